What follows belongs to an exercise in optimizing a design on an open flow for small area and a short achievable clock period; a production flow would make more cautious choices.
RTL that was checked went through simulation tests only; none was proved equivalent to the original.
Runs are listed by start time; runs that overlapped did not see each other's results, and the first one shown may already differ from the original design.
The series may have gaps, and a smaller design here may also do less where the tests do not look.
The RTL of run 2 was laid out without a check of its function.

===== flow/constraint.sdc =====
create_clock -name core_clock -period 30.0 [get_ports {clk}]
set_input_delay 6.0000 -clock core_clock [delete_from_list [all_inputs] [get_ports {clk}]]
set_output_delay 6.0000 -clock core_clock [all_outputs]
set_load 0.01 [all_outputs]

===== flow/config.mk =====
export PLATFORM = sky130hd
export DESIGN_NAME = ERM16_microprocessor
export DESIGN_NICKNAME = ERM16_microprocessor
export VERILOG_FILES = /design/flow/design.v
export SDC_FILE = /design/flow/constraint.sdc
export NUM_CORES = 4
export LEC_CHECK = 0
export CAP_MARGIN = 20
export CORE_MARGIN = 2
export CORE_UTILIZATION = 40
export SLEW_MARGIN = 20

===== flow/run.sh =====
#!/bin/bash
# synth_recipe.tcl (not shown) runs the flow's synth.tcl, then flattens the netlist and writes it again
# the make line also repeats each setting of config.mk as NAME=value (left out here)
make -C /OpenROAD-flow-scripts/flow DESIGN_CONFIG=/design/flow/config.mk WORK_HOME=/design/flow/orfs CLKGATE_MAP_FILE= SYNTH_SCRIPT=/design/flow/synth_recipe.tcl finish

===== flow/design.v =====
module muxN
 #(parameter bits = 16,size = 2,set=1)
 (input logic [size-1:0] [bits-1:0] DI,input logic [set-1:0] sel,output logic [bits-1:0] DO);
 assign DO = DI[sel];
 endmodule
module muxflags (input logic [5:0] DI,input logic [2:0] sel,output logic DO);
assign DO = DI[sel];
endmodule
module register 
 #(parameter bits = 6)
 (input logic [bits-1:0]  D,input logic clk,rst,hlt,output logic [bits-1:0] Q);
 always_ff @ (posedge clk,posedge rst) begin
	 if (rst) Q <= 'b0;
	 else if (hlt) Q <= D;
 end
endmodule
module reg_file
 #(parameter bits = 16,N = 3)
 (input logic [N-1:0] RA1,RA2,WA3,input logic WE3,clk,rst,input logic [bits-1:0] WD3,output logic [bits-1:0] RD1,RD2);
 logic [bits-1:0] sram [2**N-1:0];
 always_ff @ (posedge clk,posedge rst) begin
	 if (rst) begin
		 sram[0] <= 'b0;
		 sram[1] <= 'b0;
		 sram[2] <= 'b0;
		 sram[3] <= 'b0;
		 sram[4] <= 'b0;
		 sram[5] <= 'b0;
		 sram[6] <= 'b0;
		 sram[7] <= 'b0;
	end
	 else if (WE3) sram[WA3] <= WD3;
 end
 assign RD1 = sram[RA1];
 assign RD2 = sram[RA2];
endmodule
module extension
#(parameter inp_bits = 6)
(input logic [inp_bits-1:0] DI,output logic [2*inp_bits-1:0] DO);
always_comb begin
	DO = 'b0;
	case(DI[inp_bits-1])
		1: begin 
			DO[inp_bits-1:0] = DI;
			DO[2*inp_bits-1:inp_bits] = 'b11111111;
		end
		0: begin
			DO[inp_bits-1:0] = DI;
			DO[2*inp_bits-1:inp_bits] = 'b0;
		 end
		default: DO = 'b0;
	endcase
end
endmodule
module alu16
 #(parameter control_alu = 5)
 (input logic [15:0] a,b,input logic [control_alu-1:0] func,input logic [5:0] flagsin,output logic [5:0] flagsout,output logic [15:0] y);
 always_comb begin
	flagsout = 'b0;
	y = 'b0;
	case(func)
		0: {flagsout[4],y} = a+b+flagsin[3];  
		1: {flagsout[4],y} = a-b-flagsin[3];
		2: {flagsout[4],y} = a*b;
		3: {flagsout[4],y} = (b == 16'b0) ? 17'h0ffff : a/b;  
		4: y = (b == 16'b0) ? a : a%b;  
		5: y = ~b;
		6: y = a|b;
		7: y = a&b;
		8: y = ~(a|b);
		9: y = ~(a&b);
		10: y = a^b;
		11: y = ~(a^b);
		12: begin
			y[7:0] = b[15:8];
			y[15:8] = b[7:0];
		    end
		13: {flagsout[3],y} = a << b;
		14: {flagsout[3],y} = a >> b;
		15: {flagsout[3],y} = a >>> b;
		16: y = y;
		17: begin
		flagsout[5] = (a == b);
		flagsout[2] = (y%2);
		flagsout[1] = (a>b);
		flagsout[0] = (a<b); 
		end
		default: begin
			y = 'b0;
			flagsout = 'b0;
		 end
	endcase
 end	 
endmodule
module control_unit
 #(parameter FLAGS_size = 6)
 (input logic [6:0] opcode,input logic clk,state_flag_bit,init,
 output logic wrmem,ioe,intreq,decodeinstr,we3,rst,hlt,wrpc,prefix,jump,ch,ret,wrflags,seladdr,
 output logic [FLAGS_size-1:0] Jcc,output logic [4:0] func,output logic [3:0] stwr,
 output logic [1:0] spc_a,output logic [2:0] spc_b);
 typedef enum logic [5:0] {LDW = 6'b0,STW,MOV,
			HLT,RST,INT,IN,OUT,CH,RET,
			ADD,SUB,MUL,DIV,
			MVN,OR,AND,ORN,ANDN,EOR,EON,LSL,
			LSR,ASR,REV,
			J,JZ,JNZ,JC,JNC,JO,JNO,JP,JNP,JG,JL,JNG,JNL,CMP,MOD} instr;
	typedef enum logic [4:0] {ADD_OP = 5'b0,SUB_OP,MUL_OP,DIV_OP,MOD_OP,
			MVN_OP,OR_OP,AND_OP,ORN_OP,ANDN_OP,EOR_OP,EON_OP,REV_OP,
			LSL_OP,LSR_OP,ASR_OP,
			NOP_OP,CMP_OP} alu;
 typedef enum logic {r=1'b0,i} prefx;
 instr command;
 prefx ext;
 logic [2:0] state;
 assign {command,ext} = opcode;
 always_ff @(posedge clk,posedge init) begin
	if (init) begin
		func <= NOP_OP;
		wrmem <= 0;
		ioe <= 0;
		intreq <= 0;
		decodeinstr <= 1; 
		stwr <= 'b0;
		we3 <= 0;
		rst <= 1;
		wrpc <= 0;
		prefix <= 0;
		jump <= 0;
		ch <= 0;
		hlt <= 0;
		ret <= 0;
		spc_a <= 'b0;
		spc_b <= 'b0;
		wrflags <= 0;
		Jcc <= 'b0;
		seladdr <= 0;
		state <= 0;
	end
	else begin
		if (hlt) state <= state;
		else begin 
			hlt <= 0;
			state <= state + 3'b001;
		end
		case(state)
			0: begin  
				func <= NOP_OP;
				wrmem <= 0;
				ioe <= 0;
				intreq <= 0;
				decodeinstr <= 1;
				stwr <= 'b0;
				we3 <= 0;
				rst <= 0;
				wrpc <= 0; 
				prefix <= 0;
				jump <= 0;
				ch <= 0;
				hlt <= 0;
				ret <= 0;
				spc_a <= 'b0;
				spc_b <= 'b0;
				wrflags <= 0;
				Jcc <= 'b0;
				seladdr <= 0;
			   end
			 1: begin  
				spc_a <= 1;
				spc_b <= 2;
				func <= ADD_OP;
				decodeinstr <= 0;
			   end
			2: begin
				wrpc <= 1;
			  end 
			3: begin  
				case(command)
					LDW: begin  
						seladdr <= 1;
						wrpc <= 0;
						func <= NOP_OP;
					   end
					STW: begin  
						wrpc <= 0;
						func <= NOP_OP;
						seladdr <= 1;
					   end
					 MOV: begin  
						func <= NOP_OP;
						wrpc <= 0;
						we3 <= 1;
						if (ext == r) stwr <= 2;
						else stwr <= 1;
						state <= 0;
					   end
					  RST: begin  
						rst <= 1;
						state <= 0;
					  end
					  HLT: begin  
						hlt <= 1;
						wrpc <= 0;
						state <= 7;
					  end
					  IN: begin  
						wrpc <= 0;
						func <= NOP_OP;
						seladdr <= 1;
					   end
					   OUT: begin  
						wrpc <= 0;
						func <= NOP_OP;
						seladdr <= 1;
					  end
					  INT: begin  
						wrpc <= 0;
						func <= NOP_OP;
						seladdr <= 1;
					   end
					  CH: begin  
						wrpc <= 0;
						ch <= 1;
						if (ext == r) prefix <= 0;
						else prefix <= i;
						jump <= 1;
						stwr <= 0;
					   end
					   RET: begin  
						wrpc <= 0;
						func <= NOP_OP;
						ret <= 1;
						prefix <= 0;
						jump <= 1;
					   end
					   CMP: begin
						   spc_a <=0;
						   func <= CMP_OP;
						   wrflags <= 1;
						   wrpc <= 0;
						   state <= 0;
					     end
					   ADD: begin  
						spc_a <= 0;
						func <= ADD_OP;
						wrflags <= 1;
						wrpc <= 0;
						stwr <= 0;
						we3 <= 1;
						state <= 0;
						if (ext == r) spc_b <= 0;
						else spc_b <= 1;
					    end
					   SUB: begin  
						spc_a <= 0;
						func <= SUB_OP;
						wrflags <= 1;
						wrpc <= 0;
						stwr <= 0;
						we3 <= 1;
						state <= 0;
						if (ext == r) spc_b <= 0;
						else spc_b <= 1;
					    end
					   MUL: begin  
						spc_a <= 0;
						func <= MUL_OP;
						wrflags <= 1;
						wrpc <= 0;
						stwr <= 0;
						we3 <= 1;
						state <= 0;
						if (ext == r) spc_b <= 0;
						else spc_b <= 1;
					    end
					    DIV: begin  
						spc_a <= 0;
						func <= DIV_OP;			
						wrflags <= 1;
						wrpc <= 0;
						stwr <= 0;
						we3 <= 1;
						state <= 0;
						if (ext == r) spc_b <= 0;
						else spc_b <= 1;
					    end
					    MOD: begin  
						spc_a <= 0;
						func <= MOD_OP;
						wrflags <= 1;
						wrpc <= 0;
						stwr <= 0;
						we3 <= 1;
						state <= 0;
						if (ext == r) spc_b <= 0;
						else spc_b <= 1;
					    end
					   MVN: begin  
						spc_a <= 0;
						func <= MVN_OP;
						wrflags <= 1;
						wrpc <= 0;
						stwr <= 0;
						we3 <= 1;
						state <= 0;
						if (ext == r) spc_b <= 0;
						else spc_b <= 1;
					    end
					    OR: begin  
						spc_a <= 0;
						func <= OR_OP;
						wrflags <= 1;
						wrpc <= 0;
						stwr <= 0;
						we3 <= 1;
						state <= 0;
						if (ext == r) spc_b <= 0;
						else spc_b <= 1;
					    end
					    AND: begin  
						spc_a <= 0;
						func <= AND_OP;
						wrflags <= 1;
						wrpc <= 0;
						stwr <= 0;
						we3 <= 1;
						state <= 0;
						if (ext == r) spc_b <= 0;
						else spc_b <= 1;
					    end
					   ANDN: begin  
						spc_a <= 0;
						func <= ANDN_OP;
						wrflags <= 1;
						wrpc <= 0;
						stwr <= 0;
						we3 <= 1;
						state <= 0;
						if (ext == r) spc_b <= 0;
						else spc_b <= 1;
					    end
					    ORN: begin  
						spc_a <= 0;
						func <= ORN_OP;
						wrflags <= 1;
						wrpc <= 0;
						stwr <= 0;
						we3 <= 1;
						state <= 0;
						if (ext == r) spc_b <= 0;
						else spc_b <= 1;
					    end
						EOR: begin  
						spc_a <= 0;
						func <= EOR_OP;
						wrflags <= 1;
						wrpc <= 0;
						stwr <= 0;
						we3 <= 1;
						state <= 0;
						if (ext == r) spc_b <= 0;
						else spc_b <= 1;
					    end
					    EON: begin  
						spc_a <= 0;
						func <= EON_OP;
						wrflags <= 1;
						wrpc <= 0;
						stwr <= 0;
						we3 <= 1;
						state <= 0;
						if (ext == r) spc_b <= 0;
						else spc_b <= 1;
					    end
					    REV: begin  
						spc_a <= 0;
						func <= REV_OP;
						wrflags <= 1;
						wrpc <= 0;
						stwr <= 0;
						we3 <= 1;
						state <= 0;
						if (ext == r) spc_b <= 0;
						else spc_b <= 1;
					    end
					    LSL: begin  
						spc_a <= 0;
						func <= LSL_OP;
						wrflags <= 1;
						wrpc <= 0;
						stwr <= 0;
						we3 <= 1;
						state <= 0;
						if (ext == r) spc_b <= 0;
						else spc_b <= 1;
					    end
					    LSR: begin  
						spc_a <= 0;
						func <= LSR_OP;
						wrflags <= 1;
						wrpc <= 0;
						stwr <= 0;
						we3 <= 1;
						state <= 0;
						if (ext == r) spc_b <= 0;
						else spc_b <= 1;
					    end
					    ASR: begin  
						spc_a <= 0;
						func <= ASR_OP;
						wrflags <= 1;
						wrpc <= 0;
						stwr <= 0;
						we3 <= 1;
						state <= 0;
						if (ext == r) spc_b <= 0;
						else spc_b <= 1;
					    end
					    J: begin  
						if (ext == r) prefix <= 0;
						else prefix <= 1;
						jump <= 1;
						func <= NOP_OP;
						end
						JZ: begin  
						if (ext == r) prefix <= 0;
						else prefix <= 1;
						Jcc <= 5;
						jump <= 1;
						func <= NOP_OP;
						wrpc <= 0;
						end
						JNZ: begin  
						if (ext == r) prefix <= 0;
						else prefix <= 1;
						Jcc <= 5;
						jump <= 1;
						func <= NOP_OP;
						wrpc <= 0;
						end
						JC: begin  
						if (ext == r) prefix <= 0;
						else prefix <= 1;
						Jcc <= 3;
						jump <= 1;
						func <= NOP_OP;
						wrpc <= 0;
						end
						JNC: begin  
						if (ext == r) prefix <= 0;
						else prefix <= 1;
						Jcc <= 3;
						jump <= 1;
						func <= NOP_OP;
						wrpc <= 0;
						end
						JO: begin  
						if (ext == r) prefix <= 0;
						else prefix <= 1;
						Jcc <= 4;
						jump <= 1;
						func <= NOP_OP;
						wrpc <= 0;
						end
						JNO: begin  
						if (ext == r) prefix <= 0;
						else prefix <= 1;
						Jcc <= 4;
						jump <= 1;
						func <= NOP_OP;
						wrpc <= 0;
						end
						JP: begin  
						if (ext == r) prefix <= 0;
						else prefix <= 1;
						Jcc <= 2;
						jump <= 1;
						func <= NOP_OP;
						wrpc <= 0;
						end
						JNP: begin  
						if (ext == r) prefix <= 0;
						else prefix <= 1;
						Jcc <= 2;
						jump <= 1;
						func <= NOP_OP;
						wrpc <= 0;
						end
						JG: begin  
						if (ext == r) prefix <= 0;
						else prefix <= 1;
						Jcc <= 1;
						jump <= 1;
						func <= NOP_OP;
						wrpc <= 0;
						end
						JL: begin  
						if (ext == r) prefix <= 0;
						else prefix <= 1;
						Jcc <= 0;
						jump <= 1;
						func <= NOP_OP;
						wrpc <= 0;
						end
						JNG: begin  
						if (ext == r) prefix <= 0;
						else prefix <= 1;
						Jcc <= 1;
						jump <= 1;
						func <= NOP_OP;
						wrpc <= 0;
						end
						JNL: begin  
						if (ext == r) prefix <= 0;
						else prefix <= 1;
						Jcc <= 0;
						jump <= 1;
						func <= NOP_OP;
						wrpc <= 0;
						end
					    default: state <= 0;
				endcase
			   end
			4: begin  
				case(command)
					LDW: begin  
						stwr <= 3;
						we3 <= 1;
						seladdr <= 0;
						state <= 0;
					   end
					STW: begin  
						wrmem <= 1;
						state <= 0;
					   end
					IN: begin  
							ioe <= 1;
					end
					OUT: begin  
							ioe <= 1;
							state <= 0;
					end
					INT: begin  
							intreq <= 1;
							state <= 0;
					end
					CH: begin  
						we3 <= 1;
						ch <= 0;
					 end
					RET: begin  
						wrpc <= 1;
						state <= 0;
					end
					JZ: begin  
						state <= 0;
						wrpc <= state_flag_bit;
					end
					JNZ: begin  
						state <= 0;
						wrpc <= ~state_flag_bit;
					end
					JC: begin  
						state <= 0;
						wrpc <= state_flag_bit;
					end
					JNC: begin  
						state <= 0;
						wrpc <= ~state_flag_bit;
					end
					JO: begin  
						state <= 0;
						wrpc <= state_flag_bit;
					end
					JNO: begin  
						state <= 0;
						wrpc <= ~state_flag_bit;
					end
					JP: begin  
						state <= 0;
						wrpc <= state_flag_bit;
					end
					JNP: begin  
						state <= 0;
						wrpc <= ~state_flag_bit;
					end
					JG: begin  
						state <= 0;
						wrpc <= state_flag_bit;
					end
					JL: begin  
						state <= 0;
						wrpc <= state_flag_bit;
					end
					JNG: begin  
						state <= 0;
						wrpc <= ~state_flag_bit;
					end
					JNL: begin  
						state <= 0;
						wrpc <= ~state_flag_bit;
					end				
				endcase
			end
			    5: begin  
					if(command == CH) begin
						wrpc <= 1;
						state <= 0;
					end
					else if(command == IN) begin
						stwr <= 4;
						we3 <= 1;
						state <= 0;
					end
				end 
			endcase	
		end
 end
endmodule
module ERM16_microprocessor (input logic init,clk,input logic [15:0] DI,output logic [15:0] ADDR_BUS,DO,output logic wrmem,ioe,intreq);
logic [15:0] WD3,RD1,RD2;
logic [6:0] q_ir;
logic [8:0] q_op;
logic [15:0] imm,a,b,ALUresult;
logic [15:0] DI_PC,DO_PC;
logic [2:0] A1,A3;
logic [2:0] raf_const;
logic [15:0] w1,w2;
logic [15:0] A_ALU,B_ALU;
logic [5:0] flags_in,flags_out;
logic decodeinstr,we3,rst,hlt,wrpc,prefix,jump,ch,ret,wrflags,seladdr,state_flag_bit;
 logic [5:0] Jcc;
 logic [4:0] func;
 logic [3:0] stwr;
 logic [1:0] spc_a;
 logic [2:0] spc_b;
 logic [15:0] w_ALUresult;
register #(7) IR(DI[15:9],clk,rst,~hlt|decodeinstr,q_ir);
register #(9) AR(DI[8:0],clk,rst,~hlt|decodeinstr,q_op);
muxN #(16,5,3) mux4({DI,a,b,imm,w_ALUresult},stwr,WD3);
assign raf_const = 3'b111; 
muxN #(3) mux_A1 ({raf_const,q_op[8:6]},ret,A1);
muxN #(3) mux_A3 ({raf_const,q_op[8:6]},ch,A3);
reg_file regfile(A1,q_op[5:3],A3,we3,clk,rst,WD3,RD1,RD2);
logic [11:0] imm12;
extension ext16(q_op[5:0],imm12);
assign imm = {4'b0,imm12};  
register #(16*2) DR({RD1,RD2},clk,rst,~hlt,{a,b});
muxN mux_spc_a ({DO_PC,a},spc_a,A_ALU);
muxN #(16,3,2) mux_spc_b ({16'b010,imm,b},spc_b,B_ALU);
alu16 ALU(A_ALU,B_ALU,func,flags_out,flags_in,ALUresult);
latch_mem save_aluresultREG(ALUresult,clk,rst,~wrpc,w_ALUresult);
register flags(flags_in,clk,rst,wrflags,flags_out);
muxflags mux_Jcc(flags_out,Jcc,state_flag_bit);
muxN mux_prefix({imm,a},prefix,w1);
muxN mux_jump({w1,w_ALUresult},jump,DI_PC);
register #(16) PC(DI_PC,clk,rst,wrpc,DO_PC);
muxN mux_sel_addr ({b,DO_PC},seladdr,w2);
register #(16) ARR(w2,clk,rst,~hlt,ADDR_BUS);
register #(16) MD(a,clk,rst,~hlt,DO);
control_unit cb(q_ir,clk,state_flag_bit,init,wrmem,ioe,intreq,decodeinstr,we3,rst,hlt,wrpc,prefix,jump,ch,ret,wrflags,seladdr,Jcc,func,stwr,spc_a,spc_b);
endmodule
module latch_mem (input logic [15:0] DI,input logic clk,rst,wrpc,output logic [15:0] DO);
logic [15:0] held;
always_ff @(posedge clk,posedge rst) begin
	if (rst) held <= 16'h0;
	else if (wrpc) held <= DI;
end
assign DO = wrpc ? DI : held;
endmodule

==> flow_metrics.tcl, run 1 <==
set metrics [dict create \
    layout_commonest_cell "buf_4" \
    synth_ff_type "dfrtp_1" \
    start_util_pct 40.14 \
    worstPathArrival_ns 29.18 \
    status "finished clean" \
    grt_start_max_net_pins 97 \
    grt_pass1_vias 40600 \
    wirelength_um 179600 \
    async_reset_ff_share_pct 100.0 \
    clock.fmax_mhz 34.77 \
    dp.cells 6716 \
    critPathMaxStageDelay_ns 0.53 \
    clkLatencyLatePin_ns 0.56 \
    synth-seq-area-share_pct 17.57 \
    gp_congestion 1.032 \
    cp_max_fo 14 \
    min_period_ns 28.76 \
    drive_above_1_share_pct 20.30 \
    drtAntennaViolNets 0 \
    top_layer "met5" \
    crit_path_end_kind "register" \
    synthesis.area_sq_um 39340 \
    yosysTopAreaCellShare_pct 17.37 \
    path_common_cell "ha_1" \
    slew_headroom_pct 13.63 \
    drcViolationCount 0 \
    drt-met1-wl_um 74280 \
    worst_pin_slew_ns 1.263 \
    clk_path_buf_depth 3 \
    antenna_found_initial 9 \
    cp_data_required_time_ns 30.42 \
    drv_cap 0 \
    cts_tree "done" \
    synth_top_area_cell "dfrtp_1" \
    cts_made_buffers 34 \
    core_sq_um 97990 \
    drv_slew 0 \
    num_vias 42840 \
    htree_num_levels 2 \
    period_share_pct 95.87 \
    critPathLaunchType "register" \
    ios 53 \
    synth_area_leaders "dfrtp_1 (17%), ha_1 (13%), nand2_1 (5.2%)" \
    syn-num-nets 5597 \
    grt_pass1_wl_um 263400 \
    wl_met2_um 76860 \
    grt.overflow.total 0 \
    path_class "register to register" \
    nets 6049 \
    finalClockSkew_ns 0.02140 \
    hp-class "register to async pin" \
    io_buffers 52 \
    area_growth_pct 20.46 \
    track_usage_pct 34.22 \
    die_area_sq_um 100900 \
    post-route-util_pct 48.36 \
    cts_sinks 276 \
    setup_violations 0 \
    synthCells 5060 \
    die_w_um 317.6 \
    synth_edf_count 0 \
    finalNonFillerCells 6830 \
    finalHoldViolations 0 \
    clock_tree.root_cell "clkbuf_16" \
    rows 115 \
    crit_slowest_cell "or4_1" \
    ys_types 113 \
    ys_warn_count 15 \
    path_clk_slew_ns 0.06 \
    die_h_um 317.6 \
    drt_iter0_drc 4669 \
    ys_seq_elements 276 \
    via_per_inst 6.273 \
    most-common-layout-cells "buf_4 (598), nand2_1 (538), nor2_1 (466)" \
    drtPass1Iterations 9 \
    dp_hpwl_um 135400 \
    avgSynthCellArea_sq_um 7.774 \
    met3_length_um 17140 \
    wl_per_cell_um 26.30 \
]
sequential cells by signal, summed over array words and instances, names as in the netlist, 2 cells and up:
name,cells
ARR.Q,16
PC.Q,16
AR.Q,9
cb.Jcc,3
regfile.sram,128
save_aluresultREG.held,16
cb.state,3
cb.func,5
IR.Q,7
cb.spc_b,2
MD.Q,16
flags.Q,5
DR.Q,32
cb.stwr,3
Yosys cell counts, types with 24 or more instances:
| cell | count |
|---|---|
| or2_2 | 42 |
| a22oi_1 | 25 |
| and2_1 | 24 |
| or3_1 | 48 |
| mux2_2 | 148 |
| a31oi_1 | 78 |
| ha_1 | 420 |
| nor2b_1 | 50 |
| a222oi_1 | 33 |
| a21o_1 | 102 |
| o21ai_0 | 394 |
| a211oi_1 | 51 |
| nand4_1 | 33 |
| nor3_1 | 144 |
| o31ai_1 | 54 |
| buf_1 | 33 |
| nand2b_1 | 42 |
| o22ai_1 | 44 |
| inv_1 | 283 |
| o21a_1 | 106 |
| nor2_1 | 476 |
| nand3_1 | 121 |
| nand2_1 | 543 |
| a21boi_0 | 24 |
| a21oi_1 | 339 |
| a221oi_1 | 24 |
| buf_2 | 27 |
| and3_1 | 28 |
| o211ai_1 | 68 |
| xor2_1 | 82 |
| dfrtp_1 | 273 |
| mux2i_1 | 93 |
| xnor2_1 | 137 |
| fa_1 | 99 |
| clkbuf_1 | 176 |
through the flow:
step | hold WS [ns] | cell area (sq um) | setup slack [ns] | TNS (ns)
after global routing | 0.4660 | 47370 | -0.2370 | -2.448
after CTS | 0.4310 | 46190 | 0.02343 | 0
final | 0.3878 | 47380 | 1.238 | 0
after detailed placement | 0.4268 | 44850 | -0.7219 | -56.22
after floorplan | 0.4502 | 39350 | 0.04649 | 0
after global placement | 0.4276 | 44840 | -0.4020 | -21.43
routing by layer:
layer	GRT usage, %	vias to the layer above
li1	-	19410
met4	18.18	8
met5	0	-
met2	52.34	2280
met1	45.53	20590
met3	6.744	559
cell type report:
cell class                 instances  area, sq um
tap                             1287         1610
fill                            9729        50600
inverter                         299         1130
clock inverter                    11        186.4
timing repair buffer             664         5194
antenna                            6        15.01
multi-input combinational       4237        31340
sequential                       276         6918
clock buffer                      50        992.2
logic make-up (layout without fill, tap and decap cells):
group | Yosys count | after routing | share of synthesized area (%)
and+or+nand+nor | 1627 | 1627 | 18.87
AOI/OAI and AO/OA | 1611 | 1611 | 27.13
buffers and inverters | 547 | 1024 | 5.452
adders and majority gates | 519 | 519 | 18.40
DFF | 276 | 276 | 17.57
muxes | 261 | 261 | 7.707
xor gates and xnor gates | 219 | 219 | 4.876
other | 0 | 6 | 0
worst max-delay path, delay by kind of cell, from the launching register on:
family	cells	cell delay [ns]
simple gates	40	8.15
compound gates	72	12.58
mux	1	0.39
fa+ha+maj	16	5.13
flops	1	0.42
buf+inv	11	1.91
worst paths after layout:
| kind | cells past startpoint | slack [ns] | endpoint | start |
|---|---|---|---|---|
| max | 140 | 1.24 | regfile.sram[3][0] | cb.spc_b[0] |
| min | 1 | 0.39 | flags.Q[4] | cb.rst |
| max reg2reg | 140 | 1.24 | regfile.sram[3][0] | cb.spc_b[0] |
| min reg2reg | 1 | 0.39 | flags.Q[4] | cb.rst |
| max in group asynchronous | 3 | 23.80 | cb.hlt | init |
| min in group core_clock | 2 | 0.49 | ARR.Q[1] | ARR.Q[1] |
what timing repair did:
action / in CTS / in global routing
hold buffers: 0 / 0
cloned: 0 / 2
buffers inserted: 7 / 38
resized for setup: 28 / 205
pin swaps: 3 / 59
setup endpoints to repair: 142 / 149
Power of run 1 is not shown: default switching activity piles up to over one toggle a cycle in this logic, so the estimate is an artifact.
==> run 2: changes to the inputs <==
--- a/flow/design.v
+++ b/flow/design.v
@@ -18,3 +18,4 @@
  #(parameter bits = 16,N = 3)
- (input logic [N-1:0] RA1,RA2,WA3,input logic WE3,clk,rst,input logic [bits-1:0] WD3,output logic [bits-1:0] RD1,RD2);
+ (input logic [N-1:0] RA1,RA2,WA3,input logic WE3,LWE,input logic [N-1:0] LWA,input logic [bits-1:0] LWD,
+  input logic clk,rst,input logic [bits-1:0] WD3,output logic [bits-1:0] RD1,RD2);
  logic [bits-1:0] sram [2**N-1:0];
@@ -22,11 +23,5 @@
 	 if (rst) begin
-		 sram[0] <= 'b0;
-		 sram[1] <= 'b0;
-		 sram[2] <= 'b0;
-		 sram[3] <= 'b0;
-		 sram[4] <= 'b0;
-		 sram[5] <= 'b0;
-		 sram[6] <= 'b0;
-		 sram[7] <= 'b0;
-	end
+		 for (int i = 0; i < 2**N; i++) sram[i] <= 'b0;
+	 end
+	 else if (LWE) sram[LWA] <= LWD;
 	 else if (WE3) sram[WA3] <= WD3;
@@ -56,3 +51,13 @@
  #(parameter control_alu = 5)
- (input logic [15:0] a,b,input logic [control_alu-1:0] func,input logic [5:0] flagsin,output logic [5:0] flagsout,output logic [15:0] y);
+ (input logic [15:0] a,b,pc,input logic sel_pc,input logic [control_alu-1:0] func,input logic [5:0] flagsin,output logic [5:0] flagsout,output logic [15:0] y);
+ logic sub,cin,co;
+ logic [15:0] sum,bx;
+ logic [16:0] shl;
+ logic [15:0] shr;
+ assign sub = (func == 5'd1) | (func == 5'd17);
+ assign cin = (func == 5'd17) ? 1'b1 : (sub ^ flagsin[3]);
+ assign bx = sub ? ~b : b;
+ assign {co,sum} = a + bx + cin;
+ assign shl = {1'b0,a} << b;
+ assign shr = a >> b;
  always_comb begin
@@ -60,35 +65,65 @@
 	y = 'b0;
-	case(func)
-		0: {flagsout[4],y} = a+b+flagsin[3];  
-		1: {flagsout[4],y} = a-b-flagsin[3];
-		2: {flagsout[4],y} = a*b;
-		3: {flagsout[4],y} = (b == 16'b0) ? 17'h0ffff : a/b;  
-		4: y = (b == 16'b0) ? a : a%b;  
-		5: y = ~b;
-		6: y = a|b;
-		7: y = a&b;
-		8: y = ~(a|b);
-		9: y = ~(a&b);
-		10: y = a^b;
-		11: y = ~(a^b);
-		12: begin
-			y[7:0] = b[15:8];
-			y[15:8] = b[7:0];
-		    end
-		13: {flagsout[3],y} = a << b;
-		14: {flagsout[3],y} = a >> b;
-		15: {flagsout[3],y} = a >>> b;
-		16: y = y;
-		17: begin
-		flagsout[5] = (a == b);
-		flagsout[2] = (y%2);
-		flagsout[1] = (a>b);
-		flagsout[0] = (a<b); 
+	if (sel_pc) begin
+		if (func == 5'd0) y = pc + {14'b0,1'b1,flagsin[3]};
+	end
+	else case(func)
+		5'd0: begin y = sum; flagsout[4] = co; end
+		5'd1: begin y = sum; flagsout[4] = ~co; end
+		5'd5: y = ~b;
+		5'd6: y = a|b;
+		5'd7: y = a&b;
+		5'd8: y = ~(a|b);
+		5'd9: y = ~(a&b);
+		5'd10: y = a^b;
+		5'd11: y = ~(a^b);
+		5'd12: y = {b[7:0],b[15:8]};
+		5'd13: {flagsout[3],y} = shl;
+		5'd14: y = shr;
+		5'd15: y = shr;
+		5'd17: begin
+			flagsout[5] = (a == b);
+			flagsout[1] = co & (a != b);
+			flagsout[0] = ~co;
 		end
-		default: begin
-			y = 'b0;
-			flagsout = 'b0;
-		 end
+		default: y = 'b0;
+	endcase
+ end
+endmodule
+module long_unit
+ (input logic clk,input logic [15:0] a,b,input logic [1:0] step,input logic is_mul,is_mod,
+  output logic [15:0] res,output logic p16);
+ logic [15:0] r;
+ logic [11:0] q;
+ logic [3:0] dn,bn,qb;
+ logic [16:0] t,mt;
+ logic [15:0] rd;
+ always_comb
+	case (step)
+		2'd0: begin dn = a[15:12]; bn = b[3:0]; end
+		2'd1: begin dn = a[11:8]; bn = b[7:4]; end
+		2'd2: begin dn = a[7:4]; bn = b[11:8]; end
+		default: begin dn = a[3:0]; bn = b[15:12]; end
 	endcase
- end	 
+ always_comb begin
+	rd = r;
+	for (int k = 3; k >= 0; k--) begin
+		t = {rd,dn[k]};
+		if (t >= {1'b0,b}) begin
+			rd = t[15:0] - b;
+			qb[k] = 1'b1;
+		end
+		else begin
+			rd = t[15:0];
+			qb[k] = 1'b0;
+		end
+	end
+ end
+ assign mt = {1'b0,r} + {1'b0,a} * bn;
+ always_ff @(posedge clk) begin
+	if (step == 2'd3) r <= 16'b0;
+	else r <= is_mul ? {3'b0,mt[16:4]} : rd;
+	q <= {q[7:0],is_mul ? mt[3:0] : qb};
+ end
+ assign res = is_mul ? {mt[3:0],q[3:0],q[7:4],q[11:8]} : is_mod ? rd : {q,qb};
+ assign p16 = mt[4];
 endmodule
@@ -99,3 +134,3 @@
  output logic [FLAGS_size-1:0] Jcc,output logic [4:0] func,output logic [3:0] stwr,
- output logic [1:0] spc_a,output logic [2:0] spc_b);
+ output logic [1:0] spc_a,output logic [2:0] spc_b,output logic [2:0] state);
  typedef enum logic [5:0] {LDW = 6'b0,STW,MOV,
@@ -113,3 +148,2 @@
  prefx ext;
- logic [2:0] state;
  assign {command,ext} = opcode;
@@ -619,51 +653,87 @@
 module ERM16_microprocessor (input logic init,clk,input logic [15:0] DI,output logic [15:0] ADDR_BUS,DO,output logic wrmem,ioe,intreq);
-logic [15:0] WD3,RD1,RD2;
+logic decodeinstr,we3,rst,hlt,wrpc,prefix,jump,ch,ret,wrflags,seladdr,state_flag_bit;
+logic [5:0] Jcc;
+logic [4:0] func;
+logic [3:0] stwr;
+logic [1:0] spc_a;
+logic [2:0] spc_b;
+logic [2:0] state;
 logic [6:0] q_ir;
 logic [8:0] q_op;
-logic [15:0] imm,a,b,ALUresult;
-logic [15:0] DI_PC,DO_PC;
-logic [2:0] A1,A3;
-logic [2:0] raf_const;
-logic [15:0] w1,w2;
-logic [15:0] A_ALU,B_ALU;
+logic [15:0] imm,a,b,Bop,RD1,RD2,WD3,ALUresult,w_ALUresult,held,DI_PC,DO_PC;
 logic [5:0] flags_in,flags_out;
-logic decodeinstr,we3,rst,hlt,wrpc,prefix,jump,ch,ret,wrflags,seladdr,state_flag_bit;
- logic [5:0] Jcc;
- logic [4:0] func;
- logic [3:0] stwr;
- logic [1:0] spc_a;
- logic [2:0] spc_b;
- logic [15:0] w_ALUresult;
-register #(7) IR(DI[15:9],clk,rst,~hlt|decodeinstr,q_ir);
-register #(9) AR(DI[8:0],clk,rst,~hlt|decodeinstr,q_op);
-muxN #(16,5,3) mux4({DI,a,b,imm,w_ALUresult},stwr,WD3);
-assign raf_const = 3'b111; 
-muxN #(3) mux_A1 ({raf_const,q_op[8:6]},ret,A1);
-muxN #(3) mux_A3 ({raf_const,q_op[8:6]},ch,A3);
-reg_file regfile(A1,q_op[5:3],A3,we3,clk,rst,WD3,RD1,RD2);
-logic [11:0] imm12;
-extension ext16(q_op[5:0],imm12);
-assign imm = {4'b0,imm12};  
-register #(16*2) DR({RD1,RD2},clk,rst,~hlt,{a,b});
-muxN mux_spc_a ({DO_PC,a},spc_a,A_ALU);
-muxN #(16,3,2) mux_spc_b ({16'b010,imm,b},spc_b,B_ALU);
-alu16 ALU(A_ALU,B_ALU,func,flags_out,flags_in,ALUresult);
-latch_mem save_aluresultREG(ALUresult,clk,rst,~wrpc,w_ALUresult);
-register flags(flags_in,clk,rst,wrflags,flags_out);
-muxflags mux_Jcc(flags_out,Jcc,state_flag_bit);
-muxN mux_prefix({imm,a},prefix,w1);
-muxN mux_jump({w1,w_ALUresult},jump,DI_PC);
-register #(16) PC(DI_PC,clk,rst,wrpc,DO_PC);
-muxN mux_sel_addr ({b,DO_PC},seladdr,w2);
-register #(16) ARR(w2,clk,rst,~hlt,ADDR_BUS);
-register #(16) MD(a,clk,rst,~hlt,DO);
-control_unit cb(q_ir,clk,state_flag_bit,init,wrmem,ioe,intreq,decodeinstr,we3,rst,hlt,wrpc,prefix,jump,ch,ret,wrflags,seladdr,Jcc,func,stwr,spc_a,spc_b);
-endmodule
-module latch_mem (input logic [15:0] DI,input logic clk,rst,wrpc,output logic [15:0] DO);
-logic [15:0] held;
-always_ff @(posedge clk,posedge rst) begin
-	if (rst) held <= 16'h0;
-	else if (wrpc) held <= DI;
-end
-assign DO = wrpc ? DI : held;
+logic [2:0] A1,A3;
+logic lstart,lmul,ldiv,lmod,lbusy,llast,lhold,lcur_mul;
+logic [2:0] ldest;
+logic [15:0] lres;
+logic lp16;
+control_unit cb(q_ir,clk,state_flag_bit,init,wrmem,ioe,intreq,decodeinstr,we3,rst,hlt,wrpc,prefix,jump,ch,ret,wrflags,seladdr,Jcc,func,stwr,spc_a,spc_b,state);
+always_ff @(posedge clk,posedge rst)
+	if (rst) {q_ir,q_op} <= 16'b0;
+	else if (~hlt|decodeinstr) {q_ir,q_op} <= DI;
+assign imm = {4'b0,{6{q_op[5]}},q_op[5:0]};
+assign A1 = ret ? 3'b111 : q_op[8:6];
+assign A3 = ch ? 3'b111 : q_op[8:6];
+always_comb
+	case (stwr[2:0])
+		3'd0: WD3 = w_ALUresult;
+		3'd1: WD3 = imm;
+		3'd2: WD3 = b;
+		3'd3: WD3 = a;
+		default: WD3 = DI;
+	endcase
+reg_file regfile(A1,q_op[5:3],A3,we3,llast,ldest,lres,clk,rst,WD3,RD1,RD2);
+assign lstart = (func == 5'd2) | (func == 5'd3) | (func == 5'd4);
+assign lbusy = lmul | ldiv | lmod;
+assign llast = lbusy & (state == 3'd3);
+assign lhold = lstart | (lbusy & ~llast);
+always_ff @(posedge clk,posedge rst)
+	if (rst) {lmul,ldiv,lmod} <= 3'b0;
+	else if (lstart) {lmul,ldiv,lmod} <= {func == 5'd2,func == 5'd3,func == 5'd4};
+	else if (llast) {lmul,ldiv,lmod} <= 3'b0;
+always_ff @(posedge clk)
+	if (lstart) ldest <= q_op[8:6];
+always_ff @(posedge clk,posedge rst)
+	if (rst) a <= 16'b0;
+	else if (~hlt & ~lhold) a <= (llast & (A1 == ldest)) ? lres : RD1;
+always_ff @(posedge clk,posedge rst)
+	if (rst) b <= 16'b0;
+	else if (~hlt) b <= lhold ? Bop : (llast & (q_op[5:3] == ldest)) ? lres : RD2;
+always_comb
+	if (lbusy) Bop = b;
+	else case (spc_b[1:0])
+		2'd0: Bop = b;
+		2'd1: Bop = imm;
+		default: Bop = 16'd2;
+	endcase
+assign lcur_mul = lbusy ? lmul : (func == 5'd2);
+alu16 ALU(a,Bop,DO_PC,spc_a[0],func,flags_out,flags_in,ALUresult);
+long_unit LU(clk,a,Bop,state[1:0],lcur_mul,lmod,lres,lp16);
+always_ff @(posedge clk,posedge rst)
+	if (rst) held <= 16'b0;
+	else if (~wrpc) held <= ALUresult;
+assign w_ALUresult = wrpc ? held : ALUresult;
+logic f5,f4,f3,f1,f0;
+always_ff @(posedge clk,posedge rst)
+	if (rst) {f5,f3,f1,f0} <= 4'b0;
+	else if (wrflags) {f5,f3,f1,f0} <= {flags_in[5],flags_in[3],flags_in[1:0]};
+always_ff @(posedge clk,posedge rst)
+	if (rst) f4 <= 1'b0;
+	else if (wrflags) f4 <= flags_in[4];
+	else if (llast & lmul) f4 <= lp16;
+assign flags_out = {f5,f4,f3,1'b0,f1,f0};
+assign state_flag_bit = flags_out[Jcc[2:0]];
+assign DI_PC = jump ? (prefix ? imm : a) : w_ALUresult;
+always_ff @(posedge clk,posedge rst)
+	if (rst) DO_PC <= 16'b0;
+	else if (wrpc) DO_PC <= DI_PC;
+always_ff @(posedge clk,posedge rst)
+	if (rst) begin
+		ADDR_BUS <= 16'b0;
+		DO <= 16'b0;
+	end
+	else if (~hlt) begin
+		ADDR_BUS <= seladdr ? b : DO_PC;
+		DO <= a;
+	end
 endmodule
==> flow_metrics.tcl, run 2 <==
set metrics [dict create \
    clkLatencyLatePin_ns 0.60 \
    ys_seq_elements 310 \
    clk_path_buf_depth 3 \
    die_h_um 266.0 \
    post_cts_buffers 0 \
    multi_input_area_sq_um 18440 \
    status "finished clean" \
    worst_pin_slew_ns 1.205 \
    ys_warn_count 6 \
    r2r-start "lmod" \
    via_per_inst 6.623 \
    r2r_slack_ns 14.16 \
    crit_start "lmod" \
    grt_pass1_vias 26640 \
    area_growth_pct 10.36 \
    drtAntennaViolNets 0 \
    layout_commonest_cell "nand2_1" \
    yosysMostFrequentCell "nand2_1" \
    cts_made_buffers 39 \
    hp-class "register to register" \
    ys_types 115 \
    setup_violations 0 \
    cts_tree "done" \
    synth_ff_type "dfrtp_1" \
    io_buffers 52 \
    gp_congestion 1.049 \
    finalClockSkew_ns 0.02136 \
    most-common-layout-cells "nand2_1 (355), nor2_1 (302), a21oi_1 (293)" \
    dp_hpwl_um 86250 \
    r2r_end "regfile.sram[6][7]" \
    slew_headroom_pct 19.06 \
    start_util_pct 40.24 \
    rsz0062_at_grt "no" \
    clock.fmax_mhz 63.14 \
    wirelength_um 119400 \
    async_reset_ff_share_pct 90.00 \
    synth_edf_count 3 \
    synth_top_area_cell "dfrtp_1" \
    cts_sinks 310 \
    ios 53 \
    path_class "register to register" \
    crit_slowest_cell "a21oi_1" \
    track_usage_pct 33.10 \
    drive_above_1_share_pct 10.56 \
    syn-num-nets 3578 \
    drt_iter0_drc 3672 \
    core_sq_um 68230 \
    avgSynthCellArea_sq_um 8.127 \
    tns_ns 0 \
    period_share_pct 52.79 \
    cp_max_fo 25 \
    grt_pass1_wl_um 175300 \
    nets 3533 \
    drcViolationCount 0 \
    die_w_um 266.0 \
    grt_start_max_net_pins 113 \
    regMostFlops "regfile.sram" \
    hold_buffers 0 \
    endpoint "regfile.sram[6][7]" \
    drtPass1Iterations 8 \
    cp_data_required_time_ns 30.43 \
    regArea_sq_um 7637 \
    htree_num_levels 2 \
    netlist_top_cells_count "nand2_1 (355), nor2_1 (304), a21oi_1 (294)" \
    worstPathArrival_ns 16.27 \
    rows 96 \
    wl_per_cell_um 28.13 \
    num_vias 28110 \
    synth-seq-area-share_pct 27.81 \
    crit_path_end_kind "register" \
    finalNonFillerCells 4244 \
    die_area_sq_um 70750 \
    fillers 6838 \
    critPathLaunchType "register" \
    critPathMaxStageDelay_ns 0.91 \
    reg2reg_depth 44 \
    path_clk_slew_ns 0.06 \
    antenna_found_initial 2 \
    synthCells 3378 \
    cts_resized 0 \
    grt.overflow.total 0 \
    drv_cap 0 \
    dp.cells 4174 \
    min_period_ns 15.84 \
    largest_register_ffs 128 \
    drv_slew 0 \
    path_common_cell "a21oi_1" \
    num_antenna_cells 0 \
    synthesis.area_sq_um 27450 \
    yosysTopAreaCellShare_pct 25.16 \
    synth_area_leaders "dfrtp_1 (25%), ha_1 (6.2%), a21oi_1 (5.4%)" \
    clock_tree.root_cell "clkbuf_16" \
    finalHoldViolations 0 \
]
==> run 2: cell count changes in the layout (fill, tap and decap cells not counted), sizes merged, moves of 41 or more <==
cell | previous run | this run
buf | 610 | 91
ha | 420 | 135
nand2 | 543 | 355
nor2 | 477 | 306
inv | 291 | 136
o21ai | 414 | 271
o21a | 106 | 29
a21o | 102 | 36
xor2 | 82 | 27
fa | 99 | 47
xnor2 | 137 | 85
a21oi | 340 | 298
mux2 | 149 | 108
o211ai | 68 | 27
==> run 2: how the worst min path moves through the flow <==
| stage | startpoint | endpoint | slack (ns) | depth (start not counted) |
|---|---|---|---|---|
| 5_1_grt | LU.q[6] | LU.q[10] | 0.38 | 0 |
| 4_1_cts | LU.q[4] | LU.q[8] | 0.37 | 0 |
| 2_1_floorplan | LU.q[1] | LU.q[5] | 0.34 | 0 |
| 6_report | LU.q[4] | LU.q[8] | 0.37 | 0 |
| 3_3_place_gp | LU.q[6] | LU.q[10] | 0.36 | 0 |
| 3_5_place_dp | LU.q[4] | LU.q[8] | 0.36 | 0 |
==> run 2: stage by stage <==
stage          util (%)  setup slack (ns)  hold slack (ns)  cell area [sq um]
6_report          44.41             14.16           0.3675              30300
5_1_grt           44.41             12.98           0.3807              30300
4_1_cts           44.41             14.68           0.3679              30300
3_5_place_dp      42.38             14.72           0.3583              28910
3_3_place_gp      42.38             14.95           0.3609              28910
2_1_floorplan         -             17.88           0.3385              27450
==> run 2: cells by family after synthesis <==
family,after synthesis,synth area share [%]
AND/OR/NAND/NOR,1094,18.33
XOR/XNOR,112,3.600
buffers and inverters,367,5.186
flip-flops,310,27.81
AO/OA/AOI/OAI,1119,27.18
adder cells (fa/ha/maj),182,9.580
multiplexers,194,8.308
==> run 2: layout make-up <==
cell class / instances / share of cell area [%]
inverter: 138 / 1.734
clock inverter: 13 / 0.8301
sequential: 310 / 25.21
timing repair buffer: 143 / 3.973
tap: 882 / 3.642
multi-input combinational: 2701 / 60.87
clock buffer: 57 / 3.741
==> run 2: metal layers <==
metal  wire (um)  GRT usage [%]
met2       49200          47.77
met1       47290          43.67
met3       14000          8.928
met4        8864          21.06
met5          25              0
==> run 2: critical path: cells and delay by family, from the launching register on <==
kind | cells | cell delay, ns
buf+inv | 2 | 0.55
flops | 1 | 0.36
simple gates | 16 | 5.78
compound gates | 22 | 7.41
fa+ha+maj | 4 | 1.53
Power of run 2 is left out for the same reason.
==> run 3: changes to the inputs <==
--- a/flow/design.v
+++ b/flow/design.v
@@ -91,40 +91,2 @@
 endmodule
-module long_unit
- (input logic clk,input logic [15:0] a,b,input logic [1:0] step,input logic is_mul,is_mod,
-  output logic [15:0] res,output logic p16);
- logic [15:0] r;
- logic [11:0] q;
- logic [3:0] dn,bn,qb;
- logic [16:0] t,mt;
- logic [15:0] rd;
- always_comb
-	case (step)
-		2'd0: begin dn = a[15:12]; bn = b[3:0]; end
-		2'd1: begin dn = a[11:8]; bn = b[7:4]; end
-		2'd2: begin dn = a[7:4]; bn = b[11:8]; end
-		default: begin dn = a[3:0]; bn = b[15:12]; end
-	endcase
- always_comb begin
-	rd = r;
-	for (int k = 3; k >= 0; k--) begin
-		t = {rd,dn[k]};
-		if (t >= {1'b0,b}) begin
-			rd = t[15:0] - b;
-			qb[k] = 1'b1;
-		end
-		else begin
-			rd = t[15:0];
-			qb[k] = 1'b0;
-		end
-	end
- end
- assign mt = {1'b0,r} + {1'b0,a} * bn;
- always_ff @(posedge clk) begin
-	if (step == 2'd3) r <= 16'b0;
-	else r <= is_mul ? {3'b0,mt[16:4]} : rd;
-	q <= {q[7:0],is_mul ? mt[3:0] : qb};
- end
- assign res = is_mul ? {mt[3:0],q[3:0],q[7:4],q[11:8]} : is_mod ? rd : {q,qb};
- assign p16 = mt[4];
-endmodule
 module control_unit
@@ -665,3 +627,4 @@
 logic [2:0] A1,A3;
-logic lstart,lmul,ldiv,lmod,lbusy,llast,lhold,lcur_mul;
+logic lmul,ldiv,lmod,limm,lany,llast,lhold;
+logic [15:0] lB;
 logic [2:0] ldest;
@@ -669,6 +632,7 @@
 logic lp16;
+logic [16:0] acc,lx;
+logic [3:0] lqb;
 control_unit cb(q_ir,clk,state_flag_bit,init,wrmem,ioe,intreq,decodeinstr,we3,rst,hlt,wrpc,prefix,jump,ch,ret,wrflags,seladdr,Jcc,func,stwr,spc_a,spc_b,state);
-always_ff @(posedge clk,posedge rst)
-	if (rst) {q_ir,q_op} <= 16'b0;
-	else if (~hlt|decodeinstr) {q_ir,q_op} <= DI;
+always_ff @(posedge clk)
+	{q_ir,q_op} <= DI;
 assign imm = {4'b0,{6{q_op[5]}},q_op[5:0]};
@@ -685,21 +649,25 @@
 reg_file regfile(A1,q_op[5:3],A3,we3,llast,ldest,lres,clk,rst,WD3,RD1,RD2);
-assign lstart = (func == 5'd2) | (func == 5'd3) | (func == 5'd4);
-assign lbusy = lmul | ldiv | lmod;
-assign llast = lbusy & (state == 3'd3);
-assign lhold = lstart | (lbusy & ~llast);
 always_ff @(posedge clk,posedge rst)
-	if (rst) {lmul,ldiv,lmod} <= 3'b0;
-	else if (lstart) {lmul,ldiv,lmod} <= {func == 5'd2,func == 5'd3,func == 5'd4};
-	else if (llast) {lmul,ldiv,lmod} <= 3'b0;
+	if (rst) {lmul,ldiv,lmod,limm} <= 4'b0;
+	else if (state == 3'd3) begin
+		lmul <= q_ir[6:1] == 6'd12;
+		ldiv <= q_ir[6:1] == 6'd13;
+		lmod <= q_ir[6:1] == 6'd39;
+		limm <= q_ir[0] & ((q_ir[6:1] == 6'd12) | (q_ir[6:1] == 6'd13) | (q_ir[6:1] == 6'd39));
+	end
+	else limm <= 1'b0;
+assign lany = lmul | ldiv | lmod;
+assign llast = lany & (state == 3'd3);
+assign lhold = lany & (state != 3'd3);
 always_ff @(posedge clk)
-	if (lstart) ldest <= q_op[8:6];
-always_ff @(posedge clk,posedge rst)
-	if (rst) a <= 16'b0;
-	else if (~hlt & ~lhold) a <= (llast & (A1 == ldest)) ? lres : RD1;
-always_ff @(posedge clk,posedge rst)
-	if (rst) b <= 16'b0;
-	else if (~hlt) b <= lhold ? Bop : (llast & (q_op[5:3] == ldest)) ? lres : RD2;
+	if (state == 3'd0) ldest <= q_op[8:6];
+assign lB = limm ? imm : b;
+always_ff @(posedge clk)
+	if (lhold) a <= {a[11:0],lqb};
+	else a <= (llast & (A1 == ldest)) ? lres : RD1;
+always_ff @(posedge clk)
+	if (lhold) b <= lB;
+	else b <= (llast & (q_op[5:3] == ldest)) ? lres : RD2;
 always_comb
-	if (lbusy) Bop = b;
-	else case (spc_b[1:0])
+	case (spc_b[1:0])
 		2'd0: Bop = b;
@@ -708,8 +676,21 @@
 	endcase
-assign lcur_mul = lbusy ? lmul : (func == 5'd2);
 alu16 ALU(a,Bop,DO_PC,spc_a[0],func,flags_out,flags_in,ALUresult);
-long_unit LU(clk,a,Bop,state[1:0],lcur_mul,lmod,lres,lp16);
-always_ff @(posedge clk,posedge rst)
-	if (rst) held <= 16'b0;
-	else if (~wrpc) held <= ALUresult;
+always_comb begin
+	logic [16:0] x,addend,s;
+	logic co;
+	lx = acc;
+	for (int k = 3; k >= 0; k--) begin
+		x = {lx[15:0],lmul ? 1'b0 : a[12+k]};
+		addend = lmul ? {1'b0,lB & {16{a[12+k]}}} : {1'b1,~lB};
+		{co,s} = {1'b0,x} + {1'b0,addend} + {17'b0,~lmul};
+		lqb[k] = co;
+		lx = (lmul | co) ? s : x;
+	end
+end
+always_ff @(posedge clk)
+	acc <= (state == 3'd3) ? 17'b0 : lx;
+assign lres = (lmul | lmod) ? lx[15:0] : {a[11:0],lqb};
+assign lp16 = lx[16];
+always_ff @(posedge clk)
+	if (~wrpc) held <= ALUresult;
 assign w_ALUresult = wrpc ? held : ALUresult;
@@ -730,10 +711,6 @@
 always_ff @(posedge clk,posedge rst)
-	if (rst) begin
-		ADDR_BUS <= 16'b0;
-		DO <= 16'b0;
-	end
-	else if (~hlt) begin
-		ADDR_BUS <= seladdr ? b : DO_PC;
-		DO <= a;
-	end
+	if (rst) ADDR_BUS <= 16'b0;
+	else if (~hlt) ADDR_BUS <= seladdr ? b : DO_PC;
+always_ff @(posedge clk)
+	DO <= a;
 endmodule
--- a/flow/config.mk
+++ b/flow/config.mk
@@ -7,2 +7,3 @@
 export LEC_CHECK = 0
+export ABC_AREA = 1
 export CAP_MARGIN = 20
==> flow_metrics.tcl, run 3 <==
set metrics [dict create \
    core_sq_um 57810 \
    dp.cells 4261 \
    clk_path_buf_depth 3 \
    ys_seq_elements 298 \
    ios 53 \
    largest_register_ffs 128 \
    rows 88 \
    drcViolationCount 0 \
    ys_warn_count 5 \
    finalHoldViolations 0 \
    worstPathArrival_ns 11.64 \
    grt_pass1_vias 23610 \
    crit_path_end_kind "register" \
    setup_violations 0 \
    cts_tree "done" \
    hp-class "register to async pin" \
    die_w_um 245.9 \
    clock.fmax_mhz 89.36 \
    finalNonFillerCells 4332 \
    die_area_sq_um 60480 \
    yosysTopAreaCellShare_pct 21.06 \
    die_h_um 245.9 \
    grt_pass1_wl_um 150200 \
    clkLatencyLatePin_ns 0.58 \
    crit_slowest_cell "clkinv_1" \
    synth_area_leaders "dfrtp_1 (21%), nand2_1 (15%), dfxtp_1 (8.2%)" \
    endpoint "regfile.sram[4][14]" \
    ys_types 62 \
    drv_cap 0 \
    synth_ff_type "dfrtp_1" \
    cp_max_fo 25 \
    drt_iter0_drc 3478 \
    wl_met2_um 42520 \
    synth_top_area_cell "dfrtp_1" \
    reg2reg_depth 60 \
    layout_commonest_cell "nand2_1" \
    most-common-layout-cells "nand2_1 (966), inv_1 (399), a21oi_1 (272)" \
    worst_pin_slew_ns 1.041 \
    met3_length_um 10520 \
    rsz0062_at_grt "no" \
    yosysMostFrequentCell "nand2_1" \
    min_period_ns 11.19 \
    critPathLaunchType "register" \
    via_per_inst 5.987 \
    gp_congestion 0.9856 \
    area_growth_pct 11.45 \
    path_clk_slew_ns 0.07 \
    hold_buffers 0 \
    synthCells 3518 \
    syn-num-nets 3661 \
    grt_start_max_net_pins 104 \
    num_vias 25930 \
    period_share_pct 37.30 \
    drv_slew 0 \
    io_buffers 52 \
    post_cts_buffers 0 \
    nets 3679 \
    antenna_found_initial 6 \
    r2r_end "regfile.sram[4][14]" \
    start_util_pct 40.50 \
    path_class "register to register" \
    grt.overflow.total 0 \
    finalClockSkew_ns 0.02087 \
    cts_resized 0 \
    cts_made_buffers 37 \
    netlist_top_cells_count "nand2_1 (966), inv_1 (400), a21oi_1 (272)" \
    synthesis.area_sq_um 23410 \
    tns_ns 0 \
    track_usage_pct 32.87 \
    cts_sinks 298 \
    critPathMaxStageDelay_ns 0.59 \
    avgSynthCellArea_sq_um 6.655 \
    clock_tree.root_cell "clkbuf_16" \
    regMostFlops "regfile.sram" \
    crit_start "a[15]" \
    drtPass1Iterations 6 \
    dp_hpwl_um 73520 \
    drt-met1-wl_um 43480 \
    path_common_cell "nand2_1" \
    top_layer "met5" \
    status "finished clean" \
    drive_above_1_share_pct 5.919 \
    r2r-start "a[15]" \
    wl_per_cell_um 23.42 \
    post-route-util_pct 45.14 \
    drtAntennaViolNets 0 \
    slew_headroom_pct 28.81 \
    synth_edf_count 3 \
    cp_data_required_time_ns 30.45 \
    htree_num_levels 2 \
    r2r_slack_ns 18.81 \
    synth-seq-area-share_pct 29.88 \
    wirelength_um 101500 \
    async_reset_ff_share_pct 66.78 \
]
run 3: cell types whose count changed after synthesis, sizes merged, moves of 76 or more:
cell | previous run | this run
nand2 | 355 | 994
inv | 133 | 405
nand3 | 89 | 232
mux2 | 108 | 2
dfrtp | 276 | 197
clkbuf | 189 | 113
run 3: cells by family after synthesis:
kind of cell / after synthesis / share of synthesized area [%]
AOI/OAI and AO/OA: 859 / 21.87
xor gates and xnor gates: 64 / 2.394
adders and majority gates: 125 / 7.001
buffers and inverters: 555 / 8.995
DFF: 298 / 29.88
muxes: 4 / 0.1817
and+or+nand+nor: 1613 / 29.68
run 3: critical path, delay by kind of cell (launching register included):
family          cells  cell delay, ns
compound gates     15            2.64
xor+xnor            1            0.07
fa+ha+maj           5            1.96
buf+inv            13            2.87
flops               1            0.30
simple gates       26            3.20
run 3: per-layer routing:
metal	GRT usage, %	vias up
li1	-	11990
met1	45.74	12160
met2	48.85	1500
met3	6.745	280
met4	14.53	8
met5	0	-
run 3: area by class of cell:
class                           count  area (sq um)
Tap cell                          765         957.2
Fill cell                        6172         31710
Sequential cell                   298          6995
Timing Repair Buffer              111         983.4
Inverter                          423          1593
Clock buffer                       48         998.5
Clock inverter                     20         216.5
Antenna cell                        2         5.005
Multi-Input combinational cell   2665         14340
run 3: worst min-delay path by stage:
stage | cells past startpoint | from | endpoint | slack [ns]
global route | 1 | cb.rst | ADDR_BUS[15] | 0.24
detailed placement | 2 | regfile.sram[6][9] | regfile.sram[6][9] | 0.46
global placement | 2 | regfile.sram[1][15] | regfile.sram[1][15] | 0.46
CTS | 1 | cb.wrflags | f5 | 0.48
finish | 1 | cb.rst | f1 | 0.21
floorplan | 0 | a[12] | DO[12] | 0.37
run 3: per-stage QoR:
| stage | worst slack [ns] | hold WS (ns) | instance area (sq um) |
|---|---|---|---|
| floorplan | 20.95 | 0.3707 | 23410 |
| global placement | 19.09 | 0.4621 | 24840 |
| detailed placement | 19.09 | 0.4646 | 24840 |
| CTS | 19.04 | 0.4764 | 26060 |
| global route | 18.01 | 0.2402 | 26090 |
| finish | 18.81 | 0.2051 | 26090 |
Power of run 3 is left out for the same reason.
==> run 4: changes to the inputs <==
--- a/flow/design.v
+++ b/flow/design.v
@@ -52,39 +52,42 @@
  (input logic [15:0] a,b,pc,input logic sel_pc,input logic [control_alu-1:0] func,input logic [5:0] flagsin,output logic [5:0] flagsout,output logic [15:0] y);
- logic sub,cin,co;
- logic [15:0] sum,bx;
- logic [16:0] shl;
- logic [15:0] shr;
- assign sub = (func == 5'd1) | (func == 5'd17);
- assign cin = (func == 5'd17) ? 1'b1 : (sub ^ flagsin[3]);
+ logic sub,co,lsl,shz,s_add,s_log,s_rev,s_sh;
+ logic [15:0] sum,lg,ra,bx;
+ logic [3:0] tt;
+ logic [16:0] sin,sr;
+ assign sub = (func == 5'd1);
  assign bx = sub ? ~b : b;
- assign {co,sum} = a + bx + cin;
- assign shl = {1'b0,a} << b;
- assign shr = a >> b;
+ assign {co,sum} = a + bx + (sub ^ flagsin[3]);
+ always_comb
+	case (func)
+		5'd5: tt = 4'b0101;    
+		5'd6: tt = 4'b1110;    
+		5'd7: tt = 4'b1000;    
+		5'd8: tt = 4'b0001;    
+		5'd9: tt = 4'b0111;    
+		5'd10: tt = 4'b0110;   
+		5'd11: tt = 4'b1001;   
+		default: tt = 4'b0000;
+	endcase
+ always_comb
+	for (int i = 0; i < 16; i++) lg[i] = tt[{a[i],b[i]}];
+ assign lsl = (func == 5'd13);
+ always_comb
+	for (int i = 0; i < 16; i++) ra[i] = a[15-i];
+ assign sin = lsl ? {ra,1'b0} : {1'b0,a};
+ assign shz = |b[15:5];
+ assign sr = shz ? 17'b0 : sin >> b[4:0];
+ assign s_add = (func == 5'd0) | sub;
+ assign s_rev = (func == 5'd12);
+ assign s_sh = lsl | (func == 5'd14) | (func == 5'd15);
  always_comb begin
+	logic [15:0] shy;
+	for (int i = 0; i < 16; i++) shy[i] = lsl ? sr[16-i] : sr[i];
 	flagsout = 'b0;
-	y = 'b0;
-	if (sel_pc) begin
-		if (func == 5'd0) y = pc + {14'b0,1'b1,flagsin[3]};
-	end
-	else case(func)
-		5'd0: begin y = sum; flagsout[4] = co; end
-		5'd1: begin y = sum; flagsout[4] = ~co; end
-		5'd5: y = ~b;
-		5'd6: y = a|b;
-		5'd7: y = a&b;
-		5'd8: y = ~(a|b);
-		5'd9: y = ~(a&b);
-		5'd10: y = a^b;
-		5'd11: y = ~(a^b);
-		5'd12: y = {b[7:0],b[15:8]};
-		5'd13: {flagsout[3],y} = shl;
-		5'd14: y = shr;
-		5'd15: y = shr;
-		5'd17: begin
-			flagsout[5] = (a == b);
-			flagsout[1] = co & (a != b);
-			flagsout[0] = ~co;
-		end
-		default: y = 'b0;
-	endcase
+	if (sel_pc) y = pc + {14'b0,1'b1,flagsin[3]};
+	else y = ({16{s_add}} & sum) | lg | ({16{s_rev}} & {b[7:0],b[15:8]}) | ({16{s_sh}} & shy);
+	flagsout[4] = (func == 5'd0) ? co : (sub & ~co);
+	flagsout[3] = lsl & sr[0];
+	flagsout[5] = (func == 5'd17) & (a == 16'd2);
+	flagsout[1] = (func == 5'd17) & (a > 16'd2);
+	flagsout[0] = (func == 5'd17) & (a < 16'd2);
  end
@@ -624,3 +627,3 @@
 logic [8:0] q_op;
-logic [15:0] imm,a,b,Bop,RD1,RD2,WD3,ALUresult,w_ALUresult,held,DI_PC,DO_PC;
+logic [15:0] imm,a,b,Bop,RD1,RD2,WD3,ALUresult,DI_PC,DO_PC;
 logic [5:0] flags_in,flags_out;
@@ -642,3 +645,3 @@
 	case (stwr[2:0])
-		3'd0: WD3 = w_ALUresult;
+		3'd0: WD3 = ALUresult;
 		3'd1: WD3 = imm;
@@ -670,8 +673,3 @@
 	else b <= (llast & (q_op[5:3] == ldest)) ? lres : RD2;
-always_comb
-	case (spc_b[1:0])
-		2'd0: Bop = b;
-		2'd1: Bop = imm;
-		default: Bop = 16'd2;
-	endcase
+assign Bop = spc_b[0] ? imm : b;
 alu16 ALU(a,Bop,DO_PC,spc_a[0],func,flags_out,flags_in,ALUresult);
@@ -693,5 +691,2 @@
 assign lp16 = lx[16];
-always_ff @(posedge clk)
-	if (~wrpc) held <= ALUresult;
-assign w_ALUresult = wrpc ? held : ALUresult;
 logic f5,f4,f3,f1,f0;
@@ -706,6 +701,6 @@
 assign state_flag_bit = flags_out[Jcc[2:0]];
-assign DI_PC = jump ? (prefix ? imm : a) : w_ALUresult;
+assign DI_PC = jump ? (prefix ? imm : a) : ALUresult;
 always_ff @(posedge clk,posedge rst)
 	if (rst) DO_PC <= 16'b0;
-	else if (wrpc) DO_PC <= DI_PC;
+	else if (wrpc & (jump | (state != 3'd0))) DO_PC <= DI_PC;
 always_ff @(posedge clk,posedge rst)
==> flow_metrics.tcl, run 4 <==
set metrics [dict create \
    cts_tree "done" \
    grt_start_max_net_pins 82 \
    htree_num_levels 2 \
    period_share_pct 37.76 \
    synth-seq-area-share_pct 29.67 \
    critPathLaunchType "register" \
    cts_made_buffers 34 \
    core_sq_um 55200 \
    drcViolationCount 0 \
    hold_buffers 0 \
    reg2reg_depth 61 \
    antenna_found_initial 2 \
    drv_cap 0 \
    drtAntennaViolNets 0 \
    crit_path_end_kind "register" \
    rsz0062_at_grt "no" \
    status "finished clean" \
    path_class "register to register" \
    die_w_um 240.7 \
    min_period_ns 11.33 \
    die_h_um 240.7 \
    yosysTopAreaCellShare_pct 21.89 \
    worst_pin_slew_ns 1.010 \
    clock_tree.root_cell "clkbuf_16" \
    nets 3474 \
    ys_seq_elements 281 \
    drv_slew 0 \
    avgSynthCellArea_sq_um 6.675 \
    cp_max_fo 27 \
    die_area_sq_um 57920 \
    clkLatencyLatePin_ns 0.55 \
    dp_hpwl_um 68980 \
    cts_resized 0 \
    via_per_inst 5.893 \
    fillers 5804 \
    r2r-start "a[15]" \
    setup_violations 0 \
    multi_input_area_sq_um 13600 \
    start_util_pct 40.59 \
    grt.overflow.total 0 \
    ys_types 71 \
    wirelength_um 93100 \
    ys_warn_count 5 \
    worstSetupPathDepth 61 \
    cp_top_family "compound AO/OA/AOI/OAI gates" \
    rows 86 \
    clk_path_buf_depth 3 \
    slew_headroom_pct 30.93 \
    finalClockSkew_ns 0.03392 \
    drive_above_1_share_pct 6.436 \
    critPathMaxStageDelay_ns 0.90 \
    synth_ff_type "dfrtp_1" \
    tns_ns 0 \
    num_vias 24370 \
    yosysMostFrequentCell "nand2_1" \
    hp-class "register to async pin" \
    largest_register_ffs 128 \
    r2r_end "regfile.sram[3][1]" \
    regArea_sq_um 6650 \
    synth_top_area_cell "dfrtp_1" \
    layout_commonest_cell "nand2_1" \
    netlist_top_cells_count "nand2_1 (862), inv_1 (396), o21ai_0 (290)" \
    path_common_cell "inv_1" \
    synth_edf_count 3 \
    cts_sinks 281 \
    crit_slowest_cell "dfxtp_1" \
    synthCells 3357 \
    path_clk_slew_ns 0.07 \
    regMostFlops "regfile.sram" \
    io_buffers 52 \
    most-common-layout-cells "nand2_1 (862), inv_1 (394), o21ai_0 (288)" \
    wl_per_cell_um 22.51 \
    area_growth_pct 10.75 \
    grt_pass1_vias 22030 \
    post_cts_buffers 0 \
    finalHoldViolations 0 \
    gp_congestion 1.021 \
    ios 53 \
    async_reset_ff_share_pct 70.46 \
    track_usage_pct 31.69 \
    worstPathArrival_ns 11.72 \
    synthesis.area_sq_um 22410 \
    grt_pass1_wl_um 138000 \
    synth_area_leaders "dfrtp_1 (22%), nand2_1 (14%), dfxtp_1 (7.1%)" \
    drtPass1Iterations 6 \
    drt_iter0_drc 3527 \
    syn-num-nets 3468 \
    r2r_slack_ns 18.67 \
    cp_data_required_time_ns 30.39 \
    clock.fmax_mhz 88.27 \
    path_buf_inv 11 \
]
## run 4: cell count changes in the layout (fill, tap and decap cells not counted), sizes merged, moves of 11 or more
cell	change
o21ai	+68
o22ai	-31
o211ai	-22
nor2	-21
a21oi	+11
nand3	+38
dfxtp	-16
clkinv	-12
nand2	-104
o221ai	-11
ha	-32
## run 4: worst max path at each step
| stage | startpoint | end | slack (ns) |
|---|---|---|---|
| after floorplan | lmul | regfile.sram[4][12] | 20.47 |
| after global placement | a[15] | regfile.sram[3][1] | 19.05 |
| after detailed placement | a[15] | regfile.sram[3][1] | 18.89 |
| after CTS | a[15] | regfile.sram[3][1] | 18.85 |
| after global routing | lmul | regfile.sram[3][1] | 17.54 |
| final | a[15] | regfile.sram[3][1] | 18.67 |
## run 4: worst register-to-register path, delay by kind of cell (launching register included)
kind                       cells  cell delay [ns]
xor gates and xnor gates       1             0.05
and+or+nand+nor               26             3.26
AOI/OAI and AO/OA             18             3.39
buffers and inverters         11             1.67
adders and majority gates      5             1.87
DFF                            1             0.90
## run 4: area by class of cell
type,instances,share of cell area [%]
clock buffer,47,3.993
sequential,281,26.80
multi-input combinational,2526,54.80
timing repair buffer,103,3.640
tap,748,3.772
antenna,1,0.01008
clock inverter,13,0.6454
inverter,417,6.338
## run 4: through the flow
stage / cell area [sq um] / utilization, % / std cells / setup slack, ns / hold slack (ns)
2_1_floorplan: 22410 / - / 3357 / 20.47 / 0.3519
4_1_cts: 24810 / 44.95 / 4135 / 18.85 / 0.3038
5_1_grt: 24810 / 44.95 / 4135 / 17.54 / 0.3378
3_5_place_dp: 23660 / 42.86 / 4075 / 18.89 / 0.3056
3_3_place_gp: 23660 / 42.86 / 4075 / 19.05 / 0.3048
6_report: 24820 / 44.95 / 4136 / 18.67 / 0.2965
## run 4: cell families (layout without fill, tap and decap cells)
family,Yosys count,count (layout),synth area share (%)
AND/OR/NAND/NOR,1517,1517,30.41
AO/OA/AOI/OAI,845,845,21.66
buffers and inverters,550,580,9.929
flip-flops,281,281,29.67
adder cells (fa/ha/maj),93,93,5.528
XOR/XNOR,66,66,2.580
multiplexers,5,5,0.2290
other,0,1,0
## run 4: routing by layer
metal | GRT usage (%) | wire length [um] | vias up
li1 | - | - | 11340
met1 | 44.76 | 39900 | 11360
met2 | 47.42 | 38860 | 1421
met3 | 6.371 | 10360 | 246
met4 | 12.23 | 3966 | 2
met5 | 0 | 10 | -
Power of run 4 is left out for the same reason.
==> run 5: changes to the inputs <==
--- a/flow/design.v
+++ b/flow/design.v
@@ -18,4 +18,3 @@
  #(parameter bits = 16,N = 3)
- (input logic [N-1:0] RA1,RA2,WA3,input logic WE3,LWE,input logic [N-1:0] LWA,input logic [bits-1:0] LWD,
-  input logic clk,rst,input logic [bits-1:0] WD3,output logic [bits-1:0] RD1,RD2);
+ (input logic [N-1:0] RA1,RA2,WA3,input logic WE3,clk,rst,input logic [bits-1:0] WD3,output logic [bits-1:0] RD1,RD2);
  logic [bits-1:0] sram [2**N-1:0];
@@ -25,3 +24,2 @@
 	 end
-	 else if (LWE) sram[LWA] <= LWD;
 	 else if (WE3) sram[WA3] <= WD3;
@@ -632,2 +630,3 @@
 logic [15:0] lB;
+logic [17:0] lB3;
 logic [2:0] ldest;
@@ -642,5 +641,6 @@
 assign A1 = ret ? 3'b111 : q_op[8:6];
-assign A3 = ch ? 3'b111 : q_op[8:6];
+assign A3 = llast ? ldest : ch ? 3'b111 : q_op[8:6];
 always_comb
-	case (stwr[2:0])
+	if (llast) WD3 = lres;
+	else case (stwr[2:0])
 		3'd0: WD3 = ALUresult;
@@ -651,3 +651,3 @@
 	endcase
-reg_file regfile(A1,q_op[5:3],A3,we3,llast,ldest,lres,clk,rst,WD3,RD1,RD2);
+reg_file regfile(A1,q_op[5:3],A3,we3 | llast,clk,rst,WD3,RD1,RD2);
 always_ff @(posedge clk,posedge rst)
@@ -675,12 +675,39 @@
 alu16 ALU(a,Bop,DO_PC,spc_a[0],func,flags_out,flags_in,ALUresult);
+assign lB3 = {2'b0,lB} + {1'b0,lB,1'b0};
 always_comb begin
-	logic [16:0] x,addend,s;
-	logic co;
+	logic [17:0] t,m,y1;
+	logic [18:0] d1,d2,d3;
 	lx = acc;
-	for (int k = 3; k >= 0; k--) begin
-		x = {lx[15:0],lmul ? 1'b0 : a[12+k]};
-		addend = lmul ? {1'b0,lB & {16{a[12+k]}}} : {1'b1,~lB};
-		{co,s} = {1'b0,x} + {1'b0,addend} + {17'b0,~lmul};
-		lqb[k] = co;
-		lx = (lmul | co) ? s : x;
+	for (int k = 1; k >= 0; k--) begin
+		t = {lx[15:0],lmul ? 2'b00 : a[12+2*k +: 2]};
+		case (a[12+2*k +: 2])
+			2'd0: m = 18'b0;
+			2'd1: m = {2'b0,lB};
+			2'd2: m = {1'b0,lB,1'b0};
+			default: m = lB3;
+		endcase
+		y1 = lmul ? m : ~{2'b0,lB};
+		d1 = {1'b0,t} + {1'b0,y1} + {18'b0,~lmul};
+		d2 = {1'b0,t} - {2'b0,lB,1'b0};
+		d3 = {1'b0,t} - {1'b0,lB3};
+		if (lmul) begin
+			lx = d1[16:0];
+			lqb[2*k +: 2] = 2'd0;
+		end
+		else if (!d3[18]) begin
+			lx = d3[16:0];
+			lqb[2*k +: 2] = 2'd3;
+		end
+		else if (!d2[18]) begin
+			lx = d2[16:0];
+			lqb[2*k +: 2] = 2'd2;
+		end
+		else if (d1[18]) begin
+			lx = d1[16:0];
+			lqb[2*k +: 2] = 2'd1;
+		end
+		else begin
+			lx = t[16:0];
+			lqb[2*k +: 2] = 2'd0;
+		end
 	end
==> flow_metrics.tcl, run 5 <==
set metrics [dict create \
    start_util_pct 40.18 \
    finalClockSkew_ns 0.03470 \
    r2r_slack_ns 19.72 \
    hp-class "register to async pin" \
    drtAntennaViolNets 0 \
    die_area_sq_um 65040 \
    placed_cell_area_sq_um 26610 \
    critPathMaxStageDelay_ns 1.04 \
    htree_num_levels 2 \
    post_cts_buffers 0 \
    critPathLaunchType "register" \
    core_sq_um 62740 \
    slew_headroom_pct 16.17 \
    io_buffers 52 \
    most-common-layout-cells "nand2_1 (1065), inv_1 (391), a21oi_1 (339)" \
    grt_pass1_wl_um 168500 \
    path_common_cell "nand2_1" \
    wirelength_um 114600 \
    num_antenna_cells 0 \
    synth_area_leaders "dfrtp_1 (19%), nand2_1 (16%), ha_1 (7.0%)" \
    dp_hpwl_um 85560 \
    avgSynthCellArea_sq_um 6.468 \
    rows 92 \
    cp_data_required_time_ns 30.51 \
    path_buf_inv 6 \
    grt_pass1_vias 25970 \
    drv_slew 0 \
    drv_cap 0 \
    post-route-util_pct 44.21 \
    syn-num-nets 4068 \
    nets 4075 \
    gp_congestion 1.054 \
    grt.overflow.total 0 \
    cts_tree "done" \
    crit_slowest_cell "a21oi_1" \
    design_area_sq_um 27740 \
    period_share_pct 34.27 \
    rsz0062_at_grt "no" \
    finalHoldViolations 0 \
    worstPathArrival_ns 10.79 \
    r2r_end "regfile.sram[6][10]" \
    synth_top_area_cell "dfrtp_1" \
    area_growth_pct 10.05 \
    synthesis.area_sq_um 25200 \
    crit_start "limm" \
    path_class "register to register" \
    drt_iter0_drc 4033 \
    ys_types 74 \
    largest_register_ffs 128 \
    status "finished clean" \
    wl_per_cell_um 24.00 \
    clk_path_buf_depth 3 \
    drive_above_1_share_pct 5.727 \
    cp_top_family "simple AND/OR/NAND/NOR gates" \
    tns_ns 0 \
    crit_path_end_kind "register" \
    hold_buffers 0 \
    ys_seq_elements 281 \
    drtPass1Iterations 6 \
    cts_resized 0 \
    yosysMostFrequentCell "nand2_1" \
    clkLatencyLatePin_ns 0.58 \
    drcViolationCount 0 \
    clock_tree.root_cell "clkbuf_16" \
    cp_max_fo 19 \
    path_clk_slew_ns 0.06 \
    regMostFlops "regfile.sram" \
    worst_pin_slew_ns 1.257 \
    synthCells 3897 \
    fillers 6749 \
    die_w_um 255.0 \
    via_per_inst 6.009 \
    num_vias 28690 \
    netlist_top_cells_count "nand2_1 (1065), inv_1 (392), a21oi_1 (339)" \
    r2r-start "limm" \
    cts_made_buffers 34 \
    synth-seq-area-share_pct 26.38 \
    ys_warn_count 5 \
    grt_start_max_net_pins 71 \
    track_usage_pct 34.64 \
    ios 53 \
    antenna_found_initial 3 \
    endpoint "regfile.sram[6][10]" \
    die_h_um 255.0 \
    synth_ff_type "dfrtp_1" \
    reg2reg_depth 48 \
    clock.fmax_mhz 97.26 \
    synth_edf_count 3 \
    async_reset_ff_share_pct 70.46 \
    cts_sinks 281 \
    setup_violations 0 \
    worstSetupPathDepth 48 \
    yosysTopAreaCellShare_pct 19.46 \
    min_period_ns 10.28 \
    layout_commonest_cell "nand2_1" \
]
-- run 5: cell count changes in the layout (fill, tap and decap cells not counted), sizes merged, moves of 56 or more --
cell | previous run | this run
a21oi | 285 | 341
nand2 | 890 | 1086
o21ai | 333 | 271
nor2 | 235 | 309
nand3 | 270 | 344
ha | 83 | 142
-- run 5: how the worst min path moves through the flow --
stage	end	depth (start not counted)	slack, ns	from
after CTS	limm	1	0.29	cb.rst
after global placement	ADDR_BUS[0]	1	0.32	cb.rst
after global routing	limm	1	0.33	cb.rst
after floorplan	DO[14]	0	0.35	a[14]
after detailed placement	ADDR_BUS[0]	1	0.31	cb.rst
final	ADDR_BUS[0]	1	0.29	cb.rst
-- run 5: worst register-to-register path, delay by kind of cell (launching register included) --
kind / cells / cell delay (ns)
compound gates: 12 / 3.04
xor+xnor: 1 / 0.32
fa+ha+maj: 3 / 1.07
buf+inv: 6 / 1.57
flops: 1 / 0.61
simple gates: 26 / 3.63
-- run 5: cell families (layout without fill, tap and decap cells) --
kind of cell,Yosys count,count (layout),share of synthesized area (%)
AOI/OAI and AO/OA,906,906,20.97
xor gates and xnor gates,100,100,3.475
adders and majority gates,153,153,7.923
buffers and inverters,556,588,8.682
DFF,281,281,26.38
muxes,5,5,0.1986
and+or+nand+nor,1896,1896,32.37
-- run 5: metal layers --
metal	up-vias	part of all wire (%)	global-route usage, %
li1	13200	-	-
met1	13470	42	48.76
met2	1706	42	52.27
met3	318	11	5.553
met4	2	4.9	15.07
met5	-	0.011	0
-- run 5: per-stage QoR --
step / instances / setup WS, ns / hold slack (ns)
5_1_grt: 4775 / 19.09 / 0.3272
3_3_place_gp: 4714 / 20.29 / 0.3152
4_1_cts: 4775 / 20.10 / 0.2929
2_1_floorplan: 3897 / 23.21 / 0.3540
3_5_place_dp: 4714 / 20.06 / 0.3129
6_report: 4775 / 19.72 / 0.2859
-- run 5: final cells by class --
class | instances | area, sq um | area share (%)
multi-input combinational | 3060 | 16390 | 59.10
sequential | 281 | 6650 | 23.98
clock inverter | 11 | 131.4 | 0.4737
clock buffer | 50 | 993.5 | 3.582
inverter | 421 | 1585 | 5.715
timing repair buffer | 106 | 925.9 | 3.338
tap | 846 | 1059 | 3.816
Power of run 5 is left out for the same reason.
==> run 6: changes to the inputs <==
--- a/flow/design.v
+++ b/flow/design.v
@@ -20,8 +20,7 @@
  logic [bits-1:0] sram [2**N-1:0];
- always_ff @ (posedge clk,posedge rst) begin
-	 if (rst) begin
-		 for (int i = 0; i < 2**N; i++) sram[i] <= 'b0;
-	 end
-	 else if (WE3) sram[WA3] <= WD3;
- end
+ logic [bits-1:0] wd;
+ assign wd = rst ? {bits{1'b0}} : WD3;
+ always_ff @ (posedge clk)
+	 for (int i = 0; i < 2**N; i++)
+		 if (rst | (WE3 & (WA3 == i))) sram[i] <= wd;
  assign RD1 = sram[RA1];
@@ -653,3 +652,3 @@
 always_ff @(posedge clk,posedge rst)
-	if (rst) {lmul,ldiv,lmod,limm} <= 4'b0;
+	if (rst) {lmul,ldiv,lmod} <= 3'b0;
 	else if (state == 3'd3) begin
@@ -658,5 +657,4 @@
 		lmod <= q_ir[6:1] == 6'd39;
-		limm <= q_ir[0] & ((q_ir[6:1] == 6'd12) | (q_ir[6:1] == 6'd13) | (q_ir[6:1] == 6'd39));
 	end
-	else limm <= 1'b0;
+assign limm = (state == 3'd3) & q_ir[0] & ((q_ir[6:1] == 6'd12) | (q_ir[6:1] == 6'd13) | (q_ir[6:1] == 6'd39));
 assign lany = lmul | ldiv | lmod;
@@ -666,3 +664,3 @@
 	if (state == 3'd0) ldest <= q_op[8:6];
-assign lB = limm ? imm : b;
+assign lB = b;
 always_ff @(posedge clk)
@@ -671,4 +669,4 @@
 always_ff @(posedge clk)
-	if (lhold) b <= lB;
-	else b <= (llast & (q_op[5:3] == ldest)) ? lres : RD2;
+	if (limm) b <= {4'b0,{6{DI[5]}},DI[5:0]};
+	else if (~lhold) b <= (llast & (q_op[5:3] == ldest)) ? lres : RD2;
 assign Bop = spc_b[0] ? imm : b;
==> flow/flow/run.sh (new file) <==
#!/bin/bash
set -euo pipefail
export SETUP_SLACK_MARGIN=22.5
bash standard.sh > standard.log 2>&1
==> flow/standard.sh (new file) <==
#!/bin/bash
# synth_recipe.tcl (not shown) runs the flow's synth.tcl, then flattens the netlist and writes it again
# the make line also repeats each setting of config.mk as NAME=value (left out here)
make -C /OpenROAD-flow-scripts/flow DESIGN_CONFIG=/design/flow/config.mk WORK_HOME=/design/flow/orfs CLKGATE_MAP_FILE= SYNTH_SCRIPT=/design/flow/synth_recipe.tcl "${@:-finish}"
--- a/flow/config.mk
+++ b/flow/config.mk
@@ -10,3 +10,3 @@
 export CORE_MARGIN = 2
-export CORE_UTILIZATION = 40
+export CORE_UTILIZATION = 50
 export SLEW_MARGIN = 20
removed: flow/run.sh
==> flow_metrics.tcl, run 6 <==
set metrics [dict create \
    synth_area_leaders "edfxtp_1 (18%), nand2_1 (12%), ha_1 (7.4%)" \
    drive_above_1_share_pct 11.46 \
    most-common-layout-cells "nand2_1 (733), inv_1 (372), a21oi_1 (326)" \
    setup_violations 0 \
    rows 79 \
    track_usage_pct 41.20 \
    ys_warn_count 5 \
    drt_iter0_drc 4230 \
    crit_slowest_cell "clkdlybuf4s50_1" \
    drv_cap 0 \
    finalClockSkew_ns 0.03346 \
    worst_pin_slew_ns 1.262 \
    critPathLaunchType "register" \
    cp_data_required_time_ns 24.00 \
    grt_pass1_vias 24690 \
    dp_hpwl_um 78520 \
    area_growth_pct 16.86 \
    cp_max_fo 2 \
    drv_slew 0 \
    die_area_sq_um 49240 \
    cts_tree "done" \
    synthCells 3384 \
    nets 3662 \
    via_per_inst 6.516 \
    synth_ff_type "edfxtp_1" \
    dp_slack_ns 20.93 \
    synth_xor_area_share_pct 3.436 \
    wl_per_cell_um 25.65 \
    core_sq_um 46750 \
    ios 53 \
    hp-class "register to async pin" \
    worstPathCellList "clkdlybuf4s50_1" \
    finalHoldViolations 0 \
    antenna_found_initial 2 \
    yosysTopAreaCellShare_pct 18.09 \
    status "finished clean" \
    cp_top_family "buffers and inverters" \
    min_period_ns 7.471 \
    grt.overflow.total 0 \
    r2r_slack_ns 22.60 \
    hold_buffers 0 \
    slew_headroom_pct 15.78 \
    clk_path_buf_depth 3 \
    drtPass1Iterations 7 \
    clkLatencyLatePin_ns 0.60 \
    r2r-start "b[4]" \
    avgSynthCellArea_sq_um 7.015 \
    cts_sinks 280 \
    regMostFlops "regfile.sram" \
    clock_tree.root_cell "clkbuf_16" \
    synthAdderAreaFrac_pct 8.307 \
    syn-num-nets 3553 \
    path_buf_inv 1 \
    io_buffers 52 \
    start_util_pct 50.77 \
    reg2reg_depth 52 \
    synth_compound_gate_area_share_pct 23.39 \
    worstPathArrival_ns 1.47 \
    synth_top_area_cell "edfxtp_1" \
    tns_ns 0 \
    synth_top_family_by_area "simple AND/OR/NAND/NOR gates" \
    ys_seq_elements 280 \
    gp_congestion 1.056 \
    drtAntennaViolNets 0 \
    crit_path_end_kind "primary output" \
    yosysMostFrequentCell "nand2_1" \
    cts_made_buffers 34 \
    path_class "register to primary output" \
    synth-seq-area-share_pct 31.11 \
    grt_pass1_wl_um 153800 \
    synth_edf_count 143 \
    synthesis.area_sq_um 23740 \
    fillers 4456 \
    async_reset_ff_share_pct 24.64 \
    ys_types 69 \
    wirelength_um 105800 \
    rsz0062_at_grt "yes" \
    synth_simple_gate_area_share_pct 25.25 \
    critPathMaxStageDelay_ns 0.56 \
    period_share_pct 24.90 \
    die_w_um 221.9 \
    clock.fmax_mhz 133.9 \
    num_vias 26890 \
    layout_commonest_cell "nand2_1" \
    netlist_top_cells_count "nand2_1 (768), inv_1 (389), a21oi_1 (348)" \
    largest_register_ffs 128 \
    r2r_end "regfile.sram[0][10]" \
    synthMuxAreaShare_pct 0.1265 \
    setup_ws_ns 22.53 \
    die_h_um 221.9 \
    grt_start_max_net_pins 80 \
    htree_num_levels 2 \
    path_clk_slew_ns 0.06 \
    drcViolationCount 0 \
]
## run 6: changes by cell type after synthesis, moves of 12 or more
cell,change
a221oi_1,+16
buf_2,-17
dfrtp_1,-129
dfxtp_1,-12
edfxtp_1,+140
nand2_1,-297
nand3_1,-103
nor2_1,-64
o21ai_0,+43
o21ai_1,-23
o221ai_1,+17
o22ai_1,-39
xor2_1,-13
## run 6: kinds of logic (layout without fill, tap and decap cells)
group	count (synthesis)	count (layout)
compound gates	943	943
flops	280	280
other cells	0	2
buf+inv	522	652
mux	3	3
fa+ha+maj	151	151
simple gates	1394	1397
xor+xnor	91	91
## run 6: metrics by stage
step	cells	instance area, sq um	util, %	hold slack [ns]
floorplan	3384	23740	-	0.3540
global placement	3981	24940	53.35	0.2739
detailed placement	3981	24950	53.37	0.2826
CTS	4071	26660	57.02	0.3034
global route	4124	27740	59.32	0.3344
finish	4126	27740	59.33	0.3124
## run 6: cell type report
type	instances	area [sq um]	share of cell area (%)
diodes	2	5.005	0.01804
clock buffers	43	915.9	3.302
clock inverters	17	260.3	0.9382
inverters	411	1587	5.719
multi-input cells	2585	15240	54.93
flip-flops and latches	280	7386	26.62
well taps	607	759.5	2.738
repair buffers	181	1590	5.733
## run 6: worst max-delay path by stage
| stage | from | to | slack [ns] | cells after the start |
|---|---|---|---|---|
| after global placement | b[0] | regfile.sram[4][12] | 21.10 | 45 |
| final | ADDR_BUS[7] | ADDR_BUS[7] | 22.53 | 1 |
| after CTS | ADDR_BUS[15] | ADDR_BUS[15] | 22.50 | 1 |
| after detailed placement | b[0] | regfile.sram[5][12] | 20.93 | 45 |
| after floorplan | b[2] | regfile.sram[0][15] | 23.23 | 50 |
| after global routing | b[4] | regfile.sram[5][15] | 22.21 | 50 |
## run 6: what timing repair did
item / in CTS / in global routing
pin swaps: 10 / 79
resized for setup: 66 / 165
setup buffers: 29 / 51
hold endpoints to repair: 0 / 0
endpoints found under the setup margin: 176 / 189
cloned: 1 / 2
## run 6: metal layers
| layer | track usage, % | routed length (um) | up-vias |
|---|---|---|---|
| met5 | 0 | 14 | - |
| met1 | 54.12 | 40970 | 12620 |
| met4 | 22.89 | 7001 | 2 |
| met3 | 9.382 | 12230 | 418 |
| met2 | 62.83 | 45630 | 1859 |
| li1 | - | - | 11990 |
Power of run 6 is left out for the same reason.
==> run 7: changes to the inputs <==
==> flow/flow/run.sh (replaced) <==
#!/bin/bash
# Layout: the standard flow (standard.sh: the standard synthesis, then ORFS
# floorplan, placement, CTS, routing and finish), unchanged except for two
# ORFS settings:
#  - SETUP_SLACK_MARGIN: repair_timing aims for this setup slack (ns)
#    instead of 0, so it works on the critical paths;
set -euo pipefail
export SETUP_SLACK_MARGIN=22.5
export BUFFER_PORTS_ARGS="-buffer_cell sky130_fd_sc_hd__buf_2"
bash standard.sh > standard.log 2>&1
==> flow_metrics.tcl, run 7 <==
set metrics [dict create \
    synth-seq-area-share_pct 31.11 \
    drv_cap 0 \
    fillers 4455 \
    synthCells 3384 \
    drive_above_1_share_pct 12.68 \
    path_class "register to register" \
    via_per_inst 6.512 \
    async_reset_ff_share_pct 24.64 \
    placed_cell_area_sq_um 24650 \
    avgSynthCellArea_sq_um 7.015 \
    gp_congestion 1.052 \
    rows 79 \
    ys_types 69 \
    cp_top_family "simple AND/OR/NAND/NOR gates" \
    largest_register_ffs 128 \
    slew_headroom_pct 23.51 \
    min_period_ns 7.396 \
    synth_ff_type "edfxtp_1" \
    yosysTopAreaCellShare_pct 18.09 \
    drt_iter0_drc 3950 \
    met3_length_um 12680 \
    design_area_sq_um 27380 \
    worst_pin_slew_ns 1.147 \
    path_common_cell "nand2_1" \
    core_sq_um 46750 \
    min_from "cb.wrpc" \
    critPathLaunchType "register" \
    htree_num_levels 2 \
    dp.cells 3976 \
    finalNonFillerCells 4124 \
    die_h_um 221.9 \
    drt-met1-wl_um 40400 \
    syn-num-nets 3553 \
    rsz0062_at_grt "no" \
    crit_path_end_kind "register" \
    crit_slowest_cell "dfxtp_1" \
    hp-class "register to register" \
    netlist_top_cells_count "nand2_1 (768), inv_1 (389), a21oi_1 (348)" \
    cts_made_buffers 34 \
    synth_top_area_cell "edfxtp_1" \
    drcViolationCount 0 \
    period_share_pct 24.65 \
    antenna_found_initial 3 \
    regMostFlops "regfile.sram" \
    nets 3659 \
    clock_tree.root_cell "clkbuf_16" \
    track_usage_pct 40.59 \
    drtAntennaViolNets 0 \
    most-common-layout-cells "nand2_1 (742), inv_1 (372), a21oi_1 (325)" \
    crit_start "a[14]" \
    start_util_pct 50.77 \
    num_vias 26860 \
    clkLatencyLatePin_ns 0.56 \
    path_clk_slew_ns 0.06 \
    grt_pass1_wl_um 152000 \
    wirelength_um 104900 \
    critPathMaxStageDelay_ns 0.88 \
    cts_sinks 280 \
    io_buffers 52 \
    ys_seq_elements 280 \
    synth_edf_count 143 \
    dp_hpwl_um 78570 \
    die_w_um 221.9 \
    r2r-start "a[14]" \
    worstPathArrival_ns 7.69 \
    die_area_sq_um 49240 \
    clk_path_buf_depth 3 \
    top_layer "met5" \
    synthesis.area_sq_um 23740 \
    setup_violations 0 \
    wl_met2_um 44790 \
    finalClockSkew_ns 0.02468 \
    layout_commonest_cell "nand2_1" \
    post-route-util_pct 58.57 \
    cp_max_fo 26 \
    drv_slew 0 \
    wl_per_cell_um 25.44 \
    grt.overflow.total 0 \
    drtPass1Iterations 6 \
    ys_warn_count 5 \
    clock.fmax_mhz 135.2 \
    path_buf_inv 7 \
    finalHoldViolations 0 \
    tns_ns 0 \
    area_growth_pct 15.34 \
    cts_tree "done" \
    yosysMostFrequentCell "nand2_1" \
    ios 53 \
    grt_pass1_vias 24120 \
    status "finished clean" \
    grt_start_max_net_pins 62 \
    cp_data_required_time_ns 30.29 \
    synth_area_leaders "edfxtp_1 (18%), nand2_1 (12%), ha_1 (7.4%)" \
]
run 7: cell counts after synthesis:
Identical to the previous run, type by type.
run 7: area by class of cell:
cell class,count,area (sq um),area share [%]
Sequential cell,280,7386,26.97
Antenna cell,1,2.502,0.009139
Clock inverter,18,200.2,0.7311
Timing Repair Buffer,177,1277,4.666
Clock buffer,44,898.4,3.281
Multi-Input combinational cell,2586,15280,55.82
Tap cell,607,759.5,2.774
Inverter,411,1573,5.744
run 7: cell families (layout without fill, tap and decap cells):
logic type,after synthesis,in the layout,share of synthesized area [%]
simple gates,1394,1398,25.25
xor+xnor,91,91,3.436
compound gates,943,943,23.39
mux,3,3,0.1265
flops,280,280,31.11
fa+ha+maj,151,151,8.307
other cells,0,1,0
buf+inv,522,650,8.386
run 7: metrics by stage:
stage | setup slack (ns) | hold slack (ns)
after global routing | 22.33 | 0.5080
final | 22.60 | 0.4872
after global placement | 21.10 | 0.4716
after detailed placement | 20.88 | 0.4708
after floorplan | 23.23 | 0.3540
after CTS | 22.50 | 0.4869
run 7: worst reg2reg max path: cells and delay by family (launching register included):
family          cells  cell delay [ns]
compound gates      8             1.86
flops               1             0.88
simple gates       21             2.59
fa+ha+maj           2             0.64
buf+inv             7             1.16
run 7: timing repair:
item                                    4_1_cts  5_1_grt
endpoints found under the setup margin      176      176
resized for setup                            49      160
setup buffers                                21       59
hold buffers                                  0        0
gates cloned                                  1        4
pin swaps                                     7       54
run 7: path summary, 6_finish.rpt:
path | end | slack [ns] | cells past startpoint
worst max-delay path | regfile.sram[7][10] | 22.60 | 38
worst min-delay path | cb.wrpc | 0.49 | 2
worst max register to register | regfile.sram[7][10] | 22.60 | 38
worst min register to register | cb.wrpc | 0.49 | 2
max in group asynchronous | cb.func[4] | 24.13 | 3
min in group asynchronous | DO_PC[15] | 0.61 | 2
run 7: metal layers:
layer  GRT usage (%)  vias to the layer above
met1           54.27                    12540
li1                -                    11980
met2           61.88                     1937
met3           8.097                      399
met4           21.95                        2
met5               0                        -
Power of run 7 is left out for the same reason.
==> run 8: changes to the inputs <==
--- a/flow/config.mk
+++ b/flow/config.mk
@@ -11,2 +11,3 @@
 export CORE_UTILIZATION = 50
+export PLACE_DENSITY = 0.75
 export SLEW_MARGIN = 20
==> flow_metrics.tcl, run 8 <==
set metrics [dict create \
    status "finished clean" \
    ios 53 \
    drt_iter0_drc 4781 \
    fillers 4460 \
    grt_start_max_net_pins 81 \
    dp_hpwl_um 76940 \
    cts_tree "done" \
    worst_pin_slew_ns 1.132 \
    r2r-start "b[3]" \
    nets 3659 \
    die_w_um 221.9 \
    grt_pass1_wl_um 150700 \
    hp-class "register to async pin" \
    period_share_pct 24.75 \
    drtAntennaViolNets 0 \
    path_common_cell "nand2_1" \
    crit_slowest_cell "edfxtp_1" \
    synthCells 3384 \
    antenna_found_initial 12 \
    yosysTopAreaCellShare_pct 18.09 \
    die_area_sq_um 49240 \
    ys_types 69 \
    path_class "register to register" \
    slew_headroom_pct 24.47 \
    via_per_inst 6.514 \
    area_growth_pct 14.08 \
    finalHoldViolations 0 \
    synth_ff_type "edfxtp_1" \
    layout_commonest_cell "nand2_1" \
    rsz0062_at_grt "yes" \
    start_util_pct 50.77 \
    drcViolationCount 0 \
    worstPathArrival_ns 7.88 \
    clkLatencyLatePin_ns 0.62 \
    yosysMostFrequentCell "nand2_1" \
    netlist_top_cells_count "nand2_1 (768), inv_1 (389), a21oi_1 (348)" \
    wirelength_um 104300 \
    rows 79 \
    path_clk_slew_ns 0.07 \
    cts_made_buffers 31 \
    cp_max_fo 8 \
    synth_edf_count 143 \
    r2r_end "regfile.sram[5][3]" \
    path_buf_inv 11 \
    async_reset_ff_share_pct 24.64 \
    wl_per_cell_um 25.27 \
    reg2reg_depth 49 \
    cts_sinks 280 \
    die_h_um 221.9 \
    synth_area_leaders "edfxtp_1 (18%), nand2_1 (12%), ha_1 (7.4%)" \
    drive_above_1_share_pct 12.23 \
    drtPass1Iterations 8 \
    drv_slew 0 \
    avgSynthCellArea_sq_um 7.015 \
    r2r_slack_ns 22.57 \
    grt_pass1_vias 23890 \
    setup_violations 0 \
    hold_buffers 0 \
    track_usage_pct 40.27 \
    ys_seq_elements 280 \
    clock.fmax_mhz 134.7 \
    synth-seq-area-share_pct 31.11 \
    clock_tree.root_cell "clkbuf_16" \
    grt.overflow.total 0 \
    cp_data_required_time_ns 30.45 \
    finalClockSkew_ns 0.02312 \
    synthesis.area_sq_um 23740 \
    core_sq_um 46750 \
    multi_input_area_sq_um 15100 \
    largest_register_ffs 128 \
    critPathMaxStageDelay_ns 0.41 \
    regMostFlops "regfile.sram" \
    min_period_ns 7.425 \
    most-common-layout-cells "nand2_1 (747), inv_1 (375), a21oi_1 (324)" \
    cp_top_family "simple AND/OR/NAND/NOR gates" \
    tns_ns 0 \
    critPathLaunchType "register" \
    htree_num_levels 1 \
    drv_cap 0 \
    ys_warn_count 5 \
    clk_path_buf_depth 3 \
    io_buffers 52 \
    regArea_sq_um 7386 \
    synth_top_area_cell "edfxtp_1" \
    crit_path_end_kind "register" \
    gp_congestion 1.098 \
    syn-num-nets 3553 \
    num_vias 26890 \
]
[run 8: cell count changes in the layout (fill, tap and decap cells not counted), sizes merged]
cell / delta
clkinv: +6
diode: +5
buf: +4
nand3: -1
bufinv: -2
clkbuf: -8
[run 8: worst max path at each step]
stage                     cells after the start  slack (ns)                  end  from
after floorplan                              50       23.23  regfile.sram[0][15]  b[2]
after global placement                       43       21.55  regfile.sram[4][12]  b[0]
after detailed placement                     43       21.41  regfile.sram[0][12]  b[0]
after CTS                                    53       22.51   regfile.sram[3][9]  b[3]
after global routing                         54       22.34  regfile.sram[2][15]  b[2]
final                                        49       22.57   regfile.sram[5][3]  b[3]
[run 8: layout make-up]
type                    instances  share of cell area, %
flip-flops and latches        280                  27.27
multi-input cells            2585                  55.76
diodes                          6                0.05544
inverters                     411                  5.840
clock buffers                  36                  3.049
well taps                     607                  2.804
repair buffers                181                  4.717
clock inverters                22                 0.5036
[run 8: logic make-up (layout without fill, tap and decap cells)]
logic type,after synthesis,count (layout),share of synthesized area [%]
AND/OR/NAND/NOR,1394,1397,25.25
AO/OA/AOI/OAI,943,943,23.39
buffers and inverters,522,650,8.386
flip-flops,280,280,31.11
adder cells (fa/ha/maj),151,151,8.307
XOR/XNOR,91,91,3.436
multiplexers,3,3,0.1265
other,0,6,0
[run 8: metrics by stage]
step	setup WS, ns	area, sq um	std cells	utilization [%]	hold slack [ns]
6_report	22.57	27080	4128	57.93	0.4638
5_1_grt	22.34	27070	4123	57.90	0.4816
4_1_cts	22.51	26020	4062	55.65	0.4475
3_5_place_dp	21.41	24720	3986	52.87	0.4475
3_3_place_gp	21.55	24720	3986	52.87	0.4400
2_1_floorplan	23.23	23740	3384	-	0.3540
[run 8: timing repair]
| action | in CTS | in global routing |
|---|---|---|
| resized for setup | 46 | 142 |
| pin swaps | 5 | 58 |
| setup buffers | 17 | 57 |
| setup endpoints to repair | 176 | 176 |
| cloned | 1 | 3 |
[run 8: layer usage]
layer  track usage [%]  wire (um)  vias up
met5                 0         13        -
li1                  -          -    12000
met1             52.98      38220    12200
met4             24.87       8379        2
met2             57.85      42050     2171
met3             12.11      15660      516
Power of run 8 is left out for the same reason.
==> run 9: changes to the inputs <==
--- a/flow/config.mk
+++ b/flow/config.mk
@@ -11,3 +11,3 @@
 export CORE_UTILIZATION = 50
-export PLACE_DENSITY = 0.75
 export SLEW_MARGIN = 20
+export TNS_END_PERCENT = 20
==> flow_metrics.tcl, run 9 <==
set metrics [dict create \
    status "finished clean" \
    die_area_sq_um 49240 \
    grt.overflow.total 0 \
    worstPathArrival_ns 7.61 \
    grt_start_max_net_pins 62 \
    async_reset_ff_share_pct 24.64 \
    period_share_pct 24.38 \
    wl_per_cell_um 25.49 \
    htree_num_levels 2 \
    path_clk_slew_ns 0.06 \
    grt_use_met2_pct 61.88 \
    synthesis.area_sq_um 23740 \
    start_util_pct 50.77 \
    clock_tree.root_cell "clkbuf_16" \
    critPathMaxStageDelay_ns 0.86 \
    clk_path_buf_depth 3 \
    rows 79 \
    hp-class "register to register" \
    hold_ws_ns 0.4867 \
    ios 53 \
    path_common_cell "nand2_1" \
    regMostFlops "regfile.sram" \
    most-common-layout-cells "nand2_1 (742), inv_1 (374), a21oi_1 (325)" \
    cp_data_required_time_ns 30.29 \
    drtAntennaViolNets 0 \
    r2r-start "a[14]" \
    yosysMostFrequentCell "nand2_1" \
    netlist_top_cells_count "nand2_1 (768), inv_1 (389), a21oi_1 (348)" \
    synth_compound_gate_area_share_pct 23.39 \
    synthMuxAreaShare_pct 0.1265 \
    drt_iter0_drc 4036 \
    layout_commonest_cell "nand2_1" \
    wirelength_um 105100 \
    worstHoldPathCells 2 \
    drv_cap 0 \
    gp_congestion 1.052 \
    ys_seq_elements 280 \
    min_to "cb.wrpc" \
    dp_hpwl_um 78570 \
    synth_area_leaders "edfxtp_1 (18%), nand2_1 (12%), ha_1 (7.4%)" \
    synth_top_area_cell "edfxtp_1" \
    min_period_ns 7.313 \
    drtPass1Iterations 6 \
    drv_slew 0 \
    design_area_sq_um 27360 \
    reg2reg_depth 38 \
    slew_headroom_pct 22.72 \
    synthAdderAreaFrac_pct 8.307 \
    grt_pass1_wl_um 152000 \
    worst_pin_slew_ns 1.159 \
    ys_types 69 \
    r2r_end "regfile.sram[1][10]" \
    synth_simple_gate_area_share_pct 25.25 \
    r2r_slack_ns 22.69 \
    finalNonFillerCells 4124 \
    crit_path_end_kind "register" \
    largest_register_ffs 128 \
    syn-num-nets 3553 \
    grt_pass1_vias 24120 \
    core_sq_um 46750 \
    area_growth_pct 15.25 \
    path_class "register to register" \
    rsz0062_at_grt "yes" \
    critPathLaunchType "register" \
    dp.cells 3976 \
    gr-usage-met1_pct 54.27 \
    placed_cell_area_sq_um 24650 \
    synth_ff_type "edfxtp_1" \
    synth_edf_count 143 \
    cp_max_fo 26 \
    setup_violations 0 \
    num_vias 26830 \
    cts_tree "done" \
    finalClockSkew_ns 0.02451 \
    avgSynthCellArea_sq_um 7.015 \
    drive_above_1_share_pct 12.57 \
    clkLatencyLatePin_ns 0.56 \
    clock.fmax_mhz 136.7 \
    die_h_um 221.9 \
    multi_input_area_sq_um 15260 \
    track_usage_pct 40.59 \
    via_per_inst 6.505 \
    ys_warn_count 5 \
    io_buffers 52 \
    crit_slowest_cell "dfxtp_1" \
    die_w_um 221.9 \
    synth-seq-area-share_pct 31.11 \
    synthCells 3384 \
    hold_buffers 0 \
    synth_top_family_by_area "simple AND/OR/NAND/NOR gates" \
    fillers 4457 \
    busiest_layer "met2" \
    min_from "cb.wrpc" \
    grtUsageMet3_pct 8.097 \
    antenna_found_initial 3 \
    cts_made_buffers 34 \
    tns_ns 0 \
    finalHoldViolations 0 \
    synth_xor_area_share_pct 3.436 \
    nets 3659 \
    cts_sinks 280 \
    drcViolationCount 0 \
    yosysTopAreaCellShare_pct 18.09 \
    regArea_sq_um 7386 \
]
[run 9: cell types whose count changed in the layout (fill, tap and decap cells not counted), moves of 4 or more]
cell | before | now
a21oi_2 | 21 | 16
a21oi_4 | 5 | 9
buf_4 | 123 | 117
clkbuf_1 | 3 | 9
diode_2 | 6 | 1
ha_1 | 128 | 123
ha_4 | 11 | 15
inv_2 | 11 | 15
inv_4 | 8 | 4
nand2_1 | 747 | 742
nand2_2 | 29 | 34
[run 9: critical path: cells and delay by family, from the launching register on]
| family | cells | cell delay [ns] |
|---|---|---|
| flip-flops | 1 | 0.86 |
| adder cells (fa/ha/maj) | 2 | 0.63 |
| buffers and inverters | 7 | 1.12 |
| AO/OA/AOI/OAI | 8 | 1.84 |
| AND/OR/NAND/NOR | 21 | 2.56 |
[run 9: kinds of logic (layout without fill, tap and decap cells)]
kind of cell    after synthesis  count (layout)
fa+ha+maj                   151             151
simple gates               1394            1398
flops                       280             280
compound gates              943             943
mux                           3               3
xor+xnor                     91              91
buf+inv                     522             650
other cells                   0               1
[run 9: per-stage QoR]
step | utilization (%) | worst slack, ns
finish | 58.52 | 22.69
global placement | 52.72 | 21.10
floorplan | - | 23.23
CTS | 55.87 | 22.50
detailed placement | 52.72 | 20.88
global route | 58.52 | 22.30
[run 9: repair_timing]
| item | 4_1_cts | 5_1_grt |
|---|---|---|
| buffers inserted | 21 | 59 |
| endpoints found under the setup margin | 176 | 176 |
| gates resized for setup | 49 | 155 |
| pin swaps | 7 | 54 |
| cloned | 1 | 4 |
[run 9: layout make-up]
cell class              instances  share of cell area [%]
clock buffers                  44                   3.284
diodes                          1                0.009147
flip-flops and latches        280                   27.00
repair buffers                177                   4.669
inverters                     411                   5.749
clock inverters                18                  0.7317
well taps                     607                   2.776
multi-input cells            2586                   55.79
[run 9: worst max-delay path by stage]
stage	from	end	slack (ns)	depth (start not counted)
global placement	b[0]	regfile.sram[0][12]	21.10	45
finish	a[14]	regfile.sram[1][10]	22.69	38
floorplan	b[2]	regfile.sram[0][15]	23.23	50
global route	b[1]	regfile.sram[3][1]	22.30	45
detailed placement	b[0]	regfile.sram[7][12]	20.88	45
CTS	b[2]	regfile.sram[1][10]	22.50	50
[run 9: routing by layer]
layer	vias up	part of all wire (%)
met2	1896	42
met4	2	7.0
met1	12550	39
li1	11980	-
met3	399	12
met5	-	0.012
Power of run 9 is left out for the same reason.

-- separate check: timing with driven ports --
How much do the figures lean on ideal ports? The routed layouts below were timed once more, with nothing changed but the port constraints.
Step 1 (the two cells are an assumption about what drives the block):
set clk [get_ports {clk}]
set_driving_cell -lib_cell sky130_fd_sc_hd__clkbuf_16 $clk
set_driving_cell -lib_cell sky130_fd_sc_hd__buf_2 [delete_from_list [all_inputs] $clk]
Step 2 adds t to the input delays and takes it off the output delays; t is the mean of the earliest and latest rising clock arrival at the registers after step 1. Input paths then give back, and output paths get back, about the clock's delay inside the block.
Three values: ideal ports, drivers, drivers and shift; two values: the first two.
run | shift t [ns] | setup WS [ns] | clock arrival spread, ns | slew at the worst register clock pin (ns)
run 1 | 0.621 | 1.238 / 1.238 / 1.238 | 0.022 / 0.021 | 0.07 / 0.07
run 2 | 0.653 | 14.163 / 14.163 / 14.163 | 0.021 / 0.021 | 0.07 / 0.07
run 3 | 0.633 | 18.809 / 18.809 / 18.809 | 0.021 / 0.021 | 0.07 / 0.07
run 4 | 0.595 | 18.671 / 18.671 / 18.671 | 0.034 / 0.033 | 0.07 / 0.07
run 5 | 0.623 | 19.719 / 19.719 / 19.719 | 0.035 / 0.035 | 0.07 / 0.07
run 6 | 0.635 | 22.529 / 22.472 / 22.074 | 0.035 / 0.035 | 0.07 / 0.07
run 7 | 0.611 | 22.604 / 22.604 / 22.604 | 0.025 / 0.025 | 0.07 / 0.07
run 8 | 0.671 | 22.575 / 22.575 / 22.575 | 0.023 / 0.023 | 0.07 / 0.07
run 9 | 0.611 | 22.687 / 22.687 / 22.636 | 0.025 / 0.025 | 0.07 / 0.07
After both steps every run listed still meets setup and hold. The setup slack of run 6, which loses most, moves by -0.057 ns with the drivers and by -0.455 ns with both steps.
